Background: an optimization exercise with open tools, aiming at small area and a short achievable clock period. Do not read the settings as production practice. Only simulation tests tie the RTL to the original design; equivalence was not proved. Runs are listed by start time; runs that overlapped did not see each other's results, and the first one shown may already differ from the original design. Not every run is shown, and edits may drop behaviour that the tests do not exercise.

**flow/design.v**
```verilog
module crop (
    input logic clock_in,
    input logic reset_n_in,
    input logic [9:0] red_data_in,
    input logic [9:0] green_data_in,
    input logic [9:0] blue_data_in,
    input logic line_valid_in,
    input logic frame_valid_in,
    input logic [10:0] x_crop_start,
    input logic [10:0] x_crop_end,
    input logic [10:0] y_crop_start,
    input logic [10:0] y_crop_end,
    output logic [9:0] red_data_out,
    output logic [9:0] green_data_out,
    output logic [9:0] blue_data_out,
    output logic line_valid_out,
    output logic frame_valid_out
);
logic [10:0] x_counter;
logic [10:0] y_counter;
logic previous_line_valid;
always_ff @(posedge clock_in) begin
    if(reset_n_in == 0 || frame_valid_in == 0) begin
        line_valid_out <= 0;
        frame_valid_out <= 0;
        x_counter <= 0;
        y_counter <= 0;
        previous_line_valid <= 0;
    end
    else begin
        previous_line_valid <= line_valid_in;
        if (line_valid_in) begin
            x_counter <= x_counter + 1;
        end
        else begin
            x_counter <= 0;
            if (previous_line_valid) begin
                y_counter <= y_counter + 1;
            end
        end
        if(line_valid_in &&
           x_counter >= x_crop_start &&
           x_counter < x_crop_end &&
           y_counter >= y_crop_start &&
           y_counter < y_crop_end) begin
            line_valid_out <= 1;
            red_data_out <= red_data_in;
            green_data_out <= green_data_in;
            blue_data_out <= blue_data_in;
        end
        else begin
            line_valid_out <= 0;
            red_data_out <= 0;
            green_data_out <= 0;
            blue_data_out <= 0;
        end
        frame_valid_out <= frame_valid_in;
    end
end
endmodule
module debayer_buffer #(
    parameter DEPTH_BITS = 7
)(
    input logic clock_in,
    input logic [10:0] x_counter,
    input logic [10:0] y_counter,  
    input logic line_valid_in,
    output logic [9:0] line_buffer_a_read_data,
    output logic [9:0] line_buffer_b_read_data,
    input logic [10:0] previous_x_counter,
    input logic [10:0] previous_y_counter,  
    input logic we,
    input logic [9:0] previous_pixel
);
logic [17:0] mem [0:(1<<DEPTH_BITS)-1];
always_ff @(posedge clock_in) if (line_valid_in) begin
    line_buffer_a_read_data <= mem[x_counter[DEPTH_BITS-1:0]][17:9] << 1;
    line_buffer_b_read_data <= mem[x_counter[DEPTH_BITS-1:0]][8:0] << 1;
end
always_ff @(posedge clock_in) if (we) begin
    if (previous_y_counter[0] == 0)
        mem[previous_x_counter[DEPTH_BITS-1:0]] <= {previous_pixel[9:1], line_buffer_b_read_data[9:1]};
    else
        mem[previous_x_counter[DEPTH_BITS-1:0]] <= {line_buffer_a_read_data[9:1], previous_pixel[9:1]};
end
endmodule
module debayer (
    input logic clock_in,
    input logic reset_n_in,
    input logic [9:0] bayer_data_in,
    input logic line_valid_in,
    input logic frame_valid_in,
    output logic [9:0] red_data_out,
    output logic [9:0] green_data_out,
    output logic [9:0] blue_data_out,
    output logic line_valid_out,
    output logic frame_valid_out
);
logic [10:0] x_counter;
logic [10:0] y_counter;
logic [10:0] previous_x_counter;
logic [10:0] previous_y_counter;
logic last_line_valid_in;
logic we;
logic last_frame_valid_in;
logic [9:0] previous_pixel;
logic [9:0] previous_previous_pixel;
logic [9:0] previous_previous_previous_pixel;
logic [9:0] line_buffer_a_read_data;
logic [9:0] line_buffer_b_read_data;
logic [9:0] previous_line_buffer_a_read_data;
logic [9:0] previous_line_buffer_b_read_data;
logic [9:0] previous_previous_line_buffer_a_read_data;
logic [9:0] previous_previous_line_buffer_b_read_data;
logic [10:0] line_buffer_read_address;
logic line_index;
logic [10:0] line_buffer_write_address;
logic [9:0] line_buffer_write_data;
logic [11:0] pixel_red_data;
logic [11:0] pixel_green_data;
logic [11:0] pixel_blue_data;
assign red_data_out = pixel_red_data[9:0];
assign green_data_out = pixel_green_data[9:0];
assign blue_data_out = pixel_blue_data[9:0];
debayer_buffer debayer_buffer (
    .clock_in(clock_in),
    .x_counter(x_counter),
    .y_counter(y_counter),
    .line_valid_in(line_valid_in),
    .line_buffer_a_read_data(line_buffer_a_read_data),
    .line_buffer_b_read_data(line_buffer_b_read_data),
    .previous_x_counter(previous_x_counter),
    .previous_y_counter(previous_y_counter),
    .we(we),
    .previous_pixel(previous_pixel)
);
always_ff @(posedge clock_in) begin
    if(reset_n_in == 0) begin
        last_frame_valid_in <= 0;
        last_line_valid_in <= 0;
        we <= 0;
        x_counter <= 0;
        y_counter <= 0;
    end
    else begin
        last_frame_valid_in <= (y_counter > 1) & frame_valid_in;
        if(frame_valid_in == 0) begin
            last_line_valid_in <= 0;
            we <= 0;
            x_counter <= 0;
            y_counter <= 0;
        end
        else begin
            last_line_valid_in <= (x_counter > 1) & line_valid_in;
            we <= line_valid_in;
            if (line_valid_in) begin
                x_counter <= x_counter + 1;
                previous_x_counter <= x_counter;
                previous_y_counter <= y_counter;
                previous_previous_previous_pixel <= previous_previous_pixel;
                previous_previous_pixel <= previous_pixel;
                previous_pixel <= bayer_data_in;
                previous_previous_line_buffer_a_read_data <= previous_line_buffer_a_read_data;
                previous_previous_line_buffer_b_read_data <= previous_line_buffer_b_read_data;
                previous_line_buffer_a_read_data <= line_buffer_a_read_data;
                previous_line_buffer_b_read_data <= line_buffer_b_read_data;
            end
            else begin
                x_counter <= 0;
                if (last_line_valid_in) begin
                    y_counter <= y_counter + 1;
                end
            end
        end
    end
    if(reset_n_in == 0)
        frame_valid_out <= 0;
    else
        frame_valid_out <= last_frame_valid_in;
    if(reset_n_in == 0 || last_frame_valid_in == 0)
        line_valid_out <= 0;
    else begin
        line_valid_out <= last_line_valid_in;
        if (last_line_valid_in) begin
            case ({previous_x_counter[0], previous_y_counter[0]})
                'b00: begin
                    pixel_red_data  <= previous_line_buffer_b_read_data;                    
                    pixel_green_data <= (previous_line_buffer_a_read_data +                 
                                            previous_previous_line_buffer_b_read_data +     
                                            line_buffer_b_read_data +                       
                                            previous_previous_pixel) >> 2;                   
                    pixel_blue_data <= (previous_previous_line_buffer_a_read_data +         
                                            line_buffer_a_read_data +                       
                                            previous_previous_previous_pixel +               
                                            previous_pixel) >> 2;                            
                end
                'b10: begin
                    pixel_red_data <= (previous_previous_line_buffer_b_read_data +          
                                           line_buffer_b_read_data) >> 1;                   
                    pixel_green_data <= previous_line_buffer_b_read_data;                   
                    pixel_blue_data <= (previous_line_buffer_a_read_data +                  
                                            previous_previous_pixel) >> 1;                   
                end
                'b01: begin
                    pixel_red_data <= (previous_line_buffer_b_read_data +                   
                                            previous_previous_pixel) >> 1;                   
                    pixel_green_data <= previous_line_buffer_a_read_data;                   
                    pixel_blue_data <= (previous_previous_line_buffer_a_read_data +         
                                            line_buffer_a_read_data) >> 1;                  
                end
                'b11: begin
                    pixel_red_data <= (previous_previous_line_buffer_b_read_data +          
                                            line_buffer_b_read_data +                       
                                            previous_previous_previous_pixel +               
                                            previous_pixel) >> 2;                            
                    pixel_green_data <= (previous_line_buffer_b_read_data +                 
                                            previous_previous_line_buffer_a_read_data +     
                                            line_buffer_a_read_data +                       
                                            previous_previous_pixel) >> 2;                   
                    pixel_blue_data <= previous_line_buffer_a_read_data;                    
                end
            endcase
        end
    end
end
endmodule
module metering #(
    X_WINDOW_START = 32,
    X_WINDOW_END = 96,
    Y_WINDOW_START = 32,
    Y_WINDOW_END = 96,
    SUM_BITS = 22
)(
    input logic clock_in,
    input logic reset_n_in,
    input logic [9:0] red_data_in,
    input logic [9:0] green_data_in,
    input logic [9:0] blue_data_in,
    input logic line_valid_in,
    input logic frame_valid_in,
    output logic [7:0] red_metering_out,
    output logic [7:0] green_metering_out,
    output logic [7:0] blue_metering_out
);
logic [11:0] x_counter;
logic [11:0] y_counter;
logic previous_line_valid;
logic previous_frame_valid;
logic [SUM_BITS-1:0] average_red_metering;
logic [SUM_BITS-1:0] average_green_metering;
logic [SUM_BITS-1:0] average_blue_metering;
always_ff @(posedge clock_in) begin
    previous_frame_valid <= frame_valid_in;
    if (frame_valid_in == 0 || reset_n_in == 0) begin
        x_counter <= 0;
        y_counter <= 0;
        previous_line_valid <= 0;
        if (previous_frame_valid) begin
            red_metering_out <= average_red_metering[SUM_BITS-1:SUM_BITS-8];
            green_metering_out <= average_green_metering[SUM_BITS-1:SUM_BITS-8];
            blue_metering_out <= average_blue_metering[SUM_BITS-1:SUM_BITS-8];
        end
        average_red_metering <= 0;
        average_green_metering <= 0;
        average_blue_metering <= 0;
    end
    else begin
        previous_line_valid <= line_valid_in;
        if (line_valid_in) begin
            x_counter <= x_counter + 1;
        end
        else begin
            x_counter <= 0;
            if (previous_line_valid) begin
                y_counter <= y_counter + 1;
            end
        end
        if(line_valid_in &&
           x_counter >= X_WINDOW_START &&
           x_counter < X_WINDOW_END &&
           y_counter >= Y_WINDOW_START &&
           y_counter < Y_WINDOW_END) begin
            average_red_metering <= average_red_metering + red_data_in;
            average_green_metering <= average_green_metering + green_data_in;
            average_blue_metering <= average_blue_metering + blue_data_in;
        end
    end
end
endmodule
module camera_pipeline (
    input logic clock_in,
    input logic reset_n_in,
    input logic [9:0] bayer_data_in,
    input logic line_valid_in,
    input logic frame_valid_in,
    input logic [10:0] pan_x_start_in,
    input logic [10:0] pan_x_end_in,
    input logic [10:0] pan_y_start_in,
    input logic [10:0] pan_y_end_in,
    input logic [10:0] zoom_x_start_in,
    input logic [10:0] zoom_x_end_in,
    input logic [10:0] zoom_y_start_in,
    input logic [10:0] zoom_y_end_in,
    output logic [9:0] red_data_out,
    output logic [9:0] green_data_out,
    output logic [9:0] blue_data_out,
    output logic line_valid_out,
    output logic frame_valid_out,
    output logic [7:0] red_metering_out,
    output logic [7:0] green_metering_out,
    output logic [7:0] blue_metering_out
);
logic [9:0] panned_data;
logic panned_line_valid;
logic panned_frame_valid;
crop pan_crop (
    .clock_in(clock_in),
    .reset_n_in(reset_n_in),
    .red_data_in(bayer_data_in),
    .green_data_in(10'd0),
    .blue_data_in(10'd0),
    .line_valid_in(line_valid_in),
    .frame_valid_in(frame_valid_in),
    .x_crop_start(pan_x_start_in),
    .x_crop_end(pan_x_end_in),
    .y_crop_start(pan_y_start_in),
    .y_crop_end(pan_y_end_in),
    .red_data_out(panned_data),
    .green_data_out(),
    .blue_data_out(),
    .line_valid_out(panned_line_valid),
    .frame_valid_out(panned_frame_valid)
);
logic [9:0] debayered_red_data;
logic [9:0] debayered_green_data;
logic [9:0] debayered_blue_data;
logic debayered_line_valid;
logic debayered_frame_valid;
debayer debayer (
    .clock_in(clock_in),
    .reset_n_in(reset_n_in),
    .bayer_data_in(panned_data),
    .line_valid_in(panned_line_valid),
    .frame_valid_in(panned_frame_valid),
    .red_data_out(debayered_red_data),
    .green_data_out(debayered_green_data),
    .blue_data_out(debayered_blue_data),
    .line_valid_out(debayered_line_valid),
    .frame_valid_out(debayered_frame_valid)
);
metering metering (
    .clock_in(clock_in),
    .reset_n_in(reset_n_in),
    .red_data_in(debayered_red_data),
    .green_data_in(debayered_green_data),
    .blue_data_in(debayered_blue_data),
    .line_valid_in(debayered_line_valid),
    .frame_valid_in(debayered_frame_valid),
    .red_metering_out(red_metering_out),
    .green_metering_out(green_metering_out),
    .blue_metering_out(blue_metering_out)
);
crop zoom_crop (
    .clock_in(clock_in),
    .reset_n_in(reset_n_in),
    .red_data_in(debayered_red_data),
    .green_data_in(debayered_green_data),
    .blue_data_in(debayered_blue_data),
    .line_valid_in(debayered_line_valid),
    .frame_valid_in(debayered_frame_valid),
    .x_crop_start(zoom_x_start_in),
    .x_crop_end(zoom_x_end_in),
    .y_crop_start(zoom_y_start_in),
    .y_crop_end(zoom_y_end_in),
    .red_data_out(red_data_out),
    .green_data_out(green_data_out),
    .blue_data_out(blue_data_out),
    .line_valid_out(line_valid_out),
    .frame_valid_out(frame_valid_out)
);
endmodule
```
**flow/run.sh**
```bash
#!/bin/bash
# synth_recipe.tcl (not shown) runs the flow's synth.tcl, then flattens the netlist and writes it again
# the make line also repeats each setting of config.mk as NAME=value (left out here)
make -C /OpenROAD-flow-scripts/flow DESIGN_CONFIG=/design/flow/config.mk WORK_HOME=/design/flow/orfs CLKGATE_MAP_FILE= SYNTH_SCRIPT=/design/flow/synth_recipe.tcl finish
```
**flow/config.mk**
```make
export PLATFORM = sky130hd
export DESIGN_NAME = camera_pipeline
export DESIGN_NICKNAME = camera_pipeline
export VERILOG_FILES = /design/flow/design.v
export SDC_FILE = /design/flow/constraint.sdc
export NUM_CORES = 4
export LEC_CHECK = 0
export CAP_MARGIN = 20
export CORE_MARGIN = 2
export CORE_UTILIZATION = 45
export PLACE_DENSITY = 0.6
export SLEW_MARGIN = 20
```
**flow/constraint.sdc**
```tcl
create_clock -name core_clock -period 10.0 [get_ports {clock_in}]
set_input_delay 2.0000 -clock core_clock [delete_from_list [all_inputs] [get_ports {clock_in}]]
set_output_delay 2.0000 -clock core_clock [all_outputs]
set_load 0.01 [all_outputs]
```
==> impl_results.md, run 1 <==
* # rows at 181
* Clk root buf: clkbuf_16
* DRT antenna net count at 0
* Final setup fails at 0
* Area fraction of the dominant cell type after synthesis at 0.680
* Hold depth at 0
* # nets final at 6,770
* Synth Flop Type: edfxtp_1
* DRT iter0 DRCs at 6,901
* Seq/Total Area, Yosys at 0.711
* H-tree lvl count at 5
* Synth area leader: edfxtp_1
* Via count at 58.6k
* TritonCTS Buffers at 295
* Latest clock arrival within the worst-skew pair at 0.93 ns
* Max Cap Viol at 0
* Number of synthesized flops with an enable pin at 2,490
* Outcome: no timing/DRC/antenna violations
* Cells after Synth at 6,015
* Relative slew slack at 0.179
* Pin count of the biggest net entering global routing at 116
* Die Ht at 498 µm
* Slew @ Worst Pin at 1.23 ns
* RSZ-0062 raised after global routing: false
* Routability cong. at 0.871
* Worst EP required at 10.62 ns
* Startpoint Class: register
* Cell chain of the critical path: buf_4, buf_4, mux4_2, mux2_2, a21oi_1, nand3_1, o22ai_1, o21ai_1
* Most used cell, CP: buf_4
* IO Pins at 158
* DP HPWL at 178 mm
* CORE AREA at 243,000 µm²
* TritonCTS Sinks at 2,658
* Yosys warnings at 4
* Pre-CTS setup slack at 4.89 ns
* Layout filler cell count at 19.3k
* Port-buffer cells at 157
* Flop2flop setup slack at 4.79 ns
* Final Non-Filler Cells at 9,824
* Count leader, synth: edfxtp_1
* Post-cts sizing count at 0
* P&R area growth vs syn at 14.3%
* CP Data Arrival Time at 5.83 ns
* DP Cell Count at 9,308
* Final WL at 292 mm
* Post-synthesis cell type count at 83
* Largest cells by area after synthesis: edfxtp_1, mux4_2, dfxtp_1, ha_1, mux2i_1
* CP bufs+invs at 2
* Die Wd at 498 µm
* Multi-input logic area at 30,200 µm²
* Drt drc at 0
* Wire per inst at 29.7 µm
* Final Hold Vio Count at 0
* Final core occ at 0.517
* Worst min-delay path endpoint: metering.previous_frame_valid$_DFF_P_
* Mean Syn Cell Area at 18.3 µm²
* CTS tree: built
* Vias/cell at 5.96
* Achievable clock frequency at 192 MHz
* Post-route setup TNS at 0 ns
* Synthesized cell area at 110,000 µm²
* Reg2Reg Capture Point: debayer.debayer_buffer.line_buffer_b_read_data[4]$_DFFE_PP_
* CTS Hold Bufs at 0
* DR pass1 iterations at 5
* Vias in the first global route at 58.5k
* Critical path class: register to register
* Ys async rst share at 0
* Reg-to-reg startpoint: debayer.x_counter[1]$_SDFF_PN0_
* Total gr overflow at 0
* Max-slew violations at 0
* Final period utilization at 0.521
* Cell count of the worst reg-to-reg path at 8
* Skew final at 0.0706 ns
* CP top delay family: buffers and inverters
* Global-route wire length before repair at 421 mm
* Clock-pin slew on the worst setup and hold paths at 0.06 ns
* Minimum clock period after layout at 5.21 ns
* Endpoint class of the critical path: register
* Setup Buffers After CTS at 0
* Share of layout cells above drive strength 1 at 0.209
* All-layer global routing usage at 0.234
* Buffer depth of the longest clock path at 4
* Crit-path max FO at 51
* Hold Path Class: register to register
* Die Area at 248,000 µm²
* PnR worst setup slack at 4.79 ns
* Total area of sequential cells at 78,200 µm²
* Slowest CP cell: o22ai_1
* Starting density of the core at 0.452
* Initial antenna violation count at 14
* Largest stage delay, worst path at 1.02 ns
* Hold Startpoint: debayer.frame_valid_out$_SDFF_PN0_
* Most frequent cells after synthesis: edfxtp_1, mux4_2, nor2_1
* Net Count, Synth at 6,382
* Synthesis-stage register bit count at 2,658
## state kept, by name, indices dropped and copies added (netlist names), 11 cells and up
signal	cells
debayer.debayer_buffer.mem	2304
metering.average_blue_metering	22
metering.average_green_metering	22
metering.average_red_metering	22
metering.x_counter	12
metering.y_counter	12
debayer.x_counter	11
debayer.y_counter	11
pan_crop.x_counter	11
pan_crop.y_counter	11
zoom_crop.x_counter	11
zoom_crop.y_counter	11
## per-layer routing
layer,GRT usage,up-vias,share of wire
met5,0,-,0.000045
met4,0.0727,2,0.032
met3,0.0415,466,0.077
met2,0.365,2328,0.47
met1,0.336,31000,0.42
li1,-,24800,-
## logic make-up (layout without fill, tap and decap cells)
kind of cell	count (synthesis)	in the layout	share of synthesized area
adders and majority gates	265	265	0.0334
and+or+nand+nor	924	924	0.0405
AOI/OAI and AO/OA	676	676	0.0404
other	0	8	0
buffers and inverters	528	1127	0.0216
DFF	2658	2658	0.711
muxes	797	797	0.140
xor gates and xnor gates	167	167	0.0133
## worst register-to-register path: stages, from the launching register on
cell and delay, ns:
dfxtp_4 0.80, buf_4 0.64, buf_4 0.84, mux4_2 0.68, mux2_2 0.28, a21oi_1 0.22
nand3_1 0.29, o22ai_1 1.02, o21ai_1 0.14
## worst max-delay path by stage
| stage | startpoint | slack, ns | end | cells after the start |
|---|---|---|---|---|
| floorplan | debayer.previous_y_counter[0]$_DFFE_PP_ | 2.81 | debayer.debayer_buffer.mem[0][0]$_DFFE_PP_ | 4 |
| global placement | debayer.x_counter[0]$_SDFF_PN0_ | 4.71 | debayer.debayer_buffer.line_buffer_b_read_data[9]$_DFFE_PP_ | 6 |
| detailed placement | debayer.x_counter[1]$_SDFF_PN0_ | 4.89 | debayer.debayer_buffer.line_buffer_b_read_data[4]$_DFFE_PP_ | 8 |
| CTS | debayer.x_counter[1]$_SDFF_PN0_ | 4.89 | debayer.debayer_buffer.line_buffer_b_read_data[4]$_DFFE_PP_ | 8 |
| global route | debayer.x_counter[1]$_SDFF_PN0_ | 4.72 | debayer.debayer_buffer.line_buffer_b_read_data[4]$_DFFE_PP_ | 8 |
| finish | debayer.x_counter[1]$_SDFF_PN0_ | 4.79 | debayer.debayer_buffer.line_buffer_b_read_data[4]$_DFFE_PP_ | 8 |
## area by class of cell
| type | instances | share of cell area |
|---|---|---|
| Tap cell | 3202 | 0.0319 |
| Inverter | 266 | 0.00796 |
| Antenna cell | 8 | 0.000159 |
| Sequential cell | 2658 | 0.622 |
| Clock buffer | 364 | 0.0630 |
| Clock inverter | 144 | 0.00934 |
| Timing Repair Buffer | 353 | 0.0252 |
| Multi-Input combinational cell | 2829 | 0.240 |
## per-stage QoR
step / hold slack (ns) / cell area (µm²)
after detailed placement: 0.390 / 116000
after CTS: 0.388 / 126000
final: 0.382 / 126000
after global placement: 0.386 / 116000
after global routing: 0.403 / 126000
after floorplan: 0.331 / 110000
## placed cells by master, fill, tap and decap left out, types with 46 or more instances in the layout
cell type	synthesis	final
mux2i_1	198	198
mux4_2	590	590
ha_1	218	218
edfxtp_1	2490	2490
a21oi_1	174	174
and2_1	52	51
buf_4	27	185
clkbuf_16	0	305
nor2_1	314	184
clkdlybuf4s50_1	0	157
clkinv_1	1	60
clkbuf_1	87	53
xnor2_1	96	96
fa_1	47	47
nand2_1	200	198
inv_1	265	263
o21ai_0	119	102
nand3_1	82	82
and3_1	46	46
xor2_1	71	71
nor2_2	1	94
a22oi_1	111	110
clkinv_2	0	53
dfxtp_1	168	161
Power of run 1 is not shown: the default activity estimate is doubtful for this run.
==> run 2: changes to the inputs <==
==> flow/design.v (replaced) <==
module crop (
    input logic clock_in,
    input logic reset_n_in,
    input logic [9:0] data_in,
    input logic line_valid_in,
    input logic frame_valid_in,
    input logic [10:0] x_crop_start,
    input logic [10:0] x_crop_end,
    input logic [10:0] y_crop_start,
    input logic [10:0] y_crop_end,
    output logic [9:0] data_out,
    output logic line_valid_out,
    output logic frame_valid_out
);
logic [10:0] xs_left;    
logic [10:0] xe_left;    
logic [10:0] ys_left;
logic [10:0] ye_left;
logic previous_line_valid;
function automatic logic [10:0] sat_dec(input logic [10:0] v);
    sat_dec = (v == 0) ? 11'd0 : v - 11'd1;
endfunction
logic in_window;
assign in_window = (xs_left == 0) && (xe_left != 0) && (ys_left == 0) && (ye_left != 0);
always_ff @(posedge clock_in) begin
    if (reset_n_in == 0 || frame_valid_in == 0) begin
        xs_left <= x_crop_start;
        xe_left <= x_crop_end;
        ys_left <= y_crop_start;
        ye_left <= y_crop_end;
        previous_line_valid <= 0;
    end
    else begin
        previous_line_valid <= line_valid_in;
        if (line_valid_in) begin
            xs_left <= sat_dec(xs_left);
            xe_left <= sat_dec(xe_left);
        end
        else begin
            xs_left <= x_crop_start;
            xe_left <= x_crop_end;
            if (previous_line_valid) begin
                ys_left <= sat_dec(ys_left);
                ye_left <= sat_dec(ye_left);
            end
        end
    end
    line_valid_out <= reset_n_in & frame_valid_in & line_valid_in & in_window;
    frame_valid_out <= reset_n_in & frame_valid_in;
    data_out <= data_in;
end
endmodule
module zoom_crop (
    input logic clock_in,
    input logic reset_n_in,
    input logic [9:0] red_data_in,
    input logic [9:0] green_data_in,
    input logic [9:0] blue_data_in,
    input logic line_valid_in,
    input logic frame_valid_in,
    input logic [10:0] x_crop_start,
    input logic [10:0] x_crop_end,
    input logic [10:0] y_crop_start,
    input logic [10:0] y_crop_end,
    output logic [6:0] x_counter,
    output logic [10:0] y_counter,
    output logic [9:0] red_data_out,
    output logic [9:0] green_data_out,
    output logic [9:0] blue_data_out,
    output logic line_valid_out,
    output logic frame_valid_out
);
logic previous_line_valid;
always_ff @(posedge clock_in) begin
    if (frame_valid_in == 0) begin
        x_counter <= 0;
        y_counter <= 0;
        previous_line_valid <= 0;
    end
    else begin
        previous_line_valid <= line_valid_in;
        if (line_valid_in) begin
            x_counter <= x_counter + 1;
        end
        else begin
            x_counter <= 0;
            if (previous_line_valid) begin
                y_counter <= y_counter + 1;
            end
        end
    end
    line_valid_out <= reset_n_in & frame_valid_in & line_valid_in &
                      ({4'd0, x_counter} >= x_crop_start) &&
                      ({4'd0, x_counter} < x_crop_end) &&
                      (y_counter >= y_crop_start) &&
                      (y_counter < y_crop_end);
    frame_valid_out <= reset_n_in & frame_valid_in;
    red_data_out <= red_data_in;
    green_data_out <= green_data_in;
    blue_data_out <= blue_data_in;
end
endmodule
module debayer (
    input logic clock_in,
    input logic reset_n_in,
    input logic [9:0] bayer_data_in,
    input logic line_valid_in,
    input logic frame_valid_in,
    output logic [9:0] red_data_out,
    output logic [9:0] green_data_out,
    output logic [9:0] blue_data_out,
    output logic line_valid_out,
    output logic frame_valid_out
);
logic [7:0] x_counter;
logic [1:0] y_count;
logic y_parity;
logic [6:0] width_less_one;
logic last_line_valid_in;
logic last_frame_valid_in;
logic x_parity;
logic line_parity;
logic [8:0] mid_delay [0:127];
logic [8:0] mid0, mid1, mid2;
logic [8:0] top0, top1, top2;
logic [9:0] b0, b1, b2;
logic [8:0] seg64 [0:63];
logic [8:0] seg32 [0:31];
logic [8:0] seg16 [0:15];
logic [8:0] seg8 [0:7];
logic [8:0] seg4 [0:3];
logic [8:0] seg2 [0:1];
logic [8:0] seg1;
logic [8:0] after64, after32, after16, after8, after4, after2, after1;
assign after64 = width_less_one[6] ? seg64[63] : mid0;
assign after32 = width_less_one[5] ? seg32[31] : after64;
assign after16 = width_less_one[4] ? seg16[15] : after32;
assign after8 = width_less_one[3] ? seg8[7] : after16;
assign after4 = width_less_one[2] ? seg4[3] : after8;
assign after2 = width_less_one[1] ? seg2[1] : after4;
assign after1 = width_less_one[0] ? seg1 : after2;
always_ff @(posedge clock_in) begin
    if (line_valid_in) begin
        mid_delay[0] <= bayer_data_in[9:1];
        for (int i = 1; i < 128; i++) mid_delay[i] <= mid_delay[i-1];
        mid0 <= mid_delay[width_less_one];
        mid1 <= mid0;
        mid2 <= mid1;
        seg64[0] <= mid0;
        for (int i = 1; i < 64; i++) seg64[i] <= seg64[i-1];
        seg32[0] <= after64;
        for (int i = 1; i < 32; i++) seg32[i] <= seg32[i-1];
        seg16[0] <= after32;
        for (int i = 1; i < 16; i++) seg16[i] <= seg16[i-1];
        seg8[0] <= after16;
        for (int i = 1; i < 8; i++) seg8[i] <= seg8[i-1];
        seg4[0] <= after8;
        for (int i = 1; i < 4; i++) seg4[i] <= seg4[i-1];
        seg2[0] <= after4;
        seg2[1] <= seg2[0];
        seg1 <= after2;
        top0 <= after1;
        top1 <= top0;
        top2 <= top1;
        b0 <= bayer_data_in;
        b1 <= b0;
        b2 <= b1;
        x_parity <= x_counter[0];
        line_parity <= y_parity;
    end
end
always_ff @(posedge clock_in) begin
    if (frame_valid_in == 0) begin
        x_counter <= 0;
        y_count <= 0;
        y_parity <= 0;
    end
    else if (line_valid_in) begin
        x_counter <= x_counter + 1;
    end
    else begin
        x_counter <= 0;
        if (x_counter != 0) width_less_one <= 7'(x_counter - 8'd1);
        if (last_line_valid_in) begin
            y_parity <= ~y_parity;
            if (y_count != 2) y_count <= y_count + 1;
        end
    end
    last_frame_valid_in <= reset_n_in & frame_valid_in & y_count[1];
    last_line_valid_in <= reset_n_in & frame_valid_in & line_valid_in & (x_counter > 1);
end
logic [9:0] m0, m1, m2, t0, t1, t2;
assign m0 = {mid0, 1'b0};
assign m1 = {mid1, 1'b0};
assign m2 = {mid2, 1'b0};
assign t0 = {top0, 1'b0};
assign t1 = {top1, 1'b0};
assign t2 = {top2, 1'b0};
logic [10:0] horizontal;     
logic [10:0] vertical;       
logic [11:0] diagonal;       
logic [11:0] plus_sum;          
assign horizontal = m0 + m2;
assign vertical = t1 + b1;
assign diagonal = t0 + b0 + t2 + b2;
assign plus_sum = t1 + b1 + m0 + m2;
always_ff @(posedge clock_in) begin
    frame_valid_out <= reset_n_in & last_frame_valid_in;
    line_valid_out <= reset_n_in & last_frame_valid_in & last_line_valid_in;
    case ({x_parity, line_parity})
        2'b00: begin
            red_data_out <= m1;
            green_data_out <= plus_sum[11:2];
            blue_data_out <= diagonal[11:2];
        end
        2'b10: begin
            red_data_out <= horizontal[10:1];
            green_data_out <= m1;
            blue_data_out <= vertical[10:1];
        end
        2'b01: begin
            red_data_out <= vertical[10:1];
            green_data_out <= m1;
            blue_data_out <= horizontal[10:1];
        end
        default: begin
            red_data_out <= diagonal[11:2];
            green_data_out <= plus_sum[11:2];
            blue_data_out <= m1;
        end
    endcase
end
endmodule
module metering (
    input logic clock_in,
    input logic [9:0] red_data_in,
    input logic [9:0] green_data_in,
    input logic [9:0] blue_data_in,
    input logic line_valid_in,
    input logic frame_valid_in,
    input logic [6:0] x_counter,
    input logic [10:0] y_counter,
    output logic [7:0] red_metering_out,
    output logic [7:0] green_metering_out,
    output logic [7:0] blue_metering_out
);
logic previous_frame_valid;
logic [12:0] red_low, green_low, blue_low;
logic [9:0] red_high, green_high, blue_high;
logic in_window;
assign in_window = line_valid_in &&
                   (x_counter[6:5] == 2'b01 || x_counter[6:5] == 2'b10) &&
                   y_counter[10:7] == 0 &&
                   (y_counter[6:5] == 2'b01 || y_counter[6:5] == 2'b10);
always_ff @(posedge clock_in) begin
    previous_frame_valid <= frame_valid_in;
    if (frame_valid_in == 0) begin
        if (previous_frame_valid) begin
            red_metering_out <= red_high[9:2];
            green_metering_out <= green_high[9:2];
            blue_metering_out <= blue_high[9:2];
        end
        red_low <= 0;
        green_low <= 0;
        blue_low <= 0;
        red_high <= 0;
        green_high <= 0;
        blue_high <= 0;
    end
    else begin
        red_low <= {1'b0, red_low[11:0]} + (in_window ? red_data_in : 10'd0);
        green_low <= {1'b0, green_low[11:0]} + (in_window ? green_data_in : 10'd0);
        blue_low <= {1'b0, blue_low[11:0]} + (in_window ? blue_data_in : 10'd0);
        red_high <= red_high + red_low[12];
        green_high <= green_high + green_low[12];
        blue_high <= blue_high + blue_low[12];
    end
end
endmodule
module camera_pipeline (
    input logic clock_in,
    input logic reset_n_in,
    input logic [9:0] bayer_data_in,
    input logic line_valid_in,
    input logic frame_valid_in,
    input logic [10:0] pan_x_start_in,
    input logic [10:0] pan_x_end_in,
    input logic [10:0] pan_y_start_in,
    input logic [10:0] pan_y_end_in,
    input logic [10:0] zoom_x_start_in,
    input logic [10:0] zoom_x_end_in,
    input logic [10:0] zoom_y_start_in,
    input logic [10:0] zoom_y_end_in,
    output logic [9:0] red_data_out,
    output logic [9:0] green_data_out,
    output logic [9:0] blue_data_out,
    output logic line_valid_out,
    output logic frame_valid_out,
    output logic [7:0] red_metering_out,
    output logic [7:0] green_metering_out,
    output logic [7:0] blue_metering_out
);
logic [9:0] panned_data;
logic panned_line_valid;
logic panned_frame_valid;
crop pan_crop (
    .clock_in(clock_in),
    .reset_n_in(reset_n_in),
    .data_in(bayer_data_in),
    .line_valid_in(line_valid_in),
    .frame_valid_in(frame_valid_in),
    .x_crop_start(pan_x_start_in),
    .x_crop_end(pan_x_end_in),
    .y_crop_start(pan_y_start_in),
    .y_crop_end(pan_y_end_in),
    .data_out(panned_data),
    .line_valid_out(panned_line_valid),
    .frame_valid_out(panned_frame_valid)
);
logic [9:0] debayered_red_data;
logic [9:0] debayered_green_data;
logic [9:0] debayered_blue_data;
logic debayered_line_valid;
logic debayered_frame_valid;
debayer debayer (
    .clock_in(clock_in),
    .reset_n_in(reset_n_in),
    .bayer_data_in(panned_data),
    .line_valid_in(panned_line_valid),
    .frame_valid_in(panned_frame_valid),
    .red_data_out(debayered_red_data),
    .green_data_out(debayered_green_data),
    .blue_data_out(debayered_blue_data),
    .line_valid_out(debayered_line_valid),
    .frame_valid_out(debayered_frame_valid)
);
logic [6:0] debayered_x;
logic [10:0] debayered_y;
zoom_crop zoom_crop (
    .clock_in(clock_in),
    .reset_n_in(reset_n_in),
    .red_data_in(debayered_red_data),
    .green_data_in(debayered_green_data),
    .blue_data_in(debayered_blue_data),
    .line_valid_in(debayered_line_valid),
    .frame_valid_in(debayered_frame_valid),
    .x_crop_start(zoom_x_start_in),
    .x_crop_end(zoom_x_end_in),
    .y_crop_start(zoom_y_start_in),
    .y_crop_end(zoom_y_end_in),
    .x_counter(debayered_x),
    .y_counter(debayered_y),
    .red_data_out(red_data_out),
    .green_data_out(green_data_out),
    .blue_data_out(blue_data_out),
    .line_valid_out(line_valid_out),
    .frame_valid_out(frame_valid_out)
);
metering metering (
    .clock_in(clock_in),
    .red_data_in(debayered_red_data),
    .green_data_in(debayered_green_data),
    .blue_data_in(debayered_blue_data),
    .line_valid_in(debayered_line_valid),
    .frame_valid_in(debayered_frame_valid),
    .x_counter(debayered_x),
    .y_counter(debayered_y),
    .red_metering_out(red_metering_out),
    .green_metering_out(green_metering_out),
    .blue_metering_out(blue_metering_out)
);
endmodule
==> run 2 against run 1 <==
- synthesized cell count fell by 15%
- worst hold slack got worse by 0.017 ns
- non-clock buffer count fell by 77
- final cell count fell by 15%
- sequential share of layout area rose by 8.5 points
- worst setup slack improved by 0.48 ns
- routed wire length fell by 17%
- critical endpoint is now debayer.mid0[5]$_DFFE_PP_
==> impl_results.md, run 2 <==
* Number of synthesized flops with an enable pin at 2,389 (-4.1%)
* Pin count of the biggest net entering global routing at 200 (+72%)
* Share of layout cells above drive strength 1 at 0.112 (-0.0965)
* Synthesis-stage register bit count at 2,590 (-2.6%)
* Die Wd at 458 µm (-8.0%)
* Latest clock arrival within the worst-skew pair at 0.92 ns (about the same)
* # nets final at 5,711 (-16%)
* CP bufs+invs at 3 (+1)
* Synth area leader: edfxtp_1
* Total gr overflow at 0 (unchanged)
* TritonCTS Sinks at 2,590 (-2.6%)
* Post-synthesis cell type count at 76 (-8.4%)
* Outcome: no timing/DRC/antenna violations
* P&R area growth vs syn at 15.4%
* Initial antenna violation count at 8 (-6)
* Mean Syn Cell Area at 18.2 µm² (-0.66%)
* Top Layer Used: met5
* Slew @ Worst Pin at 1.22 ns (-0.0145 ns)
* Flop2flop setup slack at 5.27 ns (+0.48 ns)
* Drt drc at 0 (unchanged)
* CORE AREA at 205,000 µm² (-16%)
* TritonCTS Buffers at 280 (-5.1%)
* All-layer global routing usage at 0.225 (-0.00843)
* Ys async rst share at 0 (unchanged)
* Via count at 50.7k (-14%)
* Vias in the first global route at 48.8k (-16%)
* Synth Flop Type: edfxtp_1
* Reg-to-reg startpoint: debayer.width_less_one[5]$_DFFE_PP_
* Largest register FFs at 1,152 (-50%)
* Hold Path Class: register to register
* Most common cell after layout, fill and taps aside: edfxtp_1
* Wire per inst at 29.0 µm (-2.3%)
* Most frequent cells in the layout: edfxtp_1, clkbuf_16, a22oi_1
* Met1 Wirelength at 95.3 mm (-23%)
* Synthesized cell area at 92,800 µm² (-16%)
* Cells after Synth at 5,113 (-15%)
* IO Pins at 158 (unchanged)
* Relative slew slack at 0.186 (+0.00669)
* DR pass1 iterations at 7 (+2)
* Critical path depth at 10 (+2)
* DR WL met2 at 102 mm (-25%)
* CP Data Arrival Time at 5.34 ns (-0.49 ns)
* Largest stage delay, worst path at 0.93 ns (-0.09 ns)
* CP top delay family: simple AND/OR/NAND/NOR gates
* Die Area at 210,000 µm² (-15%)
* Setup Buffers After CTS at 0 (unchanged)
* Clk root buf: clkbuf_16
* # rows at 166 (-8.3%)
* Vias/cell at 6.07 (+1.8%)
* Slowest CP cell: edfxtp_1
* DP HPWL at 149 mm (-16%)
* Skew final at 0.0802 ns (+0.00957 ns)
* Minimum clock period after layout at 4.73 ns (-0.485 ns)
* Post-cts sizing count at 0 (unchanged)
* Final Hold Vio Count at 0 (unchanged)
* Final period utilization at 0.473 (-0.0485)
* Critical path class: register to register
* Critical path endpoint: debayer.mid0[5]$_DFFE_PP_
* Max-slew violations at 0 (unchanged)
* Buffer depth of the longest clock path at 4 (unchanged)
* Post-route setup TNS at 0 ns (unchanged)
* Crit-path max FO at 40 (-22%)
* Worst EP required at 10.61 ns (about the same)
* H-tree lvl count at 5 (unchanged)
* Die Ht at 458 µm (-8.0%)
* Clock-pin slew on the worst setup and hold paths at 0.06 ns (about the same)
* Area fraction of the dominant cell type after synthesis at 0.773 (+0.0927)
* Count leader, synth: edfxtp_1
* Cell chain of the critical path: buf_4, and3b_2, buf_4, buf_4, and3_1, a2111oi_0, nand4_1, or4_1, nor4_1, a21oi_1
* Critical path origin: debayer.width_less_one[5]$_DFFE_PP_
* DRT iter0 DRCs at 7,888 (+14%)
* RSZ-0062 raised after global routing: false
* Reg2Reg Capture Point: debayer.mid0[5]$_DFFE_PP_
* Starting density of the core at 0.453 (+0.000897)
* Port-buffer cells at 157 (unchanged)
* Yosys warnings at 11 (+7)
* Cell count of the worst reg-to-reg path at 10 (+2)
* Final WL at 242 mm (-17%)
* Most used cell, CP: buf_4
* Max Cap Viol at 0 (unchanged)
* Startpoint Class: register
* Final setup fails at 0 (unchanged)
* DRT antenna net count at 0 (unchanged)
* CTS Hold Bufs at 0 (unchanged)
* Routability cong. at 0.984 (+13%)
* Endpoint class of the critical path: register
* Global-route wire length before repair at 344 mm (-18%)
* Net Count, Synth at 5,371 (-16%)
* Achievable clock frequency at 212 MHz (+10%)
* Routed wl met3 at 30.6 mm (+36%)
* Largest cells by area after synthesis: edfxtp_1, dfxtp_1, a22oi_1, ha_1, nand3_1
* CTS tree: built
* Biggest regs: debayer.mid_delay (1152), debayer.seg64 (558), debayer.seg32 (288)
* Most frequent cells after synthesis: edfxtp_1, a22oi_1, dfxtp_1
* Seq/Total Area, Yosys at 0.816 (+0.105)
==> run 2: through the flow <==
step	utilization	instance area, µm²	std cells	worst slack, ns	hold WS, ns
after global routing	0.523	107000	8342	5.28	0.364
after CTS	0.523	107000	8342	5.47	0.363
final	0.523	107000	8344	5.27	0.365
after floorplan	-	92800	5113	-8.97	0.323
after global placement	0.479	98100	7859	5.14	0.360
after detailed placement	0.479	98100	7859	5.07	0.360
==> run 2: area by class of cell <==
cell class	count	area (µm²)
Fill cell	16100	97700
Sequential cell	2590	75800
Multi-Input combinational cell	2147	15800
Clock buffer	335	7370
Tap cell	2688	3360
Timing Repair Buffer	276	2600
Clock inverter	148	1620
Inverter	158	593
Antenna cell	2	5.00
==> run 2: kinds of logic (layout without fill, tap and decap cells) <==
logic type,after synthesis,count (layout),share of synthesized area
AO/OA/AOI/OAI,900,900,0.0718
XOR/XNOR,132,132,0.0125
adder cells (fa/ha/maj),156,156,0.0231
buffers and inverters,376,917,0.0158
flip-flops,2590,2590,0.816
multiplexers,76,76,0.00921
other,0,2,0
AND/OR/NAND/NOR,883,883,0.0513
==> run 2: worst min-delay path by stage <==
| stage | cells past startpoint | slack [ns] | to | startpoint |
|---|---|---|---|---|
| global placement | 0 | 0.36 | zoom_crop.blue_data_out[5]$_DFF_P_ | debayer.blue_data_out[5]$_DFF_P_ |
| detailed placement | 0 | 0.36 | zoom_crop.blue_data_out[7]$_DFF_P_ | debayer.blue_data_out[7]$_DFF_P_ |
| CTS | 0 | 0.36 | zoom_crop.blue_data_out[7]$_DFF_P_ | debayer.blue_data_out[7]$_DFF_P_ |
| global route | 0 | 0.36 | zoom_crop.blue_data_out[0]$_DFF_P_ | debayer.blue_data_out[0]$_DFF_P_ |
| finish | 0 | 0.37 | zoom_crop.blue_data_out[7]$_DFF_P_ | debayer.blue_data_out[7]$_DFF_P_ |
| floorplan | 0 | 0.32 | zoom_crop.blue_data_out[0]$_DFF_P_ | debayer.blue_data_out[0]$_DFF_P_ |
==> run 2: routing by layer <==
metal	track usage	vias up
met2	0.318	3374
met4	0.114	12
li1	-	21100
met5	0	-
met3	0.0805	867
met1	0.308	25300
Power of run 2 is not shown: the default activity estimate is doubtful for this run.
==> run 3: changes to the inputs <==
--- a/flow/design.v
+++ b/flow/design.v
@@ -118,2 +118,4 @@
 logic [6:0] width_less_one;
+logic [7:0] tap_select_low;
+logic [15:0] tap_select_high;
 logic last_line_valid_in;
@@ -124,4 +126,17 @@
 logic [8:0] mid0, mid1, mid2;
-logic [8:0] top0, top1, top2;
-logic [9:0] b0, b1, b2;
+logic [8:0] top0;
+logic [9:0] b0;
+logic [10:0] vertical1, vertical2;
+logic [8:0] tap_group [0:15];
+logic [8:0] tap;
+always_comb begin
+    for (int g = 0; g < 16; g++) begin
+        tap_group[g] = 0;
+        for (int l = 0; l < 8; l++)
+            tap_group[g] = tap_group[g] | (tap_select_low[l] ? mid_delay[8*g+l] : 9'd0);
+    end
+    tap = 0;
+    for (int g = 0; g < 16; g++)
+        tap = tap | (tap_select_high[g] ? tap_group[g] : 9'd0);
+end
 logic [8:0] seg64 [0:63];
@@ -145,3 +160,3 @@
         for (int i = 1; i < 128; i++) mid_delay[i] <= mid_delay[i-1];
-        mid0 <= mid_delay[width_less_one];
+        mid0 <= tap;
         mid1 <= mid0;
@@ -162,7 +177,5 @@
         top0 <= after1;
-        top1 <= top0;
-        top2 <= top1;
         b0 <= bayer_data_in;
-        b1 <= b0;
-        b2 <= b1;
+        vertical1 <= {top0, 1'b0} + b0;
+        vertical2 <= vertical1;
         x_parity <= x_counter[0];
@@ -182,3 +195,9 @@
         x_counter <= 0;
-        if (x_counter != 0) width_less_one <= 7'(x_counter - 8'd1);
+        if (x_counter != 0) begin
+            width_less_one <= 7'(x_counter - 8'd1);
+            for (int i = 0; i < 8; i++)
+                tap_select_low[i] <= (3'(x_counter - 8'd1) == 3'(i));
+            for (int i = 0; i < 16; i++)
+                tap_select_high[i] <= (4'((x_counter - 8'd1) >> 3) == 4'(i));
+        end
         if (last_line_valid_in) begin
@@ -191,3 +210,3 @@
 end
-logic [9:0] m0, m1, m2, t0, t1, t2;
+logic [9:0] m0, m1, m2, t0;
 assign m0 = {mid0, 1'b0};
@@ -196,4 +215,2 @@
 assign t0 = {top0, 1'b0};
-assign t1 = {top1, 1'b0};
-assign t2 = {top2, 1'b0};
 logic [10:0] horizontal;     
@@ -203,5 +220,5 @@
 assign horizontal = m0 + m2;
-assign vertical = t1 + b1;
-assign diagonal = t0 + b0 + t2 + b2;
-assign plus_sum = t1 + b1 + m0 + m2;
+assign vertical = vertical1;
+assign diagonal = t0 + b0 + vertical2;
+assign plus_sum = vertical1 + m0 + m2;
 always_ff @(posedge clock_in) begin
==> flow/flow/run.sh (new file) <==
#!/bin/bash
set -euo pipefail
bash standard.sh SETUP_SLACK_MARGIN=${MARGIN:-6.5} finish > standard_flow.log 2>&1
==> flow/standard.sh (new file) <==
#!/bin/bash
# synth_recipe.tcl (not shown) runs the flow's synth.tcl, then flattens the netlist and writes it again
# the make line also repeats each setting of config.mk as NAME=value (left out here)
make -C /OpenROAD-flow-scripts/flow DESIGN_CONFIG=/design/flow/config.mk WORK_HOME=/design/flow/orfs CLKGATE_MAP_FILE= SYNTH_SCRIPT=/design/flow/synth_recipe.tcl "${@:-finish}"
removed: flow/run.sh
==> run 3 against run 2 <==
- count of clock-buffer cells in the layout is 20 higher
- worst hold slack worse by 0.039 ns
- fmax is 38% higher
- register-to-register slack better by 1.3 ns
- utilization is 0.44 points lower
- non-clock buffer count is 57 lower
- largest cell class unchanged
==> impl_results.md, run 3 <==
* Net Count, Synth at 5,039 (-6.2%)
* Die Area at 208,000 µm² (-1.1%)
* CORE AREA at 203,000 µm² (-1.1%)
* Max-slew violations at 0 (unchanged)
* Buffer depth of the longest clock path at 4 (unchanged)
* Vias/cell at 5.58 (-8.2%)
* # nets final at 5,349 (-6.3%)
* CP top delay family: flip-flops
* # rows at 165 (-0.60%)
* Count leader, synth: edfxtp_1
* Final Hold Vio Count at 0 (unchanged)
* Fraction of the mapped netlist area in adder cells at 0.0204 (-0.00268)
* Largest stage delay, worst path at 0.39 ns (-0.54 ns)
* Clk root buf: clkbuf_16
* Port-buffer cells at 157 (unchanged)
* Compound-Gate Fraction of Synth Area at 0.0756 (+0.00373)
* Minimum clock period after layout at 3.43 ns (-1.29 ns)
* Synth Area in XOR/XNOR at 0.0124 (-0.0000497)
* P&R area growth vs syn at 14.5%
* Worst EP required at 8.00 ns (-2.61 ns)
* DP HPWL at 94.2 mm (-37%)
* RSZ-0062 raised after global routing: true
* Final WL at 176 mm (-27%)
* DRT iter0 DRCs at 4,636 (-41%)
* H-tree lvl count at 5 (unchanged)
* DR pass1 iterations at 7 (unchanged)
* Most frequent cells after synthesis: edfxtp_1, a22oi_1, dfxtp_1
* Pin count of the biggest net entering global routing at 196 (-2.0%)
* Drt drc at 0 (unchanged)
* CTS tree: built
* Slowest CP cell: edfxtp_1
* Largest cells by area after synthesis: edfxtp_1, a22oi_1, dfxtp_1, ha_1, nand4_1
* Vias in the first global route at 43.9k (-10%)
* Skew final at 0.0993 ns (+0.0191 ns)
* Wire per inst at 22.1 µm (-24%)
* Cells after Synth at 4,796 (-6.2%)
* Biggest regs: debayer.mid_delay (1152), debayer.seg64 (558), debayer.seg32 (288)
* Mux cell area share after synthesis at 0.00633 (-0.00288)
* Final period utilization at 0.343 (-0.129)
* Routability cong. at 0.777 (-21%)
* Synth Flop Type: edfxtp_1
* Largest family of logic cells by synthesized area: compound AO/OA/AOI/OAI gates
* Mean Syn Cell Area at 19.1 µm² (+5.4%)
* TritonCTS Sinks at 2,616 (+1.0%)
* TritonCTS Buffers at 280 (unchanged)
* Total gr overflow at 0 (unchanged)
* Share of layout cells above drive strength 1 at 0.107 (-0.00508)
* Post-synthesis cell type count at 75 (-1.3%)
* Synth area leader: edfxtp_1
* Simple-gate share of the synthesized area at 0.0397 (-0.0116)
* Largest register FFs at 1,152 (unchanged)
* Slew @ Worst Pin at 1.21 ns (-0.0108 ns)
* Yosys warnings at 12 (+1)
* Critical path class: register to output port
* Layout filler cell count at 15.9k (-1.7%)
* Outcome: no timing/DRC/antenna violations
* Die Ht at 456 µm (-0.56%)
* All-layer global routing usage at 0.166 (-0.0594)
* Global-route wire length before repair at 268 mm (-22%)
* Clock-pin slew on the worst setup and hold paths at 0.06 ns (about the same)
* Relative slew slack at 0.196 (+0.0102)
* Final core occ at 0.519 (-0.00435)
* IO Pins at 158 (unchanged)
* Synthesis-stage register bit count at 2,616 (+1.0%)
* DRT antenna net count at 0 (unchanged)
* Via count at 44.5k (-12%)
* Latest clock arrival within the worst-skew pair at 0.93 ns (about the same)
* Cell chain of the critical path: buf_2
* CP Data Arrival Time at 1.43 ns (-3.91 ns)
* Ys async rst share at 0 (unchanged)
* Achievable clock frequency at 291 MHz (+38%)
* Initial antenna violation count at 5 (-3)
* Hold Path Class: register to register
* Endpoint class of the critical path: output port
* Post-route setup TNS at 0 ns (unchanged)
* Startpoint Class: register
* Crit-path max FO at 1 (-98%)
* Most frequent cells in the layout: edfxtp_1, a22oi_1, clkbuf_16
* CP bufs+invs at 1 (-2)
* Die Wd at 456 µm (-0.56%)
* Number of synthesized flops with an enable pin at 2,415 (+1.1%)
* Final setup fails at 0 (unchanged)
* Seq/Total Area, Yosys at 0.834 (+0.0178)
* Synthesized cell area at 91,800 µm² (-1.1%)
* Most common cell after layout, fill and taps aside: edfxtp_1
* Area fraction of the dominant cell type after synthesis at 0.790 (+0.0173)
* Max Cap Viol at 0 (unchanged)
* Starting density of the core at 0.453 (about the same)
* CTS Hold Bufs at 0 (unchanged)
run 3: final cells by class:
class                           instances  area [µm²]  share of cell area
Sequential cell                      2616       76500               0.729
Multi-Input combinational cell       1908       14300               0.136
Clock buffer                          355        7500              0.0714
Tap cell                             2672        3340              0.0318
Timing Repair Buffer                  219        1980              0.0188
Clock inverter                        127        1100              0.0105
Inverter                               81         304             0.00289
Antenna cell                            3        7.51           0.0000715
run 3: cells by family (layout without fill, tap and decap cells):
logic type,Yosys count,in the layout
flops,2616,2616
simple gates,669,669
fa+ha+maj,141,141
buf+inv,272,782
mux,40,40
compound gates,928,928
xor+xnor,130,130
other cells,0,3
run 3: through the flow:
stage                     worst slack (ns)  instance area, µm²  instances  hold WS (ns)
final                                 6.57              105000       7981         0.327
after global routing                  6.39              105000       7980         0.343
after CTS                             6.47              105000       7977         0.337
after detailed placement              4.99               96600       7495         0.349
after global placement                5.11               96600       7493         0.344
after floorplan                      -8.99               91800       4796         0.323
run 3: routing by layer:
metal  track usage  vias to the layer above  share of wire
li1              -                    19900              -
met1         0.250                    22700           0.46
met2         0.241                     1530           0.44
met3        0.0320                      380          0.066
met4        0.0610                        0          0.031
met5             0                        -              0
run 3: repair_timing:
| action | 4_1_cts | 5_1_grt |
|---|---|---|
| endpoints found under the setup margin | 80 | 125 |
| pin swaps | 0 | 6 |
| buffers inserted | 0 | 1 |
| resized for setup | 219 | 19 |
run 3: final timing paths:
check,cells after the start,startpoint,endpoint,slack (ns)
max,1,metering.red_metering_out[2]$_DFFE_PP_,red_metering_out[2],6.57
min,0,debayer.seg32[7][3]$_DFFE_PP_,debayer.seg32[8][3]$_DFFE_PP_,0.33
max reg2reg,7,debayer.tap_select_low[4]$_DFFE_PP_,debayer.mid0[7]$_DFFE_PP_,6.62
min reg2reg,0,debayer.seg32[7][3]$_DFFE_PP_,debayer.seg32[8][3]$_DFFE_PP_,0.33
Power of run 3 is not shown: the default activity estimate is doubtful for this run.
==> run 4: changes to the inputs <==
==> flow/flow/run.sh (replaced) <==
#!/bin/bash
set -euo pipefail
bash standard.sh SETUP_SLACK_MARGIN=6.7 finish > standard_flow.log 2>&1
--- a/flow/config.mk
+++ b/flow/config.mk
@@ -9,4 +9,6 @@
 export CORE_MARGIN = 2
-export CORE_UTILIZATION = 45
-export PLACE_DENSITY = 0.6
+export CORE_UTILIZATION = 65
+export CTS_CLUSTER_DIAMETER = 100
+export CTS_CLUSTER_SIZE = 24
+export PLACE_DENSITY = 0.75
 export SLEW_MARGIN = 20
==> run 4 against run 3 <==
- still clean on timing, DRC and antenna
- design area shrank 5.8%
- clock skew fell by 0.059 ns
- worst setup slack better by 0.099 ns
- count of clock-buffer cells in the layout fell by 157
- synthesized cell count stayed put
- die area shrank 31%
- sequential cell count unchanged
- fmax rose by 3.0%
- critical path type unchanged
==> impl_results.md, run 4 <==
* Relative slew slack at 0.181 (-0.0149)
* # rows at 137 (-17%)
* Vias/cell at 6.29 (+13%)
* Hold Startpoint: debayer.red_data_out[0]$_DFF_P_
* CORE AREA at 140,000 µm² (-31%)
* Ys async rst share at 0 (unchanged)
* Die Wd at 380 µm (-17%)
* Number of synthesized flops with an enable pin at 2,415 (unchanged)
* Total gr overflow at 0 (unchanged)
* Worst EP required at 8.00 ns (about the same)
* Slew @ Worst Pin at 1.23 ns (+0.0223 ns)
* Post-synthesis cell type count at 75 (unchanged)
* Initial antenna violation count at 2 (-3)
* Buffer depth of the longest clock path at 3 (-1)
* Drt drc at 0 (unchanged)
* Ant diodes at 0 (-3)
* TritonCTS Buffers at 118 (-58%)
* DRT antenna net count at 0 (unchanged)
* DP Area at 95,500 µm² (-1.1%)
* Clk root buf: clkbuf_16
* Minimum clock period after layout at 3.33 ns (-0.0987 ns)
* Startpoint Class: register
* Latest clock arrival within the worst-skew pair at 0.78 ns (-0.15 ns)
* CP Data Arrival Time at 1.33 ns (-0.10 ns)
* Crit-path max FO at 1 (unchanged)
* Skew final at 0.0401 ns (-0.0592 ns)
* Reg-to-reg startpoint: debayer.mid_delay[0][1]$_DFFE_PP_
* Endpoint class of the critical path: output port
* Most frequent cells in the layout: edfxtp_1, a22oi_1, dfxtp_1
* Final Instance Area at 99,000 µm² (-5.8%)
* Routability cong. at 0.833 (+7.2%)
* Wire per inst at 24.1 µm (+9.3%)
* Synthesized cell area at 91,800 µm² (unchanged)
* DRT iter0 DRCs at 5,353 (+15%)
* Area fraction of the dominant cell type after synthesis at 0.790 (unchanged)
* Hold Path Class: register to register
* # nets final at 5,192 (-2.9%)
* Largest register FFs at 1,152 (unchanged)
* Final period utilization at 0.333 (-0.00987)
* All-layer global routing usage at 0.225 (+0.0594)
* Pin count of the biggest net entering global routing at 197 (+0.51%)
* Total area of sequential cells at 76,600 µm² (about the same)
* Final WL at 167 mm (-5.4%)
* Port-buffer cells at 157 (unchanged)
* Via count at 43.5k (-2.3%)
* Cell chain of the critical path: buf_2
* DR pass1 iterations at 6 (-1)
* Count leader, synth: edfxtp_1
* Synth area leader: edfxtp_1
* Achievable clock frequency at 300 MHz (+3.0%)
* Multi-input logic area at 14,300 µm² (+0.26%)
* Global-route wire length before repair at 251 mm (-6.6%)
* Share of layout cells above drive strength 1 at 0.0703 (-0.0367)
* Net Count, Synth at 5,039 (unchanged)
* Max Cap Viol at 0 (unchanged)
* Critical path origin: metering.blue_metering_out[2]$_DFFE_PP_
* P&R area growth vs syn at 7.89%
* Most frequent cells after synthesis: edfxtp_1, a22oi_1, dfxtp_1
* Seq/Total Area, Yosys at 0.834 (unchanged)
* DP HPWL at 91.5 mm (-2.9%)
* Starting density of the core at 0.656 (+0.203)
* Min Hold Slack at 0.351 ns (+0.0244 ns)
* Outcome: no timing/DRC/antenna violations
* RSZ-0062 raised after global routing: true
* TritonCTS Sinks at 2,616 (unchanged)
* Yosys warnings at 12 (unchanged)
* Synthesis-stage register bit count at 2,616 (unchanged)
* Cells after Synth at 4,796 (unchanged)
* Slowest CP cell: edfxtp_1
* Biggest regs: debayer.mid_delay (1152), debayer.seg64 (558), debayer.seg32 (288)
* CP bufs+invs at 1 (unchanged)
* IO Pins at 158 (unchanged)
* Mean Syn Cell Area at 19.1 µm² (unchanged)
* H-tree lvl count at 3 (-2)
* CP top delay family: flip-flops
* Max-slew violations at 0 (unchanged)
* Largest stage delay, worst path at 0.40 ns (about the same)
* Most common cell after layout, fill and taps aside: edfxtp_1
* Critical path class: register to output port
* CTS Hold Bufs at 0 (unchanged)
* Die Area at 144,000 µm² (-31%)
* Synth Flop Type: edfxtp_1
* Final Hold Vio Count at 0 (unchanged)
* Die Ht at 380 µm (-17%)
* Vias in the first global route at 41.8k (-4.6%)
* Post-route setup TNS at 0 ns (unchanged)
* Layout filler cell count at 8,457 (-47%)
* Clock-pin slew on the worst setup and hold paths at 0.09 ns (+0.03 ns)
* CTS tree: built
* Final setup fails at 0 (unchanged)
* Largest cells by area after synthesis: edfxtp_1, a22oi_1, dfxtp_1, ha_1, nand4_1
==> run 4: layout make-up <==
| cell class | count | share of cell area |
|---|---|---|
| clock buffer | 198 | 0.0331 |
| clock inverter | 6 | 0.000897 |
| inverter | 81 | 0.00307 |
| multi-input combinational | 1908 | 0.145 |
| sequential | 2616 | 0.773 |
| tap | 1876 | 0.0237 |
| timing repair buffer | 224 | 0.0214 |
==> run 4: logic make-up after synthesis <==
kind of cell / share of synthesized area
buffers and inverters: 0.0116
AO/OA/AOI/OAI: 0.0756
AND/OR/NAND/NOR: 0.0397
XOR/XNOR: 0.0124
adder cells (fa/ha/maj): 0.0204
flip-flops: 0.834
multiplexers: 0.00633
==> run 4: final timing paths <==
path | slack, ns | cells past startpoint | to
worst max-delay path | 6.67 | 1 | blue_metering_out[2]
worst min-delay path | 0.35 | 0 | zoom_crop.red_data_out[0]$_DFF_P_
worst max register to register | 6.84 | 15 | debayer.red_data_out[8]$_DFF_P_
worst min register to register | 0.35 | 0 | zoom_crop.red_data_out[0]$_DFF_P_
==> run 4: metrics by stage <==
stage | setup slack, ns | utilization | instances
4_1_cts | 6.60 | 0.707 | 6903
6_report | 6.67 | 0.708 | 6909
5_1_grt | 6.61 | 0.708 | 6909
2_1_floorplan | -8.99 | - | 4796
3_3_place_gp | 5.18 | 0.683 | 6689
3_5_place_dp | 5.13 | 0.683 | 6690
==> run 4: timing repair <==
item | 4_1_cts | 5_1_grt
buffers inserted | 8 | 5
gates cloned | 1 | 1
pin swaps | 3 | 5
resized for setup | 255 | 26
setup endpoints to repair | 1052 | 476
hold endpoints to repair | 0 | 0
==> run 4: worst register-to-register path: cells and delay by family, from the launching register on <==
family | cells | cell delay (ns)
AOI/OAI and AO/OA | 7 | 1.10
adders and majority gates | 2 | 0.64
buffers and inverters | 3 | 0.47
DFF | 1 | 0.39
xor gates and xnor gates | 2 | 0.30
and+or+nand+nor | 1 | 0.12
==> run 4: metal layers <==
layer,wire length (µm),GRT usage
met1,73700,0.357
met2,75200,0.333
met3,13600,0.0365
met4,4040,0.0577
met5,0,0
Power of run 4 is not shown: the default activity estimate is doubtful for this run.
==> run 5: changes to the inputs <==
--- a/flow/design.v
+++ b/flow/design.v
@@ -14,18 +14,9 @@
 );
-logic [10:0] xs_left;    
-logic [10:0] xe_left;    
-logic [10:0] ys_left;
-logic [10:0] ye_left;
+logic [10:0] x_counter;
+logic [10:0] y_counter;
 logic previous_line_valid;
-function automatic logic [10:0] sat_dec(input logic [10:0] v);
-    sat_dec = (v == 0) ? 11'd0 : v - 11'd1;
-endfunction
-logic in_window;
-assign in_window = (xs_left == 0) && (xe_left != 0) && (ys_left == 0) && (ye_left != 0);
 always_ff @(posedge clock_in) begin
     if (reset_n_in == 0 || frame_valid_in == 0) begin
-        xs_left <= x_crop_start;
-        xe_left <= x_crop_end;
-        ys_left <= y_crop_start;
-        ye_left <= y_crop_end;
+        x_counter <= 0;
+        y_counter <= 0;
         previous_line_valid <= 0;
@@ -35,11 +26,8 @@
         if (line_valid_in) begin
-            xs_left <= sat_dec(xs_left);
-            xe_left <= sat_dec(xe_left);
+            x_counter <= x_counter + 1;
         end
         else begin
-            xs_left <= x_crop_start;
-            xe_left <= x_crop_end;
+            x_counter <= 0;
             if (previous_line_valid) begin
-                ys_left <= sat_dec(ys_left);
-                ye_left <= sat_dec(ye_left);
+                y_counter <= y_counter + 1;
             end
@@ -47,3 +35,7 @@
     end
-    line_valid_out <= reset_n_in & frame_valid_in & line_valid_in & in_window;
+    line_valid_out <= reset_n_in & frame_valid_in & line_valid_in &
+                      (x_counter >= x_crop_start) &&
+                      (x_counter < x_crop_end) &&
+                      (y_counter >= y_crop_start) &&
+                      (y_counter < y_crop_end);
     frame_valid_out <= reset_n_in & frame_valid_in;
@@ -112,3 +104,4 @@
     output logic line_valid_out,
-    output logic frame_valid_out
+    output logic frame_valid_out,
+    output logic frame_valid_next    
 );
@@ -210,2 +203,3 @@
 end
+assign frame_valid_next = reset_n_in & last_frame_valid_in;
 logic [9:0] m0, m1, m2, t0;
@@ -224,3 +218,3 @@
 always_ff @(posedge clock_in) begin
-    frame_valid_out <= reset_n_in & last_frame_valid_in;
+    frame_valid_out <= frame_valid_next;
     line_valid_out <= reset_n_in & last_frame_valid_in & last_line_valid_in;
@@ -257,2 +251,3 @@
     input logic frame_valid_in,
+    input logic frame_valid_next_in,    
     input logic [6:0] x_counter,
@@ -263,3 +258,3 @@
 );
-logic previous_frame_valid;
+logic [7:0] red_result, green_result, blue_result;
 logic [12:0] red_low, green_low, blue_low;
@@ -272,9 +267,11 @@
 always_ff @(posedge clock_in) begin
-    previous_frame_valid <= frame_valid_in;
+    if (frame_valid_in && !frame_valid_next_in) begin
+        red_result <= 8'((red_high + red_low[12]) >> 2);
+        green_result <= 8'((green_high + green_low[12]) >> 2);
+        blue_result <= 8'((blue_high + blue_low[12]) >> 2);
+    end
+    red_metering_out <= red_result;
+    green_metering_out <= green_result;
+    blue_metering_out <= blue_result;
     if (frame_valid_in == 0) begin
-        if (previous_frame_valid) begin
-            red_metering_out <= red_high[9:2];
-            green_metering_out <= green_high[9:2];
-            blue_metering_out <= blue_high[9:2];
-        end
         red_low <= 0;
@@ -341,2 +338,3 @@
 logic debayered_frame_valid;
+logic debayered_frame_valid_next;
 debayer debayer (
@@ -351,3 +349,4 @@
     .line_valid_out(debayered_line_valid),
-    .frame_valid_out(debayered_frame_valid)
+    .frame_valid_out(debayered_frame_valid),
+    .frame_valid_next(debayered_frame_valid_next)
 );
@@ -382,2 +381,3 @@
     .frame_valid_in(debayered_frame_valid),
+    .frame_valid_next_in(debayered_frame_valid_next),
     .x_counter(debayered_x),
==> flow/flow/run.sh (replaced) <==
#!/bin/bash
set -euo pipefail
bash standard.sh SETUP_SLACK_MARGIN=6.7 \
    "BUFFER_PORTS_ARGS=-buffer_cell sky130_fd_sc_hd__buf_2" \
    finish > standard_flow.log 2>&1
==> run 5 against run 4 <==
- die area about the same
- still clean
- global-route usage up 0.15 points
- critical endpoint is now blue_data_out[0]
- worst setup slack better by 0.099 ns
- critical path type unchanged
- critical path depth unchanged
- first-iteration DRC count down 1.0%
- count of clock-buffer cells in the layout down 14
==> impl_results.md, run 5 <==
* Outcome: no timing/DRC/antenna violations
* Fraction of the mapped netlist area in adder cells at 0.0257 (+0.00530)
* TritonCTS Sinks at 2,617 (+0.038%)
* P&R area growth vs syn at 7.11%
* # rows at 137 (unchanged)
* Skew final at 0.0577 ns (+0.0176 ns)
* Biggest regs: debayer.mid_delay (1152), debayer.seg64 (558), debayer.seg32 (288)
* Most common cell after layout, fill and taps aside: edfxtp_1
* Slew @ Worst Pin at 1.13 ns (-0.102 ns)
* Pin count of the biggest net entering global routing at 221 (+12%)
* Final core occ at 0.703 (-0.00470)
* Port-buffer cells at 157 (unchanged)
* Share of layout cells above drive strength 1 at 0.0862 (+0.0159)
* Yosys warnings at 12 (unchanged)
* Synth Flop Type: edfxtp_1
* Endpoint class of the critical path: output port
* Seq/Total Area, Yosys at 0.831 (-0.00271)
* Wire per inst at 24.1 µm (+0.12%)
* DP HPWL at 91.7 mm (+0.28%)
* Worst EP required at 8.00 ns (about the same)
* Startpoint Class: register
* Most frequent cells after synthesis: edfxtp_1, a22oi_1, dfxtp_1
* Synth area leader: edfxtp_1
* Latest clock arrival within the worst-skew pair at 0.78 ns (about the same)
* Number of synthesized flops with an enable pin at 2,393 (-0.91%)
* Vias in the first global route at 42.4k (+1.2%)
* Cells after Synth at 4,813 (+0.35%)
* Minimum clock period after layout at 3.24 ns (-0.0985 ns)
* Count leader, synth: edfxtp_1
* Largest cells by area after synthesis: edfxtp_1, dfxtp_1, a22oi_1, ha_1, nand4_1
* CORE AREA at 140,000 µm² (unchanged)
* Die Area at 144,000 µm² (about the same)
* Clk root buf: clkbuf_16
* Slowest CP cell: dfxtp_1
* Largest register FFs at 1,152 (unchanged)
* Crit-path max FO at 1 (unchanged)
* Max-slew violations at 0 (unchanged)
* Ant diodes at 0 (unchanged)
* CP Data Arrival Time at 1.24 ns (-0.09 ns)
* CP top delay family: flip-flops
* Total gr overflow at 0 (unchanged)
* DRT iter0 DRCs at 5,297 (-1.0%)
* TritonCTS Buffers at 119 (+0.85%)
* Simple-gate share of the synthesized area at 0.0380 (-0.00162)
* CTS tree: built
* Mux cell area share after synthesis at 0.00732 (+0.000991)
* Critical path class: register to output port
* Post-synthesis cell type count at 81 (+8.0%)
* DRT antenna net count at 0 (unchanged)
* Final Hold Vio Count at 0 (unchanged)
* CP bufs+invs at 1 (unchanged)
* IO Pins at 158 (unchanged)
* Die Ht at 380 µm (about the same)
* Synthesized cell area at 91,800 µm² (about the same)
* Compound-Gate Fraction of Synth Area at 0.0745 (-0.00102)
* Ys async rst share at 0 (unchanged)
* Clock-pin slew on the worst setup and hold paths at 0.09 ns (about the same)
* Hold Path Class: register to register
* Achievable clock frequency at 309 MHz (+3.0%)
* Buffer depth of the longest clock path at 3 (unchanged)
* # nets final at 5,254 (+1.2%)
* Via count at 43.7k (+0.58%)
* Largest family of logic cells by synthesized area: compound AO/OA/AOI/OAI gates
* H-tree lvl count at 3 (unchanged)
* Max Cap Viol at 0 (unchanged)
* Relative slew slack at 0.249 (+0.0682)
* Mean Syn Cell Area at 19.1 µm² (-0.29%)
* PnR worst setup slack at 6.76 ns (+0.0985 ns)
* Largest stage delay, worst path at 0.33 ns (-0.07 ns)
* Vias/cell at 6.32 (+0.42%)
* Net Count, Synth at 5,095 (+1.1%)
* Final setup fails at 0 (unchanged)
* Synth Area in XOR/XNOR at 0.00973 (-0.00268)
* Final period utilization at 0.324 (-0.00985)
* Die Wd at 380 µm (about the same)
* Most frequent cells in the layout: edfxtp_1, a22oi_1, dfxtp_1
* Post-route setup TNS at 0 ns (unchanged)
* All-layer global routing usage at 0.227 (+0.00154)
* Initial antenna violation count at 3 (+1)
* RSZ-0062 raised after global routing: true
* Final Instance Area at 98,400 µm² (-0.66%)
* Synthesis-stage register bit count at 2,617 (+0.038%)
* DR pass1 iterations at 6 (unchanged)
* DP Area at 94,800 µm² (-0.82%)
* Cell chain of the critical path: buf_2
* Routability cong. at 0.815 (-2.1%)
* Area fraction of the dominant cell type after synthesis at 0.783 (-0.00770)
* Drt drc at 0 (unchanged)
* Global-route wire length before repair at 253 mm (+0.76%)
* Starting density of the core at 0.656 (about the same)
* Pre-CTS setup slack at 6.15 ns (+1.02 ns)
* Final WL at 167 mm (+0.28%)
-- run 5: cell count changes after synthesis, moves of 15 or more --
cell	previous run	this run
o21ai_1	52	26
a22o_1	51	36
nand3_1	37	53
dfxtp_1	201	224
nand2_1	110	82
ha_1	127	166
o21a_1	8	25
o31ai_1	32	11
inv_1	75	111
xnor2_1	94	55
nand2b_1	15	33
edfxtp_1	2415	2393
nor2b_1	37	16
-- run 5: per-layer routing --
layer,routed length [µm],vias up,GRT usage,share of wire
met5,0,-,0,0
met4,3870,0,0.0596,0.023
met3,13900,257,0.0330,0.083
met2,76800,1944,0.348,0.46
met1,72400,22100,0.349,0.43
li1,-,19500,-,-
-- run 5: cell type report --
| class | instances | area, µm² |
|---|---|---|
| Clock buffer | 184 | 3220 |
| Clock inverter | 9 | 154 |
| Fill cell | 8495 | 41500 |
| Inverter | 125 | 482 |
| Multi-Input combinational cell | 1892 | 14400 |
| Sequential cell | 2617 | 76400 |
| Tap cell | 1876 | 2350 |
| Timing Repair Buffer | 217 | 1420 |
-- run 5: logic make-up after synthesis --
| kind of cell | after synthesis |
|---|---|
| compound gates | 915 |
| xor+xnor | 102 |
| fa+ha+maj | 180 |
| buf+inv | 304 |
| flops | 2617 |
| mux | 48 |
| simple gates | 647 |
-- run 5: worst paths after layout --
check | startpoint | endpoint | slack, ns | cells past startpoint
worst max-delay path | zoom_crop.blue_data_out[0]$_DFF_P_ | blue_data_out[0] | 6.76 | 1
worst min-delay path | debayer.green_data_out[0]$_SDFF_PP0_ | zoom_crop.green_data_out[0]$_DFF_P_ | 0.35 | 0
worst max register to register | debayer.mid_delay[0][0]$_DFFE_PP_ | debayer.blue_data_out[6]$_DFF_P_ | 6.86 | 12
worst min register to register | debayer.green_data_out[0]$_SDFF_PP0_ | zoom_crop.green_data_out[0]$_DFF_P_ | 0.35 | 0
-- run 5: what timing repair did --
| action | in CTS | in global routing |
|---|---|---|
| cloned | 0 | 1 |
| pin swaps | 0 | 4 |
| endpoints found under the setup margin | 335 | 114 |
| resized for setup | 8 | 22 |
| hold buffers | 0 | 0 |
| setup buffers | 1 | 5 |
-- run 5: metrics by stage --
step / instances / hold slack (ns)
6_report: 6920 / 0.346
2_1_floorplan: 4813 / 0.323
5_1_grt: 6920 / 0.356
3_5_place_dp: 6719 / 0.328
4_1_cts: 6913 / 0.348
3_3_place_gp: 6719 / 0.327
Power of run 5 is not shown: the default activity estimate is doubtful for this run.
==> run 6: changes to the inputs <==
--- a/flow/design.v
+++ b/flow/design.v
@@ -111,2 +111,4 @@
 logic [6:0] width_less_one;
+logic [6:0] width_less_two;
+assign width_less_two = width_less_one - 7'd1;
 logic [7:0] tap_select_low;
@@ -119,5 +121,4 @@
 logic [8:0] mid0, mid1, mid2;
-logic [8:0] top0;
-logic [9:0] b0;
-logic [10:0] vertical1, vertical2;
+logic [8:0] top_next;
+logic [10:0] vertical0, vertical1, vertical2;
 logic [8:0] tap_group [0:15];
@@ -142,9 +143,9 @@
 logic [8:0] after64, after32, after16, after8, after4, after2, after1;
-assign after64 = width_less_one[6] ? seg64[63] : mid0;
-assign after32 = width_less_one[5] ? seg32[31] : after64;
-assign after16 = width_less_one[4] ? seg16[15] : after32;
-assign after8 = width_less_one[3] ? seg8[7] : after16;
-assign after4 = width_less_one[2] ? seg4[3] : after8;
-assign after2 = width_less_one[1] ? seg2[1] : after4;
-assign after1 = width_less_one[0] ? seg1 : after2;
+assign after64 = width_less_two[6] ? seg64[63] : mid0;
+assign after32 = width_less_two[5] ? seg32[31] : after64;
+assign after16 = width_less_two[4] ? seg16[15] : after32;
+assign after8 = width_less_two[3] ? seg8[7] : after16;
+assign after4 = width_less_two[2] ? seg4[3] : after8;
+assign after2 = width_less_two[1] ? seg2[1] : after4;
+assign after1 = width_less_two[0] ? seg1 : after2;
 always_ff @(posedge clock_in) begin
@@ -169,5 +170,5 @@
         seg1 <= after2;
-        top0 <= after1;
-        b0 <= bayer_data_in;
-        vertical1 <= {top0, 1'b0} + b0;
+        top_next <= after1;
+        vertical0 <= {top_next, 1'b0} + bayer_data_in;
+        vertical1 <= vertical0;
         vertical2 <= vertical1;
@@ -204,3 +205,3 @@
 assign frame_valid_next = reset_n_in & last_frame_valid_in;
-logic [9:0] m0, m1, m2, t0;
+logic [9:0] m0, m1, m2;
 assign m0 = {mid0, 1'b0};
@@ -208,3 +209,2 @@
 assign m2 = {mid2, 1'b0};
-assign t0 = {top0, 1'b0};
 logic [10:0] horizontal;     
@@ -215,3 +215,3 @@
 assign vertical = vertical1;
-assign diagonal = t0 + b0 + vertical2;
+assign diagonal = vertical0 + vertical2;
 assign plus_sum = vertical1 + m0 + m2;
==> flow/flow/run.sh (replaced) <==
#!/bin/bash
set -euo pipefail
bash standard.sh SETUP_SLACK_MARGIN=6.85 \
    "BUFFER_PORTS_ARGS=-buffer_cell sky130_fd_sc_hd__buf_2" \
    finish > standard_flow.log 2>&1
==> run 6 against run 5 <==
- via count is 1.5% higher
- highest routed layer unchanged
- still clean
- critical path depth stayed put
- utilization is 0.19 points higher
- routed wire length is 3.6% higher
- fmax is 0.22% higher
- first-iteration DRC count is 3.5% higher
- synthesized cell count is 0.89% higher
- register-to-register slack better by 0.07 ns
- global-route usage is 0.63 points higher
- sequential cell count is 10 higher
- sequential share of layout area is 0.50 points lower
- non-clock buffer count is 19 higher
==> impl_results.md, run 6 <==
* Drt drc at 0 (unchanged)
* Min Hold Slack at 0.345 ns (-0.000638 ns)
* Crit-path max FO at 1 (unchanged)
* DP HPWL at 93.1 mm (+1.5%)
* Critical path class: register to output port
* DR pass1 iterations at 6 (unchanged)
* CP Data Arrival Time at 1.23 ns (about the same)
* CORE AREA at 141,000 µm² (+0.85%)
* Pin count of the biggest net entering global routing at 205 (-7.2%)
* Synthesis-stage register bit count at 2,627 (+0.38%)
* CP top delay family: flip-flops
* Simple-gate share of the synthesized area at 0.0378 (-0.000201)
* Ys async rst share at 0 (unchanged)
* Mean Syn Cell Area at 19.0 µm² (-0.57%)
* Final Instance Area at 99,500 µm² (+1.1%)
* Initial antenna violation count at 6 (+3)
* Slowest CP cell: dfxtp_2
* IO Pins at 158 (unchanged)
* # rows at 138 (+0.73%)
* Cell count of the worst reg-to-reg path at 16 (+4)
* TritonCTS Sinks at 2,627 (+0.38%)
* Port-buffer cells at 157 (unchanged)
* # nets final at 5,315 (+1.2%)
* Worst min-delay path endpoint: metering.red_metering_out[2]$_DFF_P_
* TritonCTS Buffers at 119 (unchanged)
* DRT antenna net count at 0 (unchanged)
* Achievable clock frequency at 310 MHz (+0.22%)
* Global-route wire length before repair at 258 mm (+2.3%)
* Number of synthesized flops with an enable pin at 2,403 (+0.42%)
* Largest register FFs at 1,152 (unchanged)
* RSZ-0062 raised after global routing: true
* Net Count, Synth at 5,139 (+0.86%)
* DRT iter0 DRCs at 5,481 (+3.5%)
* Cells after Synth at 4,856 (+0.89%)
* Synth Area in XOR/XNOR at 0.0113 (+0.00159)
* Minimum clock period after layout at 3.23 ns (-0.00702 ns)
* Biggest regs: debayer.mid_delay (1152), debayer.seg64 (558), debayer.seg32 (288)
* Clock-pin slew on the worst setup and hold paths at 0.10 ns (about the same)
* Relative slew slack at 0.214 (-0.0358)
* Area fraction of the dominant cell type after synthesis at 0.783 (+0.000794)
* CP bufs+invs at 1 (unchanged)
* PnR worst setup slack at 6.77 ns (+0.00702 ns)
* Vias in the first global route at 42.8k (+1.0%)
* Skew final at 0.0250 ns (-0.0327 ns)
* Largest stage delay, worst path at 0.36 ns (+0.03 ns)
* Seq/Total Area, Yosys at 0.832 (about the same)
* Max-slew violations at 0 (unchanged)
* Final period utilization at 0.323 (-0.000702)
* Count leader, synth: edfxtp_1
* Compound-Gate Fraction of Synth Area at 0.0758 (+0.00129)
* All-layer global routing usage at 0.233 (+0.00626)
* Vias/cell at 6.34 (+0.32%)
* Reg-to-reg startpoint: zoom_crop.y_counter[7]$_SDFFE_PN0P_
* Slew @ Worst Pin at 1.18 ns (+0.0537 ns)
* Reg2Reg Capture Point: metering.green_low[11]$_SDFF_PN0_
* Synthesized cell area at 92,100 µm² (+0.32%)
* Buffer depth of the longest clock path at 3 (unchanged)
* Largest cells by area after synthesis: edfxtp_1, dfxtp_1, a22oi_1, ha_1, nand4_1
* Routability cong. at 0.839 (+2.9%)
* Final WL at 173 mm (+3.6%)
* Post-route setup TNS at 0 ns (unchanged)
* H-tree lvl count at 3 (unchanged)
* Endpoint class of the critical path: output port
* Startpoint Class: register
* Via count at 44.4k (+1.5%)
* Most frequent cells after synthesis: edfxtp_1, a22oi_1, dfxtp_1
* Final setup fails at 0 (unchanged)
* Wire per inst at 24.7 µm (+2.4%)
* Starting density of the core at 0.653 (-0.00350)
* Die Area at 145,000 µm² (+0.31%)
* Post-synthesis cell type count at 69 (-15%)
* Cell chain of the critical path: buf_6
* Hold Startpoint: metering.red_result[2]$_DFFE_PP_
* Flop2flop setup slack at 6.93 ns (+0.07 ns)
* Die Ht at 380 µm (+0.16%)
* Worst EP required at 8.00 ns (about the same)
* Max Cap Viol at 0 (unchanged)
* Synth area leader: edfxtp_1
* Most frequent cells in the layout: edfxtp_1, a22oi_1, dfxtp_1
* Largest family of logic cells by synthesized area: compound AO/OA/AOI/OAI gates
* Fraction of the mapped netlist area in adder cells at 0.0257 (+0.0000549)
* Synth Flop Type: edfxtp_1
* CTS tree: built
* Hold Path Class: register to register
* Outcome: no timing/DRC/antenna violations
* Yosys warnings at 12 (unchanged)
* Latest clock arrival within the worst-skew pair at 0.78 ns (about the same)
* Share of layout cells above drive strength 1 at 0.0957 (+0.00943)
* P&R area growth vs syn at 7.97%
* Hold depth at 0 (unchanged)
* Most common cell after layout, fill and taps aside: edfxtp_1
* Total gr overflow at 0 (unchanged)
* CTS Hold Bufs at 0 (unchanged)
* Mux cell area share after synthesis at 0.00406 (-0.00326)
* Die Wd at 380 µm (+0.16%)
* Final Hold Vio Count at 0 (unchanged)
* Clk root buf: clkbuf_16
* DP Area at 95,200 µm² (+0.41%)
* Pre-CTS setup slack at 5.82 ns (-0.330 ns)
==> run 6: how the worst max path moves through the flow <==
stage | from | to | slack, ns | cells after the start
5_1_grt | zoom_crop.green_data_out[8]$_DFF_P_ | green_data_out[8] | 6.69 | 1
2_1_floorplan | pan_crop.line_valid_out$_DFF_P_ | debayer.tap_select_high[0]$_DFFE_PP_ | -16.56 | 1
4_1_cts | zoom_crop.red_data_out[9]$_DFF_P_ | red_data_out[9] | 6.71 | 1
3_5_place_dp | reset_n_in | pan_crop.line_valid_out$_DFF_P_ | 5.82 | 7
3_3_place_gp | reset_n_in | pan_crop.line_valid_out$_DFF_P_ | 5.77 | 7
6_report | zoom_crop.red_data_out[8]$_DFF_P_ | red_data_out[8] | 6.77 | 1
==> run 6: area by class of cell <==
| cell class | count | area [µm²] |
|---|---|---|
| sequential | 2627 | 76700 |
| inverter | 137 | 514 |
| clock buffer | 193 | 3280 |
| tap | 1890 | 2360 |
| multi-input combinational | 1911 | 14500 |
| timing repair buffer | 236 | 2010 |
| clock inverter | 7 | 98.8 |
| fill | 8433 | 41600 |
| antenna | 1 | 2.50 |
==> run 6: metrics by stage <==
stage | util | cells
2_1_floorplan | - | 4856
3_3_place_gp | 0.675 | 6766
3_5_place_dp | 0.675 | 6766
4_1_cts | 0.701 | 6983
5_1_grt | 0.705 | 7001
6_report | 0.705 | 7002
==> run 6: routing by layer <==
layer / vias up / routed length, µm / global-route usage / share of wire
li1: 19600 / - / - / -
met1: 22500 / 72400 / 0.354 / 0.42
met2: 2026 / 82300 / 0.365 / 0.48
met3: 243 / 14400 / 0.0341 / 0.083
met4: 0 / 3940 / 0.0578 / 0.023
met5: - / 0 / 0 / 0
==> run 6: kinds of logic (layout without fill, tap and decap cells) <==
logic type,Yosys count,in the layout
AND/OR/NAND/NOR,634,634
flip-flops,2627,2627
multiplexers,35,35
XOR/XNOR,116,116
buffers and inverters,318,573
AO/OA/AOI/OAI,945,945
other,0,1
adder cells (fa/ha/maj),181,181
==> run 6: timing repair <==
item                       4_1_cts  5_1_grt
hold endpoints to repair         0        0
pin swaps                        8       17
setup endpoints to repair      152      836
buffers inserted                15       14
gates cloned                     2        4
resized for setup               60       85
Power of run 6 is not shown: the default activity estimate is doubtful for this run.
==> run 7: changes to the inputs <==
--- a/flow/design.v
+++ b/flow/design.v
@@ -110,7 +110,12 @@
 logic y_parity;
-logic [6:0] width_less_one;
-logic [6:0] width_less_two;
-assign width_less_two = width_less_one - 7'd1;
 logic [7:0] tap_select_low;
 logic [15:0] tap_select_high;
+logic [6:0] width_less_one;
+always_comb begin
+    width_less_one = 0;
+    for (int i = 0; i < 8; i++)
+        if (tap_select_low[i]) width_less_one[2:0] = width_less_one[2:0] | 3'(i);
+    for (int i = 0; i < 16; i++)
+        if (tap_select_high[i]) width_less_one[6:3] = width_less_one[6:3] | 4'(i);
+end
 logic last_line_valid_in;
@@ -121,4 +126,5 @@
 logic [8:0] mid0, mid1, mid2;
-logic [8:0] top_next;
-logic [10:0] vertical0, vertical1, vertical2;
+logic [8:0] top0;
+logic [9:0] b0;
+logic [10:0] vertical1, vertical2;
 logic [8:0] tap_group [0:15];
@@ -143,9 +149,9 @@
 logic [8:0] after64, after32, after16, after8, after4, after2, after1;
-assign after64 = width_less_two[6] ? seg64[63] : mid0;
-assign after32 = width_less_two[5] ? seg32[31] : after64;
-assign after16 = width_less_two[4] ? seg16[15] : after32;
-assign after8 = width_less_two[3] ? seg8[7] : after16;
-assign after4 = width_less_two[2] ? seg4[3] : after8;
-assign after2 = width_less_two[1] ? seg2[1] : after4;
-assign after1 = width_less_two[0] ? seg1 : after2;
+assign after64 = width_less_one[6] ? seg64[63] : mid0;
+assign after32 = width_less_one[5] ? seg32[31] : after64;
+assign after16 = width_less_one[4] ? seg16[15] : after32;
+assign after8 = width_less_one[3] ? seg8[7] : after16;
+assign after4 = width_less_one[2] ? seg4[3] : after8;
+assign after2 = width_less_one[1] ? seg2[1] : after4;
+assign after1 = width_less_one[0] ? seg1 : after2;
 always_ff @(posedge clock_in) begin
@@ -170,5 +176,5 @@
         seg1 <= after2;
-        top_next <= after1;
-        vertical0 <= {top_next, 1'b0} + bayer_data_in;
-        vertical1 <= vertical0;
+        top0 <= after1;
+        b0 <= bayer_data_in;
+        vertical1 <= {top0, 1'b0} + b0;
         vertical2 <= vertical1;
@@ -190,3 +196,2 @@
         if (x_counter != 0) begin
-            width_less_one <= 7'(x_counter - 8'd1);
             for (int i = 0; i < 8; i++)
@@ -205,3 +210,3 @@
 assign frame_valid_next = reset_n_in & last_frame_valid_in;
-logic [9:0] m0, m1, m2;
+logic [9:0] m0, m1, m2, t0;
 assign m0 = {mid0, 1'b0};
@@ -209,2 +214,3 @@
 assign m2 = {mid2, 1'b0};
+assign t0 = {top0, 1'b0};
 logic [10:0] horizontal;     
@@ -215,3 +221,3 @@
 assign vertical = vertical1;
-assign diagonal = vertical0 + vertical2;
+assign diagonal = t0 + b0 + vertical2;
 assign plus_sum = vertical1 + m0 + m2;
==> flow/flow/run.sh (replaced) <==
#!/bin/bash
set -euo pipefail
bash standard.sh SETUP_SLACK_MARGIN=6.7 \
    "BUFFER_PORTS_ARGS=-buffer_cell sky130_fd_sc_hd__buf_2" \
    finish > standard_flow.log 2>&1
--- a/flow/config.mk
+++ b/flow/config.mk
@@ -9,6 +9,6 @@
 export CORE_MARGIN = 2
-export CORE_UTILIZATION = 65
+export CORE_UTILIZATION = 70
 export CTS_CLUSTER_DIAMETER = 100
 export CTS_CLUSTER_SIZE = 24
-export PLACE_DENSITY = 0.75
+export PLACE_DENSITY = 0.8
 export SLEW_MARGIN = 20
==> run 7 against run 6 <==
- via count grew 1.1%
- synthesized area is 0.56% lower
- die area is 7.6% lower
- still clean on timing, DRC and antenna
- critical path type is now register to register
- critical path depth rose by 14
==> impl_results.md, run 7 <==
* Die Ht at 366 µm (-3.9%)
* Final Hold Vio Count at 0 (unchanged)
* Initial antenna violation count at 8 (+2)
* Port-buffer cells at 157 (unchanged)
* Number of synthesized flops with an enable pin at 2,386 (-0.71%)
* CP Data Arrival Time at 4.08 ns (+2.85 ns)
* All-layer global routing usage at 0.256 (+0.0228)
* DRT iter0 DRCs at 5,929 (+8.2%)
* Wire per inst at 25.7 µm (+3.8%)
* Relative slew slack at 0.195 (-0.0189)
* Crit-path max FO at 2 (+1)
* Ys async rst share at 0 (unchanged)
* Startpoint Class: register
* Starting density of the core at 0.707 (+0.0535)
* Mean Syn Cell Area at 19.0 µm² (+0.10%)
* Count leader, synth: edfxtp_1
* Via count at 44.9k (+1.1%)
* TritonCTS Buffers at 118 (-0.84%)
* Synth area leader: edfxtp_1
* Met1 Wirelength at 70.7 mm (-2.3%)
* Endpoint class of the critical path: register
* # rows at 132 (-4.3%)
* P&R area growth vs syn at 7.25%
* Top Layer Used: met5
* Largest cells by area after synthesis: edfxtp_1, dfxtp_1, a22oi_1, ha_1, nand4_1
* Largest register FFs at 1,152 (unchanged)
* CTS tree: built
* Pin count of the biggest net entering global routing at 210 (+2.4%)
* Post-synthesis cell type count at 75 (+8.7%)
* Minimum clock period after layout at 3.43 ns (+0.200 ns)
* Most common cell after layout, fill and taps aside: edfxtp_1
* Routed wl met3 at 16.7 mm (+16%)
* Global-route wire length before repair at 262 mm (+1.3%)
* Vias/cell at 6.58 (+3.7%)
* CORE AREA at 130,000 µm² (-8.1%)
* CTS Hold Bufs at 0 (unchanged)
* Most frequent cells after synthesis: edfxtp_1, a22oi_1, dfxtp_1
* RSZ-0062 raised after global routing: true
* Net Count, Synth at 5,106 (-0.64%)
* Die Area at 134,000 µm² (-7.6%)
* Max Cap Viol at 0 (unchanged)
* H-tree lvl count at 3 (unchanged)
* Post-route setup TNS at 0 ns (unchanged)
* Final WL at 175 mm (+1.2%)
* Vias in the first global route at 43.9k (+2.6%)
* Cells after Synth at 4,824 (-0.66%)
* DR pass1 iterations at 6 (unchanged)
* Latest clock arrival within the worst-skew pair at 0.78 ns (about the same)
* Yosys warnings at 12 (unchanged)
* Max-slew violations at 0 (unchanged)
* Synthesized cell area at 91,600 µm² (-0.56%)
* Outcome: no timing/DRC/antenna violations
* Biggest regs: debayer.mid_delay (1152), debayer.seg64 (558), debayer.seg32 (288)
* Achievable clock frequency at 292 MHz (-5.8%)
* Seq/Total Area, Yosys at 0.831 (-0.000891)
* Most frequent cells in the layout: edfxtp_1, a22oi_1, dfxtp_1
* DR WL met2 at 82.3 mm (about the same)
* DRT antenna net count at 0 (unchanged)
* Drt drc at 0 (unchanged)
* Synthesis-stage register bit count at 2,610 (-0.65%)
* Share of layout cells above drive strength 1 at 0.0906 (-0.00512)
* DP HPWL at 96.8 mm (+3.9%)
* Synth Flop Type: edfxtp_1
* Routability cong. at 0.846 (+0.85%)
* Area fraction of the dominant cell type after synthesis at 0.782 (-0.00116)
* Final setup fails at 0 (unchanged)
* Hold Path Class: register to register
* Clock-pin slew on the worst setup and hold paths at 0.10 ns (about the same)
* Final period utilization at 0.343 (+0.0200)
* IO Pins at 158 (unchanged)
* Clk root buf: clkbuf_16
* Worst EP required at 10.65 ns (+2.65 ns)
* Die Wd at 366 µm (-3.9%)
* Buffer depth of the longest clock path at 3 (unchanged)
* Min Hold Slack at 0.344 ns (-0.00120 ns)
* Critical path class: register to register
* TritonCTS Sinks at 2,610 (-0.65%)
* Total gr overflow at 0 (unchanged)
* Skew final at 0.0476 ns (+0.0226 ns)
* # nets final at 5,280 (-0.66%)
* Slew @ Worst Pin at 1.21 ns (+0.0283 ns)
run 7: changes by cell type after synthesis, moves of 12 or more:
cell,previous run,this run
nand3_1,39,67
nor2b_1,40,14
a31oi_1,7,32
and2_1,100,76
inv_1,137,119
mux2_4,0,18
edfxtp_1,2403,2386
a21oi_1,78,63
xnor2_1,71,57
mux2i_1,16,4
run 7: logic make-up (layout without fill, tap and decap cells):
kind of cell / count (synthesis) / after routing / share of synthesized area
DFF: 2610 / 2610 / 0.831
AOI/OAI and AO/OA: 959 / 959 / 0.0775
and+or+nand+nor: 630 / 630 / 0.0377
buffers and inverters: 304 / 560 / 0.0129
adders and majority gates: 180 / 180 / 0.0257
xor gates and xnor gates: 109 / 109 / 0.0104
muxes: 32 / 32 / 0.00462
other: 0 / 1 / 0
run 7: metal layers:
metal	GRT usage	vias up
met1	0.380	22500
li1	-	19600
met4	0.0865	8
met2	0.396	2431
met3	0.0429	304
met5	0	-
run 7: timing repair:
item	4_1_cts	5_1_grt
setup buffers	13	8
gates resized for setup	27	19
gates cloned	0	2
pin swaps	18	14
setup endpoints to repair	97	77
run 7: worst max-delay path, stage by stage, from the launching register on:
cell and delay, ns:
edfxtp_1 0.48, ha_4 0.22, fa_2 0.34, a21o_1 0.22, a21oi_2 0.17, nor2b_1 0.06, o21a_1 0.19, nor2_2 0.13
xnor2_2 0.14, ha_1 0.27, o21a_1 0.16, o31ai_4 0.27, a311oi_4 0.09, or3_4 0.36, nand3_1 0.10, a32oi_1 0.10
run 7: path summary, 6_finish.rpt:
path                                                          from                                      to  slack [ns]  cells after the start
worst max-delay path                     debayer.top0[0]$_DFFE_PP_        debayer.blue_data_out[8]$_DFF_P_        6.57                     15
worst min-delay path            metering.green_result[0]$_DFFE_PP_  metering.green_metering_out[0]$_DFF_P_        0.34                      0
worst max register to register           debayer.top0[0]$_DFFE_PP_        debayer.blue_data_out[8]$_DFF_P_        6.57                     15
worst min register to register  metering.green_result[0]$_DFFE_PP_  metering.green_metering_out[0]$_DFF_P_        0.34                      0
run 7: area by class of cell:
type	instances	area [µm²]
Antenna cell	1	2.50
Timing Repair Buffer	237	1630
Sequential cell	2610	76100
Clock buffer	195	3260
Fill cell	6913	31400
Inverter	121	454
Multi-Input combinational cell	1910	14500
Clock inverter	7	98.8
Tap cell	1742	2180
run 7: stage by stage:
step	cell area [µm²]	setup slack [ns]	instances	util
3_3_place_gp	94500	6.25	6596	0.729
5_1_grt	98200	6.46	6822	0.758
4_1_cts	98100	6.58	6811	0.756
6_report	98200	6.57	6823	0.758
2_1_floorplan	91600	-8.85	4824	-
3_5_place_dp	94500	6.14	6596	0.729
Power of run 7 is not shown: the default activity estimate is doubtful for this run.
==> run 8: changes to the inputs <==
--- a/flow/config.mk
+++ b/flow/config.mk
@@ -9,6 +9,6 @@
 export CORE_MARGIN = 2
-export CORE_UTILIZATION = 70
+export CORE_UTILIZATION = 65
 export CTS_CLUSTER_DIAMETER = 100
 export CTS_CLUSTER_SIZE = 24
-export PLACE_DENSITY = 0.8
+export PLACE_DENSITY = 0.75
 export SLEW_MARGIN = 20
==> run 8 against run 7 <==
- worst hold slack improved by 0.0024 ns
- sequential share of layout area fell by 0.10 points
- fmax rose by 2.2%
- global-route usage fell by 2.2 points
- non-clock buffer count fell by 3
- count of clock-buffer cells in the layout rose by 3
- design area rose by 0.13%
- die area rose by 7.6%
- still clean on timing, DRC and antenna
- utilization fell by 5.4 points
- synthesized cell count did not move
- worst setup slack improved by 0.074 ns
- final cell count rose by 2.0%
- critical path type unchanged
==> impl_results.md, run 8 <==
* Outcome: no timing/DRC/antenna violations
* Cell chain of the critical path: ha_2, fa_2, a21o_1, a21oi_2, nor2b_1, o21a_1, o41a_1, xor2_1, ha_1, inv_1, a311oi_2, o21ai_2, buf_4, a21o_1, a2bb2oi_2
* Share of layout cells above drive strength 1 at 0.0902 (-0.000394)
* Initial antenna violation count at 5 (-3)
* Critical path origin: debayer.mid_delay[0][0]$_DFFE_PP_
* Synthesis-stage register bit count at 2,610 (unchanged)
* Global-route wire length before repair at 255 mm (-2.6%)
* Compound-Gate Fraction of Synth Area at 0.0775 (unchanged)
* Synth Flop Type: edfxtp_1
* DRT antenna net count at 0 (unchanged)
* Synth Area in XOR/XNOR at 0.0104 (unchanged)
* Critical path depth at 15 (unchanged)
* Synthesized cell area at 91,600 µm² (unchanged)
* Mux cell area share after synthesis at 0.00462 (unchanged)
* Flop2flop setup slack at 6.65 ns (+0.07 ns)
* Area fraction of the dominant cell type after synthesis at 0.782 (unchanged)
* Latest clock arrival within the worst-skew pair at 0.77 ns (about the same)
* Seq/Total Area, Yosys at 0.831 (unchanged)
* Most common cell after layout, fill and taps aside: edfxtp_1
* # rows at 137 (+3.8%)
* Fraction of the mapped netlist area in adder cells at 0.0257 (unchanged)
* TritonCTS Buffers at 119 (+0.85%)
* Worst EP required at 10.71 ns (+0.06 ns)
* Clk root buf: clkbuf_16
* Net Count, Synth at 5,106 (unchanged)
* Most frequent cells after synthesis: edfxtp_1, a22oi_1, dfxtp_1
* Minimum clock period after layout at 3.35 ns (-0.0740 ns)
* DR pass1 iterations at 9 (+3)
* Buffer depth of the longest clock path at 3 (unchanged)
* TritonCTS Sinks at 2,610 (unchanged)
* Skew final at 0.0287 ns (-0.0189 ns)
* # nets final at 5,278 (-0.038%)
* Endpoint class of the critical path: register
* Min Hold Slack at 0.346 ns (+0.00239 ns)
* Number of synthesized flops with an enable pin at 2,386 (unchanged)
* CTS Hold Bufs at 0 (unchanged)
* Achievable clock frequency at 298 MHz (+2.2%)
* Count leader, synth: edfxtp_1
* Post-synthesis cell type count at 75 (unchanged)
* Pin count of the biggest net entering global routing at 196 (-6.7%)
* PnR worst setup slack at 6.65 ns (+0.0740 ns)
* Synth area leader: edfxtp_1
* Largest register FFs at 1,152 (unchanged)
* H-tree lvl count at 3 (unchanged)
* Critical path endpoint: debayer.blue_data_out[9]$_DFF_P_
* RSZ-0062 raised after global routing: true
* Most frequent cells in the layout: edfxtp_1, a22oi_1, dfxtp_1
* Total gr overflow at 0 (unchanged)
* DP HPWL at 95.3 mm (-1.5%)
* CTS tree: built
* Crit-path max FO at 3 (+1)
* Biggest regs: debayer.mid_delay (1152), debayer.seg64 (558), debayer.seg32 (288)
* Critical path class: register to register
* DRT iter0 DRCs at 5,493 (-7.4%)
* Port-buffer cells at 157 (unchanged)
* Routability cong. at 0.827 (-2.3%)
* Post-route setup TNS at 0 ns (unchanged)
* Largest family of logic cells by synthesized area: compound AO/OA/AOI/OAI gates
* Via count at 44.2k (-1.6%)
* CORE AREA at 140,000 µm² (+7.8%)
* Reg-to-reg startpoint: debayer.mid_delay[0][0]$_DFFE_PP_
* Starting density of the core at 0.656 (-0.0508)
* Slew @ Worst Pin at 1.20 ns (-0.0124 ns)
* All-layer global routing usage at 0.233 (-0.0224)
* Vias/cell at 6.35 (-3.5%)
* Most used cell, CP: a21o_1
* Yosys warnings at 12 (unchanged)
* Final WL at 170 mm (-3.0%)
* Final Hold Vio Count at 0 (unchanged)
* Hold Path Class: register to register
* CP Data Arrival Time at 4.06 ns (-0.02 ns)
* Final setup fails at 0 (unchanged)
* Largest stage delay, worst path at 0.46 ns (-0.02 ns)
* Largest cells by area after synthesis: edfxtp_1, dfxtp_1, a22oi_1, ha_1, nand4_1
* Die Ht at 379 µm (+3.7%)
* Mean Syn Cell Area at 19.0 µm² (unchanged)
* Ys async rst share at 0 (unchanged)
* CP bufs+invs at 2 (+2)
* Cells after Synth at 4,824 (unchanged)
* Layout filler cell count at 8,409 (+22%)
* IO Pins at 158 (unchanged)
* Drt drc at 0 (unchanged)
* P&R area growth vs syn at 7.38%
* Cell count of the worst reg-to-reg path at 15 (unchanged)
* Slowest CP cell: edfxtp_1
* Clock-pin slew on the worst setup and hold paths at 0.09 ns (about the same)
* CP top delay family: compound AO/OA/AOI/OAI gates
* Die Area at 144,000 µm² (+7.6%)
* Reg2Reg Capture Point: debayer.blue_data_out[9]$_DFF_P_
* Die Wd at 379 µm (+3.7%)
* Final period utilization at 0.335 (-0.00740)
* Relative slew slack at 0.203 (+0.00828)
* Wire per inst at 24.4 µm (-4.8%)
* Simple-gate share of the synthesized area at 0.0377 (unchanged)
* Pre-CTS setup slack at 6.14 ns (-0.00176 ns)
* Vias in the first global route at 42.4k (-3.3%)
* Startpoint Class: register
* Max-slew violations at 0 (unchanged)
* Max Cap Viol at 0 (unchanged)
run 8: cell counts after synthesis:
No cell type changed its count.
run 8: layout make-up:
cell class	instances	area [µm²]	share of cell area
multi-input cells	1910	14400	0.147
well taps	1876	2350	0.0239
diodes	1	2.50	0.0000254
inverters	121	454	0.00462
repair buffers	234	1560	0.0159
clock buffers	198	3300	0.0335
clock inverters	7	125	0.00127
flip-flops and latches	2610	76100	0.774
run 8: logic make-up (layout without fill, tap and decap cells):
kind of cell	Yosys count	in the layout
DFF	2610	2610
AOI/OAI and AO/OA	959	959
and+or+nand+nor	630	630
adders and majority gates	180	180
muxes	32	32
buffers and inverters	304	560
xor gates and xnor gates	109	109
other	0	1
run 8: layer usage:
layer,GRT usage,vias up,wire (µm)
met3,0.0356,274,14100
li1,-,19600,-
met1,0.360,22200,73400
met5,0,-,37
met2,0.351,2004,77400
met4,0.0715,6,4880
run 8: metrics by stage:
step	cell area [µm²]	util	instances
floorplan	91600	-	4824
global placement	94600	0.677	6736
detailed placement	94600	0.677	6736
CTS	98200	0.703	6951
global route	98400	0.704	6956
finish	98400	0.704	6957
run 8: worst reg2reg max path: stages (launching register included):
cell and delay (ns):
edfxtp_1 0.46, ha_2 0.23, fa_2 0.35, a21o_1 0.20
a21oi_2 0.16, nor2b_1 0.07, o21a_1 0.19, o41a_1 0.32
xor2_1 0.18, ha_1 0.32, inv_1 0.05, a311oi_2 0.23
o21ai_2 0.12, buf_4 0.15, a21o_1 0.18, a2bb2oi_2 0.10
run 8: worst min-delay path by stage:
stage / from / to / cells past startpoint
after CTS: metering.blue_result[4]$_DFFE_PP_ / metering.blue_metering_out[4]$_DFF_P_ / 0
after detailed placement: metering.blue_result[4]$_DFFE_PP_ / metering.blue_metering_out[4]$_DFF_P_ / 0
after global placement: metering.red_result[5]$_DFFE_PP_ / metering.red_metering_out[5]$_DFF_P_ / 0
after floorplan: debayer.blue_data_out[0]$_DFF_P_ / zoom_crop.blue_data_out[0]$_DFF_P_ / 0
after global routing: debayer.green_data_out[3]$_DFF_P_ / zoom_crop.green_data_out[3]$_DFF_P_ / 0
final: debayer.green_data_out[3]$_DFF_P_ / zoom_crop.green_data_out[3]$_DFF_P_ / 0
run 8: what timing repair did:
action                                  CTS  global route
gates resized for setup                  18            22
endpoints found under the setup margin  108            90
cloned                                    0             1
pin swaps                                 7             9
setup buffers                            10             3
Power of run 8 is not shown: the default activity estimate is doubtful for this run.
==> run 9: changes to the inputs <==
--- a/flow/design.v
+++ b/flow/design.v
@@ -113,2 +113,4 @@
 logic [6:0] width_less_one;
+logic [6:0] width_less_two;
+assign width_less_two = width_less_one - 7'd1;
 always_comb begin
@@ -126,5 +128,4 @@
 logic [8:0] mid0, mid1, mid2;
-logic [8:0] top0;
-logic [9:0] b0;
-logic [10:0] vertical1, vertical2;
+logic [8:0] top_next;
+logic [10:0] vertical0, vertical1, vertical2;
 logic [8:0] tap_group [0:15];
@@ -149,9 +150,9 @@
 logic [8:0] after64, after32, after16, after8, after4, after2, after1;
-assign after64 = width_less_one[6] ? seg64[63] : mid0;
-assign after32 = width_less_one[5] ? seg32[31] : after64;
-assign after16 = width_less_one[4] ? seg16[15] : after32;
-assign after8 = width_less_one[3] ? seg8[7] : after16;
-assign after4 = width_less_one[2] ? seg4[3] : after8;
-assign after2 = width_less_one[1] ? seg2[1] : after4;
-assign after1 = width_less_one[0] ? seg1 : after2;
+assign after64 = width_less_two[6] ? seg64[63] : mid0;
+assign after32 = width_less_two[5] ? seg32[31] : after64;
+assign after16 = width_less_two[4] ? seg16[15] : after32;
+assign after8 = width_less_two[3] ? seg8[7] : after16;
+assign after4 = width_less_two[2] ? seg4[3] : after8;
+assign after2 = width_less_two[1] ? seg2[1] : after4;
+assign after1 = width_less_two[0] ? seg1 : after2;
 always_ff @(posedge clock_in) begin
@@ -176,5 +177,5 @@
         seg1 <= after2;
-        top0 <= after1;
-        b0 <= bayer_data_in;
-        vertical1 <= {top0, 1'b0} + b0;
+        top_next <= after1;
+        vertical0 <= {top_next, 1'b0} + bayer_data_in;
+        vertical1 <= vertical0;
         vertical2 <= vertical1;
@@ -210,3 +211,3 @@
 assign frame_valid_next = reset_n_in & last_frame_valid_in;
-logic [9:0] m0, m1, m2, t0;
+logic [9:0] m0, m1, m2;
 assign m0 = {mid0, 1'b0};
@@ -214,3 +215,2 @@
 assign m2 = {mid2, 1'b0};
-assign t0 = {top0, 1'b0};
 logic [10:0] horizontal;     
@@ -221,3 +221,3 @@
 assign vertical = vertical1;
-assign diagonal = t0 + b0 + vertical2;
+assign diagonal = vertical0 + vertical2;
 assign plus_sum = vertical1 + m0 + m2;
==> run 9 against run 8 <==
- fmax up 0.43%
- non-clock buffer count up 21
- critical path depth down 5
- worst hold slack worse by 0.0017 ns
- highest routed layer unchanged
- die area up 0.58%
- largest cell class unchanged
- via count up 0.97%
- critical path type unchanged
- design area up 1.2%
- sequential cell count up 10
- register-to-register slack about the same
==> impl_results.md, run 9 <==
* Outcome: no timing/DRC/antenna violations
* Hold Path Class: register to register
* CORE AREA at 141,000 µm² (+0.98%)
* Achievable clock frequency at 299 MHz (+0.43%)
* CP Data Arrival Time at 3.89 ns (-0.17 ns)
* Min Hold Slack at 0.345 ns (-0.00170 ns)
* All-layer global routing usage at 0.237 (+0.00346)
* Die Wd at 380 µm (+0.29%)
* Share of layout cells above drive strength 1 at 0.0952 (+0.00508)
* Synth Area in XOR/XNOR at 0.0121 (+0.00165)
* Fraction of the mapped netlist area in adder cells at 0.0257 (about the same)
* Vias/cell at 6.32 (-0.48%)
* IO Pins at 158 (unchanged)
* Yosys warnings at 12 (unchanged)
* Final Non-Filler Cells at 7,058 (+1.5%)
* Via count at 44.6k (+0.97%)
* Final setup fails at 0 (unchanged)
* Synthesized cell area at 92,100 µm² (+0.59%)
* Largest register FFs at 1,152 (unchanged)
* Mean Syn Cell Area at 18.9 µm² (-0.55%)
* Most common cell after layout, fill and taps aside: edfxtp_1
* Max-slew violations at 0 (unchanged)
* Die Area at 145,000 µm² (+0.58%)
* Largest cells by area after synthesis: edfxtp_1, dfxtp_1, a22oi_1, ha_1, nand4_1
* Buffer depth of the longest clock path at 3 (unchanged)
* Largest stage delay, worst path at 0.56 ns (+0.10 ns)
* Post-synthesis cell type count at 75 (unchanged)
* TritonCTS Buffers at 119 (unchanged)
* Post-route setup TNS at 0 ns (unchanged)
* Max Cap Viol at 0 (unchanged)
* Relative slew slack at 0.137 (-0.0662)
* Mux cell area share after synthesis at 0.00467 (+0.0000546)
* H-tree lvl count at 3 (unchanged)
* Largest family of logic cells by synthesized area: compound AO/OA/AOI/OAI gates
* Count leader, synth: edfxtp_1
* Die Ht at 380 µm (+0.29%)
* Seq/Total Area, Yosys at 0.830 (-0.00158)
* Critical path class: register to register
* DR pass1 iterations at 6 (-3)
* Drt drc at 0 (unchanged)
* Latest clock arrival within the worst-skew pair at 0.79 ns (+0.02 ns)
* CP top delay family: simple AND/OR/NAND/NOR gates
* Wire per inst at 24.7 µm (+1.3%)
* DRT antenna net count at 0 (unchanged)
* # nets final at 5,354 (+1.4%)
* Final WL at 174 mm (+2.7%)
* Vias in the first global route at 43.1k (+1.5%)
* Routability cong. at 0.850 (+2.8%)
* Minimum clock period after layout at 3.34 ns (-0.0143 ns)
* Most frequent cells after synthesis: edfxtp_1, a22oi_1, dfxtp_1
* Clk root buf: clkbuf_16
* CTS tree: built
* Final period utilization at 0.334 (-0.00143)
* CP bufs+invs at 3 (+1)
* Most frequent cells in the layout: edfxtp_1, a22oi_1, dfxtp_1
* Total gr overflow at 0 (unchanged)
* Starting density of the core at 0.653 (-0.00254)
* Crit-path max FO at 11 (+8)
* Startpoint Class: register
* Number of synthesized flops with an enable pin at 2,396 (+0.42%)
* TritonCTS Sinks at 2,620 (+0.38%)
* DRT iter0 DRCs at 5,282 (-3.8%)
* Endpoint class of the critical path: register
* Final core occ at 0.705 (+0.00123)
* Clock-pin slew on the worst setup and hold paths at 0.10 ns (about the same)
* Global-route wire length before repair at 261 mm (+2.3%)
* Ys async rst share at 0 (unchanged)
* Initial antenna violation count at 7 (+2)
* Cell chain of the critical path: buf_4, nor4_4, and2_1, nand3_2, xor2_4, buf_12, buf_16, mux2_4, mux2_4, mux2_4
* DP HPWL at 97.3 mm (+2.0%)
* Net Count, Synth at 5,162 (+1.1%)
* Pin count of the biggest net entering global routing at 214 (+9.2%)
* Final Hold Vio Count at 0 (unchanged)
* Cells after Synth at 4,879 (+1.1%)
* Synthesis-stage register bit count at 2,620 (+0.38%)
* Port-buffer cells at 157 (unchanged)
* Synth area leader: edfxtp_1
* # rows at 138 (+0.73%)
* Worst EP required at 10.55 ns (-0.16 ns)
* Compound-Gate Fraction of Synth Area at 0.0763 (-0.00127)
* Skew final at 0.0441 ns (+0.0154 ns)
* Simple-gate share of the synthesized area at 0.0381 (+0.000405)
* Area fraction of the dominant cell type after synthesis at 0.781 (-0.00130)
* Slowest CP cell: nor4_4
* RSZ-0062 raised after global routing: true
* Biggest regs: debayer.mid_delay (1152), debayer.seg64 (558), debayer.seg32 (288)
* DP Cell Count at 6,804 (+1.0%)
* Synth Flop Type: edfxtp_1
* Most used cell, CP: mux2_4
* P&R area growth vs syn at 7.99%
* Slew @ Worst Pin at 1.29 ns (+0.0994 ns)
[run 9: worst paths after layout]
path / startpoint / end / slack [ns] / cells past startpoint
min: metering.green_result[3]$_DFFE_PP_ / metering.green_metering_out[3]$_DFF_P_ / 0.34 / 0
min reg2reg: metering.green_result[3]$_DFFE_PP_ / metering.green_metering_out[3]$_DFF_P_ / 0.34 / 0
max reg2reg: debayer.tap_select_high[13]$_DFFE_PP_ / debayer.seg8[0][7]$_DFFE_PP_ / 6.66 / 10
max: debayer.tap_select_high[13]$_DFFE_PP_ / debayer.seg8[0][7]$_DFFE_PP_ / 6.66 / 10
[run 9: what timing repair did]
item	in CTS	in global routing
setup endpoints to repair	414	395
gates resized for setup	60	35
pin swaps	4	11
hold buffers	0	0
setup buffers	14	14
cloned	6	1
[run 9: cell families (layout without fill, tap and decap cells)]
family | count (synthesis) | in the layout
compound gates | 959 | 959
xor+xnor | 124 | 124
fa+ha+maj | 181 | 181
buf+inv | 330 | 617
flops | 2620 | 2620
mux | 36 | 36
other cells | 0 | 2
simple gates | 629 | 629
[run 9: cell type report]
| class | instances | area, µm² |
|---|---|---|
| Antenna cell | 2 | 5.00 |
| Multi-Input combinational cell | 1929 | 14700 |
| Tap cell | 1890 | 2360 |
| Timing Repair Buffer | 255 | 1980 |
| Inverter | 146 | 553 |
| Sequential cell | 2620 | 76500 |
| Clock buffer | 208 | 3310 |
| Clock inverter | 8 | 159 |
| Fill cell | 8441 | 41600 |
[run 9: per-layer routing]
layer | up-vias | global-route usage | share of wire
met5 | - | 0 | 0.00018
met4 | 4 | 0.0816 | 0.034
met3 | 276 | 0.0400 | 0.092
met2 | 2116 | 0.362 | 0.46
met1 | 22400 | 0.353 | 0.41
li1 | 19800 | - | -
[run 9: worst reg2reg max path, cell delays in order (launching register included)]
cell and delay (ns):
edfxtp_1 0.38, buf_4 0.26, nor4_4 0.56, and2_1 0.38, nand3_2 0.17, xor2_4 0.23
buf_12 0.14, buf_16 0.11, mux2_4 0.33, mux2_4 0.28, mux2_4 0.27
[run 9: per-stage QoR]
stage | setup WS (ns) | area, µm²
2_1_floorplan | -8.93 | 92200
3_3_place_gp | 5.94 | 95200
3_5_place_dp | 5.80 | 95200
4_1_cts | 6.62 | 99200
5_1_grt | 6.60 | 99500
6_report | 6.66 | 99500
Power of run 9 is not shown: the default activity estimate is doubtful for this run.
==> run 10: changes to the inputs <==
--- a/flow/design.v
+++ b/flow/design.v
@@ -112,12 +112,3 @@
 logic [15:0] tap_select_high;
-logic [6:0] width_less_one;
 logic [6:0] width_less_two;
-assign width_less_two = width_less_one - 7'd1;
-always_comb begin
-    width_less_one = 0;
-    for (int i = 0; i < 8; i++)
-        if (tap_select_low[i]) width_less_one[2:0] = width_less_one[2:0] | 3'(i);
-    for (int i = 0; i < 16; i++)
-        if (tap_select_high[i]) width_less_one[6:3] = width_less_one[6:3] | 4'(i);
-end
 logic last_line_valid_in;
@@ -197,2 +188,3 @@
         if (x_counter != 0) begin
+            width_less_two <= 7'(x_counter - 8'd2);
             for (int i = 0; i < 8; i++)
--- a/flow/config.mk
+++ b/flow/config.mk
@@ -11,3 +11,3 @@
 export CTS_CLUSTER_DIAMETER = 100
-export CTS_CLUSTER_SIZE = 24
+export CTS_CLUSTER_SIZE = 28
 export PLACE_DENSITY = 0.75
==> run 10 against run 9 <==
- still clean
- die area is essentially flat
- synthesized cell count is 0.86% lower
- clock skew shrank 0.021 ns
- sequential share of layout area is 1.3 points higher
- worst setup slack improved by 0.12 ns
- critical path depth shrank 9
- largest cell class unchanged
==> impl_results.md, run 10 <==
* Outcome: no timing/DRC/antenna violations
* Hold depth at 0 (unchanged)
* Cell count of the worst reg-to-reg path at 14 (+4)
* Vias/cell at 6.28 (-0.57%)
* CTS tree: built
* Number of synthesized flops with an enable pin at 2,403 (+0.29%)
* Synth area leader: edfxtp_1
* Final period utilization at 0.322 (-0.0116)
* Area fraction of the dominant cell type after synthesis at 0.784 (+0.00270)
* Total gr overflow at 0 (unchanged)
* Yosys warnings at 12 (unchanged)
* Via count at 43.4k (-2.7%)
* Share of layout cells above drive strength 1 at 0.0770 (-0.0183)
* # rows at 138 (unchanged)
* TritonCTS Sinks at 2,627 (+0.27%)
* Port-buffer cells at 157 (unchanged)
* Most frequent cells after synthesis: edfxtp_1, a22oi_1, dfxtp_1
* Multi-input logic area at 14,300 µm² (-2.4%)
* Worst EP required at 8.00 ns (-2.55 ns)
* DR WL met2 at 75.0 mm (-6.3%)
* H-tree lvl count at 3 (unchanged)
* Global-route wire length before repair at 248 mm (-4.7%)
* Largest cells by area after synthesis: edfxtp_1, dfxtp_1, a22oi_1, ha_1, nand4_1
* Relative slew slack at 0.197 (+0.0599)
* Skew final at 0.0234 ns (-0.0207 ns)
* Reg2Reg Capture Point: metering.green_low[7]$_SDFF_PN0_
* RSZ-0062 raised after global routing: true
* Pin count of the biggest net entering global routing at 218 (+1.9%)
* Max-slew violations at 0 (unchanged)
* Post-route setup TNS at 0 ns (unchanged)
* Cell chain of the critical path: buf_2
* Largest register FFs at 1,152 (unchanged)
* Final Hold Vio Count at 0 (unchanged)
* Cells after Synth at 4,837 (-0.86%)
* DP HPWL at 88.8 mm (-8.8%)
* CP top delay family: flip-flops
* Layout filler cell count at 8,588 (+1.7%)
* Post-synthesis cell type count at 67 (-11%)
* Clk root buf: clkbuf_16
* CTS Hold Bufs at 0 (unchanged)
* Most frequent cells in the layout: edfxtp_1, a22oi_1, dfxtp_1
* IO Pins at 158 (unchanged)
* Crit-path max FO at 1 (-10)
* Ys async rst share at 0 (unchanged)
* Met1 Wirelength at 71.1 mm (-1.5%)
* Total area of sequential cells at 76,700 µm² (+0.27%)
* Routability cong. at 0.826 (-2.8%)
* Achievable clock frequency at 310 MHz (+3.6%)
* Buffer depth of the longest clock path at 3 (unchanged)
* Die Ht at 380 µm (about the same)
* Wire per inst at 23.8 µm (-3.6%)
* Synthesis-stage register bit count at 2,627 (+0.27%)
* Routed wl met3 at 13.8 mm (-14%)
* Minimum clock period after layout at 3.22 ns (-0.117 ns)
* Latest clock arrival within the worst-skew pair at 0.77 ns (-0.02 ns)
* Die Area at 145,000 µm² (about the same)
* Drt drc at 0 (unchanged)
* Final setup fails at 0 (unchanged)
* Critical path class: register to output port
* Net Count, Synth at 5,122 (-0.77%)
* CP Data Arrival Time at 1.22 ns (-2.67 ns)
* P&R area growth vs syn at 6.60%
* Startpoint Class: register
* Largest stage delay, worst path at 0.35 ns (-0.21 ns)
* Slowest CP cell: dfxtp_2
* Seq/Total Area, Yosys at 0.832 (+0.00272)
* Die Wd at 380 µm (about the same)
* DRT iter0 DRCs at 5,229 (-1.0%)
* Endpoint class of the critical path: output port
* Top Layer Used: met5
* Flop2flop setup slack at 6.85 ns (+0.19 ns)
* Final WL at 165 mm (-5.7%)
* Starting density of the core at 0.653 (about the same)
* Count leader, synth: edfxtp_1
* DRT antenna net count at 0 (unchanged)
* Max Cap Viol at 0 (unchanged)
* Vias in the first global route at 42.0k (-2.4%)
* Synth Flop Type: edfxtp_1
* Mean Syn Cell Area at 19.0 µm² (+0.81%)
* Synthesized cell area at 92,100 µm² (about the same)
* Clock-pin slew on the worst setup and hold paths at 0.10 ns (about the same)
* Reg-to-reg startpoint: zoom_crop.y_counter[6]$_SDFFE_PN0P_
* Hold Path Class: register to register
* CORE AREA at 141,000 µm² (unchanged)
* # nets final at 5,248 (-2.0%)
* Min Hold Slack at 0.345 ns (+0.0000390 ns)
* DR pass1 iterations at 8 (+2)
* Slew @ Worst Pin at 1.21 ns (-0.0898 ns)
* Initial antenna violation count at 5 (-2)
* CP bufs+invs at 1 (-2)
* Hold Startpoint: metering.red_result[2]$_DFFE_PP_
* Most common cell after layout, fill and taps aside: edfxtp_1
* Biggest regs: debayer.mid_delay (1152), debayer.seg64 (558), debayer.seg32 (288)
* Worst min-delay path endpoint: metering.red_metering_out[2]$_DFF_P_
* TritonCTS Buffers at 104 (-13%)
* All-layer global routing usage at 0.223 (-0.0136)
[run 10: changes by cell type in the layout (fill, tap and decap cells not counted), moves of 11 or more]
cell | before | now
buf_4 | 65 | 24
o21ai_0 | 64 | 24
or2_2 | 12 | 0
clkbuf_16 | 120 | 107
nor2_1 | 97 | 119
clkbuf_1 | 89 | 44
mux2_4 | 22 | 9
o21ai_1 | 13 | 51
mux2_2 | 7 | 18
nand4_1 | 158 | 169
inv_1 | 144 | 122
[run 10: kinds of logic (layout without fill, tap and decap cells)]
group / count (synthesis) / count (layout) / share of synthesized area
flops: 2627 / 2627 / 0.832
compound gates: 927 / 927 / 0.0741
simple gates: 636 / 636 / 0.0374
buf+inv: 310 / 488 / 0.0130
fa+ha+maj: 183 / 183 / 0.0260
xor+xnor: 111 / 111 / 0.0106
mux: 43 / 43 / 0.00663
other cells: 0 / 1 / 0
[run 10: worst max-delay path by stage]
stage                                   startpoint                               to  slack [ns]  cells past startpoint
2_1_floorplan      pan_crop.line_valid_out$_DFF_P_  debayer.x_counter[0]$_SDFF_PN0_       -8.78                      2
3_3_place_gp                            reset_n_in  pan_crop.line_valid_out$_DFF_P_        6.02                      7
3_5_place_dp                            reset_n_in  pan_crop.line_valid_out$_DFF_P_        6.01                      7
4_1_cts          zoom_crop.red_data_out[7]$_DFF_P_                  red_data_out[7]        6.70                      1
5_1_grt        zoom_crop.y_counter[6]$_SDFFE_PN0P_  metering.red_low[12]$_SDFF_PN0_        6.60                     14
6_report         zoom_crop.red_data_out[7]$_DFF_P_                  red_data_out[7]        6.78                      1
[run 10: area by class of cell]
cell class                 count  area share
antenna                        1   0.0000255
clock buffer                 151      0.0290
clock inverter                 7     0.00115
inverter                     126     0.00482
multi-input combinational   1900       0.146
sequential                  2627       0.781
tap                         1890      0.0241
timing repair buffer         204      0.0141
[run 10: per-layer routing]
layer  GRT usage  up-vias
met5     0.00529        -
met4      0.0663        6
met3      0.0441      253
met2       0.333     1697
met1       0.340    22000
li1            -    19400
[run 10: through the flow]
stage,setup WS [ns],area (µm²),cells,util
global route,6.60,98200,6905,0.696
global placement,6.02,95000,6735,0.674
floorplan,-8.78,92100,4837,-
CTS,6.70,98000,6896,0.695
detailed placement,6.01,95000,6736,0.674
finish,6.78,98200,6906,0.696
[run 10: what timing repair did]
item / 4_1_cts / 5_1_grt
resized for setup: 7 / 12
pin swaps: 1 / 6
setup endpoints to repair: 16 / 255
buffers inserted: 1 / 7
gates cloned: 1 / 1
Power of run 10 is not shown: the default activity estimate is doubtful for this run.
==> run 11: changes to the inputs <==
--- a/flow/design.v
+++ b/flow/design.v
@@ -110,5 +110,5 @@
 logic y_parity;
+logic [6:0] width_less_one;
 logic [7:0] tap_select_low;
 logic [15:0] tap_select_high;
-logic [6:0] width_less_two;
 logic last_line_valid_in;
@@ -119,4 +119,5 @@
 logic [8:0] mid0, mid1, mid2;
-logic [8:0] top_next;
-logic [10:0] vertical0, vertical1, vertical2;
+logic [8:0] top0;
+logic [9:0] b0;
+logic [10:0] vertical1, vertical2;
 logic [8:0] tap_group [0:15];
@@ -141,9 +142,9 @@
 logic [8:0] after64, after32, after16, after8, after4, after2, after1;
-assign after64 = width_less_two[6] ? seg64[63] : mid0;
-assign after32 = width_less_two[5] ? seg32[31] : after64;
-assign after16 = width_less_two[4] ? seg16[15] : after32;
-assign after8 = width_less_two[3] ? seg8[7] : after16;
-assign after4 = width_less_two[2] ? seg4[3] : after8;
-assign after2 = width_less_two[1] ? seg2[1] : after4;
-assign after1 = width_less_two[0] ? seg1 : after2;
+assign after64 = width_less_one[6] ? seg64[63] : mid0;
+assign after32 = width_less_one[5] ? seg32[31] : after64;
+assign after16 = width_less_one[4] ? seg16[15] : after32;
+assign after8 = width_less_one[3] ? seg8[7] : after16;
+assign after4 = width_less_one[2] ? seg4[3] : after8;
+assign after2 = width_less_one[1] ? seg2[1] : after4;
+assign after1 = width_less_one[0] ? seg1 : after2;
 always_ff @(posedge clock_in) begin
@@ -168,5 +169,5 @@
         seg1 <= after2;
-        top_next <= after1;
-        vertical0 <= {top_next, 1'b0} + bayer_data_in;
-        vertical1 <= vertical0;
+        top0 <= after1;
+        b0 <= bayer_data_in;
+        vertical1 <= {top0, 1'b0} + b0;
         vertical2 <= vertical1;
@@ -188,3 +189,3 @@
         if (x_counter != 0) begin
-            width_less_two <= 7'(x_counter - 8'd2);
+            width_less_one <= 7'(x_counter - 8'd1);
             for (int i = 0; i < 8; i++)
@@ -203,3 +204,3 @@
 assign frame_valid_next = reset_n_in & last_frame_valid_in;
-logic [9:0] m0, m1, m2;
+logic [9:0] m0, m1, m2, t0;
 assign m0 = {mid0, 1'b0};
@@ -207,2 +208,3 @@
 assign m2 = {mid2, 1'b0};
+assign t0 = {top0, 1'b0};
 logic [10:0] horizontal;     
@@ -213,3 +215,3 @@
 assign vertical = vertical1;
-assign diagonal = vertical0 + vertical2;
+assign diagonal = t0 + b0 + vertical2;
 assign plus_sum = vertical1 + m0 + m2;
==> run 11 against run 10 <==
- register-to-register slack improved by 0.02 ns
- routed wire length increased by 0.52%
- highest routed layer unchanged
- critical endpoint is now blue_data_out[6]
- still clean
- synthesized area decreased by 0.29%
- synthesized cell count decreased by 0.50%
- via count increased by 0.20%
- die area decreased by 0.28%
- first-iteration DRC count increased by 5.6%
- non-clock buffer count increased by 13
- fmax decreased by 0.19%
==> impl_results.md, run 11 <==
* Max Cap Viol at 0 (unchanged)
* Wire per inst at 24.0 µm (+0.55%)
* # nets final at 5,239 (-0.17%)
* Endpoint class of the critical path: output port
* Most frequent cells in the layout: edfxtp_1, a22oi_1, dfxtp_1
* P&R area growth vs syn at 6.72%
* Synth Flop Type: edfxtp_1
* Drt drc at 0 (unchanged)
* Total gr overflow at 0 (unchanged)
* Achievable clock frequency at 310 MHz (-0.19%)
* Share of layout cells above drive strength 1 at 0.0831 (+0.00617)
* Largest cells by area after synthesis: edfxtp_1, dfxtp_1, a22oi_1, ha_1, nand4_1
* DRT antenna net count at 0 (unchanged)
* H-tree lvl count at 3 (unchanged)
* Post-synthesis cell type count at 81 (+21%)
* Die Ht at 380 µm (-0.14%)
* Final setup fails at 0 (unchanged)
* All-layer global routing usage at 0.224 (+0.00107)
* Startpoint Class: register
* Latest clock arrival within the worst-skew pair at 0.76 ns (about the same)
* DP Area at 94,800 µm² (-0.28%)
* Minimum clock period after layout at 3.23 ns (+0.00598 ns)
* Outcome: no timing/DRC/antenna violations
* Final Non-Filler Cells at 6,904 (-0.029%)
* Starting density of the core at 0.656 (+0.00369)
* Cell chain of the critical path: buf_2
* CTS Hold Bufs at 0 (unchanged)
* Worst EP required at 8.00 ns (about the same)
* Biggest regs: debayer.mid_delay (1152), debayer.seg64 (558), debayer.seg32 (288)
* Cells after Synth at 4,813 (-0.50%)
* Reg-to-reg startpoint: debayer.tap_select_low[7]$_DFFE_PP_
* Clk root buf: clkbuf_16
* Ant diodes at 0 (-1)
* Reg2Reg Capture Point: debayer.mid0[6]$_DFFE_PP_
* Final Instance Area at 98,000 µm² (-0.17%)
* Seq/Total Area, Yosys at 0.831 (-0.000889)
* Cell count of the worst reg-to-reg path at 7 (-7)
* Largest stage delay, worst path at 0.34 ns (about the same)
* Count leader, synth: edfxtp_1
* Critical path depth at 1 (unchanged)
* Crit-path max FO at 1 (unchanged)
* Slowest CP cell: dfxtp_1
* Post-route setup TNS at 0 ns (unchanged)
* Synthesized cell area at 91,800 µm² (-0.29%)
* Via count at 43.5k (+0.20%)
* IO Pins at 158 (unchanged)
* Ys async rst share at 0 (unchanged)
* Min Hold Slack at 0.341 ns (-0.00356 ns)
* CP bufs+invs at 1 (unchanged)
* CP Data Arrival Time at 1.23 ns (about the same)
* Die Wd at 380 µm (-0.14%)
* Vias in the first global route at 41.6k (-0.94%)
* Clock-pin slew on the worst setup and hold paths at 0.10 ns (about the same)
* Critical path class: register to output port
* Yosys warnings at 12 (unchanged)
* TritonCTS Sinks at 2,617 (-0.38%)
* CORE AREA at 140,000 µm² (-0.85%)
* Number of synthesized flops with an enable pin at 2,393 (-0.42%)
* Pin count of the biggest net entering global routing at 221 (+1.4%)
* DR pass1 iterations at 6 (-2)
* Initial antenna violation count at 6 (+1)
* Hold Startpoint: metering.green_result[3]$_DFFE_PP_
* Flop2flop setup slack at 6.87 ns (+0.02 ns)
* Relative slew slack at 0.246 (+0.0491)
* Critical path endpoint: blue_data_out[6]
* CTS tree: built
* Synth area leader: edfxtp_1
* Largest register FFs at 1,152 (unchanged)
* Vias/cell at 6.29 (+0.22%)
* Mean Syn Cell Area at 19.1 µm² (+0.21%)
* Die Area at 144,000 µm² (-0.28%)
* DP HPWL at 91.7 mm (+3.4%)
* Max-slew violations at 0 (unchanged)
* Synthesis-stage register bit count at 2,617 (-0.38%)
* Port-buffer cells at 157 (unchanged)
* Critical path origin: zoom_crop.blue_data_out[6]$_DFF_P_
* Net Count, Synth at 5,095 (-0.53%)
* Skew final at 0.0534 ns (+0.0300 ns)
* Final period utilization at 0.323 (+0.000598)
* # rows at 137 (-0.72%)
* CP top delay family: flip-flops
* Slew @ Worst Pin at 1.13 ns (-0.0736 ns)
* Global-route wire length before repair at 249 mm (+0.27%)
* RSZ-0062 raised after global routing: true
* DP Cell Count at 6,719 (-0.25%)
* Routability cong. at 0.815 (-1.3%)
* Most common cell after layout, fill and taps aside: edfxtp_1
* Area fraction of the dominant cell type after synthesis at 0.783 (-0.00103)
* Buffer depth of the longest clock path at 3 (unchanged)
* TritonCTS Buffers at 104 (unchanged)
* Most frequent cells after synthesis: edfxtp_1, a22oi_1, dfxtp_1
* DRT iter0 DRCs at 5,524 (+5.6%)
* Hold Path Class: register to register
* Final WL at 165 mm (+0.52%)
* Final Hold Vio Count at 0 (unchanged)
run 11: logic make-up after synthesis:
group / Yosys count / synth area share
AO/OA/AOI/OAI: 915 / 0.0745
XOR/XNOR: 102 / 0.00973
adder cells (fa/ha/maj): 180 / 0.0257
buffers and inverters: 304 / 0.0133
flip-flops: 2617 / 0.831
multiplexers: 48 / 0.00732
AND/OR/NAND/NOR: 647 / 0.0380
run 11: worst min path at each step:
stage                                                         to  slack [ns]  depth (start not counted)
after floorplan               zoom_crop.blue_data_out[0]$_DFF_P_        0.32                          0
after global placement    metering.green_metering_out[3]$_DFF_P_        0.33                          0
after detailed placement  metering.green_metering_out[5]$_DFF_P_        0.33                          0
after CTS                 metering.green_metering_out[3]$_DFF_P_        0.35                          0
after global routing      metering.green_metering_out[0]$_DFF_P_        0.36                          0
final                     metering.green_metering_out[3]$_DFF_P_        0.34                          0
run 11: layout make-up:
cell class	count	area, µm²
clock buffer	172	2920
clock inverter	5	78.8
fill	8525	41900
inverter	125	482
multi-input combinational	1892	14400
sequential	2617	76300
tap	1876	2350
timing repair buffer	217	1430
run 11: timing repair:
item                                    4_1_cts  5_1_grt
buffers inserted                              1        5
gates resized for setup                       8       23
gates cloned                                  0        1
pin swaps                                     0        5
endpoints found under the setup margin      320      114
run 11: metrics by stage:
step,setup slack [ns],utilization
6_report,6.77,0.701
5_1_grt,6.70,0.701
4_1_cts,6.71,0.699
3_5_place_dp,6.15,0.677
3_3_place_gp,6.18,0.677
2_1_floorplan,-8.99,-
run 11: metal layers:
metal	routed length, µm	GRT usage	up-vias	part of all wire
met1	71400	0.343	21900	0.43
met3	13900	0.0412	267	0.084
met5	63	0	-	0.00038
met4	4460	0.0598	8	0.027
met2	75500	0.339	1838	0.46
li1	-	-	19500	-
Power of run 11 is not shown: the default activity estimate is doubtful for this run.

-- what the ideal ports hide --
No port has a modelled driver above. Below, the same layouts with a new extraction and two added sets of constraints.
Step 1 assumes that a clkbuf_16 drives the clock port and a buf_2 every other input.
Step 2 times the ports against the registers' clock, not the clock port: input delays grow and output delays shrink by t, the midpoint of the rising clock arrivals with the driver on.
a / b / c = ideal / step 1 / step 2; a / b = the first two.
run | shift t [ns] | setup WS [ns] | worst setup path after step 2 | clock arrival spread, ns | worst data-port slew with drivers (ns)
run 1 | 0.984 | 4.790 / 4.790 / 4.790 | register to register | 0.081 / 0.081 | 0.05
run 2 | 0.974 | 5.275 / 5.275 / 5.038 | input to register | 0.084 / 0.084 | 0.07
run 3 | 0.971 | 6.568 / 6.476 / 5.942 | input to register | 0.106 / 0.106 | 0.06
run 4 | 0.837 | 6.666 / 6.586 / 6.109 | input to register | 0.047 / 0.047 | 0.05
run 5 | 0.841 | 6.765 / 6.686 / 6.156 | input to register | 0.077 / 0.077 | 0.10
run 6 | 0.843 | 6.772 / 6.695 / 6.258 | input to register | 0.035 / 0.035 | 0.06
run 7 | 0.841 | 6.572 / 6.572 / 6.096 | input to register | 0.056 / 0.055 | 0.16
run 8 | 0.830 | 6.646 / 6.646 / 6.102 | input to register | 0.030 / 0.030 | 0.16
run 9 | 0.854 | 6.660 / 6.660 / 6.094 | input to register | 0.046 / 0.046 | 0.05
run 10 | 0.829 | 6.777 / 6.698 / 6.171 | input to register | 0.033 / 0.033 | 0.07
run 11 | 0.814 | 6.771 / 6.696 / 6.126 | input to register | 0.072 / 0.072 | 0.12
After both steps setup and hold are still met in every run listed. For run 11, which loses most, drivers alone change the setup slack by -0.075 ns; drivers and shift together by -0.645 ns.
